Background: an optimization exercise with open tools, aiming at small area and a short achievable clock period. Do not read the settings as production practice. In this exercise RTL edits were held to simulation tests only and were not proved equivalent to the original. Order is by start time. A run may have started before the one above it ended, and the first run may already hold edits. Not every run is shown, and edits may drop behaviour that the tests do not exercise. Power figures rest on the tool's default switching activity, not on a simulated workload.

===== design/flow/design.v =====
`timescale 1ns / 1ps
module ARMcpu64(ibus, clk, reset, daddrbus, databus_in, databus_out, dwrite, iaddrbus);
    input [31:0] ibus;
    input clk, reset;
    output [63:0] daddrbus, iaddrbus;
    input [63:0] databus_in;
    output [63:0] databus_out;
    output dwrite;
    reg [63:2] pc;
    assign iaddrbus = {pc, 2'b00};
    wire if_cb_or_st = (ibus[31:24] == 8'b10110100) | (ibus[31:24] == 8'b10110101) |
                       (ibus[31:24] == 8'b01010101) | (ibus[31:24] == 8'b01010110) |
                       (ibus[31:24] == 8'b01010111) | (ibus[31:24] == 8'b01011000) |
                       (ibus[31:21] == 11'b11111000000);
    wire [4:0] if_rb = if_cb_or_st ? ibus[4:0] : ibus[20:16];
    reg [31:0] ir;
    reg [4:0]  id_rb;
    reg [63:2] id_pc;
    always @(posedge clk) begin
        ir    <= ibus;
        id_rb <= if_rb;
        id_pc <= pc;
    end
    wire [10:0] op11 = ir[31:21];
    wire [9:0]  op10 = ir[31:22];
    wire [7:0]  op8  = ir[31:24];
    wire [5:0]  op6  = ir[31:26];
    wire [8:0]  op9  = ir[31:23];
    wire i_add   = op11 == 11'b10001011000;
    wire i_adds  = op11 == 11'b10101011000;
    wire i_sub   = op11 == 11'b11001011000;
    wire i_subs  = op11 == 11'b11101011000;
    wire i_and   = op11 == 11'b10001010000;
    wire i_ands  = op11 == 11'b11101010000;
    wire i_orr   = op11 == 11'b10101010000;
    wire i_eor   = op11 == 11'b11001010000;
    wire i_lsl   = op11 == 11'b11010011011;
    wire i_lsr   = op11 == 11'b11010011010;
    wire i_ldur  = op11 == 11'b11111000010;
    wire i_stur  = op11 == 11'b11111000000;
    wire i_addi  = op10 == 10'b1001000100;
    wire i_addis = op10 == 10'b1011000100;
    wire i_subi  = op10 == 10'b1101000100;
    wire i_subis = op10 == 10'b1111000100;
    wire i_andi  = op10 == 10'b1001001000;
    wire i_andis = op10 == 10'b1111001000;
    wire i_orri  = op10 == 10'b1011001000;
    wire i_eori  = op10 == 10'b1101001000;
    wire i_movz  = op9  == 9'b110100101;
    wire i_b     = op6  == 6'b000101;
    wire i_cbz   = op8  == 8'b10110100;
    wire i_cbnz  = op8  == 8'b10110101;
    wire i_beq   = op8  == 8'b01010101;
    wire i_bne   = op8  == 8'b01010110;
    wire i_blt   = op8  == 8'b01010111;
    wire i_bge   = op8  == 8'b01011000;
    wire d_branch = i_b | i_cbz | i_cbnz | i_beq | i_bne | i_blt | i_bge;
    wire d_immI   = i_addi | i_addis | i_subi | i_subis | i_andi | i_andis | i_orri | i_eori;
    wire d_mem    = i_ldur | i_stur;
    wire d_sub    = i_sub | i_subs | i_subi | i_subis;
    wire d_flags  = i_adds | i_subs | i_ands | i_addis | i_subis | i_andis;
    wire d_fand   = i_ands | i_andis;
    wire d_sel_and = i_and | i_ands | i_andi | i_andis;
    wire d_sel_or  = i_orr | i_orri | i_movz;
    wire d_sel_xor = i_eor | i_eori;
    wire d_sel_shl = i_lsl;
    wire d_sel_shr = i_lsr;
    wire d_sel_add = ~(d_sel_and | d_sel_or | d_sel_xor | d_sel_shl | d_sel_shr);
    wire [4:0] rn = ir[9:5];
    wire [4:0] rd = ir[4:0];
    reg  [63:0] wb_data;
    reg  [4:0]  wb_rd;
    reg         wb_we;       
    reg         wb_zero;     
    reg [31*64-1:0] rf;      
    reg [30:0] rz;           
    integer k;
    always @(posedge clk) begin
        for (k = 0; k < 31; k = k + 1)
            if (wb_we && wb_rd == k) begin
                rf[64*k +: 64] <= wb_data;
                rz[k] <= wb_zero;
            end
    end
    wire [30:0] sa, sb;
    genvar gi;
    generate
        for (gi = 0; gi < 31; gi = gi + 1) begin : g_sel
            assign sa[gi] = (rn == gi);
            assign sb[gi] = (id_rb == gi);
        end
    endgenerate
    reg [63:0] rfa, rfb;
    reg        rfbz;
    always @(*) begin
        rfa  = 64'b0;
        rfb  = 64'b0;
        rfbz = 1'b0;
        for (k = 0; k < 31; k = k + 1) begin
            rfa  = rfa  | ({64{sa[k]}} & rf[64*k +: 64]);
            rfb  = rfb  | ({64{sb[k]}} & rf[64*k +: 64]);
            rfbz = rfbz | (sb[k] & rz[k]);
        end
    end
    wire byp_a = wb_we & (wb_rd == rn);
    wire byp_b = wb_we & (wb_rd == id_rb);
    wire [63:0] ra = byp_a ? wb_data : rfa;
    wire [63:0] rb = byp_b ? wb_data : rfb;
    wire        rbz = byp_b ? wb_zero : (rfbz | (id_rb == 5'd31));
    wire [63:0] movval = {ir[22:21] == 2'd3 ? ir[20:5] : 16'b0,
                          ir[22:21] == 2'd2 ? ir[20:5] : 16'b0,
                          ir[22:21] == 2'd1 ? ir[20:5] : 16'b0,
                          ir[22:21] == 2'd0 ? ir[20:5] : 16'b0};
    wire [63:0] immval = d_mem ? {{55{ir[20]}}, ir[20:12]} : {52'b0, ir[21:10]};
    reg [63:0] ra_rev;
    always @(*) for (k = 0; k < 64; k = k + 1) ra_rev[k] = ra[63-k];
    wire [63:0] opa = i_movz ? movval : (i_lsr ? ra_rev : ra);
    wire [63:0] opb0 = i_movz ? 64'b0 : ((d_immI | d_mem) ? immval : rb);
    wire [63:0] opb = d_sub ? ~opb0 : opb0;
    reg [63:0] ex_a, ex_b;
    reg [63:0] ex_sd;
    reg        ex_cin, ex_f, ex_fand;
    reg        ex_sadd, ex_sand, ex_sor, ex_sxor, ex_sshl, ex_sshr;
    reg [5:0]  ex_sh;
    reg        ex_ld, ex_st, ex_we;
    reg [4:0]  ex_rd;
    always @(posedge clk) begin
        ex_a    <= opa;
        ex_b    <= opb;
        ex_sd   <= rb;
        ex_cin  <= d_sub;
        ex_f    <= d_flags;
        ex_fand <= d_fand;
        ex_sadd <= d_sel_add;
        ex_sand <= d_sel_and;
        ex_sor  <= d_sel_or;
        ex_sxor <= d_sel_xor;
        ex_sshl <= d_sel_shl;
        ex_sshr <= d_sel_shr;
        ex_sh   <= ir[15:10];
        ex_ld   <= i_ldur;
        ex_st   <= i_stur;
        ex_we   <= ~(i_stur | d_branch) & (rd != 5'd31);
        ex_rd   <= rd;
    end
    wire [63:0] p = ex_a ^ ex_b;
    wire [63:0] g = ex_a & ex_b;
    wire [64:0] c;
    ks64 carry(.g(g), .p(p), .cin(ex_cin), .c(c));
    wire [63:0] sum = p ^ c[63:0];
    wire [63:0] shl = ex_a << ex_sh;
    reg  [63:0] shl_rev;
    always @(*) for (k = 0; k < 64; k = k + 1) shl_rev[k] = shl[63-k];
    wire [63:0] res = ({64{ex_sadd}} & sum) |
                      ({64{ex_sand}} & g) |
                      ({64{ex_sor}}  & (p | g)) |
                      ({64{ex_sxor}} & p) |
                      ({64{ex_sshl}} & shl) |
                      ({64{ex_sshr}} & shl_rev);
    wire [63:0] kk = {ex_a[62:0] | ex_b[62:0], ex_cin};
    wire zadd = &(~(p ^ kk));
    wire zand = ~|g;
    wire fz  = ex_f & (ex_fand ? zand : zadd);
    wire flt = ex_f & (ex_fand ? (g[63] ^ c[64] ^ c[63]) : (p[63] ^ c[64]));
    wire taken = i_b | (i_cbz & rbz) | (i_cbnz & ~rbz) |
                 (i_beq & fz) | (i_bne & ~fz) | (i_blt & flt) | (i_bge & ~flt);
    wire [61:0] boff = i_b ? {{36{ir[25]}}, ir[25:0]} : {{43{ir[23]}}, ir[23:5]};
    wire [63:2] target = id_pc + boff;
    wire [63:2] pc4 = pc + 62'd1;
    always @(posedge clk) begin
        if (reset)
            pc <= 62'b0;
        else if (taken)
            pc <= target;
        else
            pc <= pc4;
    end
    reg [63:0] mem_res;
    reg [63:0] mem_sd;
    reg        mem_ld, mem_st, mem_we;
    reg [4:0]  mem_rd;
    always @(posedge clk) begin
        mem_res <= res;
        mem_sd  <= ex_sd;
        mem_ld  <= ex_ld;
        mem_st  <= ex_st;
        mem_we  <= ex_we;
        mem_rd  <= ex_rd;
    end
    assign daddrbus    = mem_res;
    assign databus_out = mem_sd;
    assign dwrite      = mem_st;
    wire [63:0] wbd = mem_ld ? databus_in : mem_res;
    always @(posedge clk) begin
        wb_data <= wbd;
        wb_zero <= ~|wbd;
        wb_we   <= mem_we;
        wb_rd   <= mem_rd;
    end
endmodule
module ks64(g, p, cin, c);
    input  [63:0] g, p;
    input         cin;
    output [64:0] c;
    wire [63:0] gg [0:6];
    wire [63:0] pp [0:6];
    assign gg[0] = {g[63:1], g[0] | (p[0] & cin)};
    assign pp[0] = p;
    genvar l, i;
    generate
        for (l = 0; l < 6; l = l + 1) begin : lvl
            for (i = 0; i < 64; i = i + 1) begin : bt
                if (i >= (1 << l)) begin : comb
                    assign gg[l+1][i] = gg[l][i] | (pp[l][i] & gg[l][i - (1 << l)]);
                    assign pp[l+1][i] = pp[l][i] & pp[l][i - (1 << l)];
                end else begin : pass
                    assign gg[l+1][i] = gg[l][i];
                    assign pp[l+1][i] = pp[l][i];
                end
            end
        end
    endgenerate
    assign c = {gg[6], cin};
endmodule

===== design/flow/run.sh =====
#!/bin/bash
# synth_recipe.tcl (not shown) runs the flow's synth.tcl, then flattens the netlist and writes it again
# the make line also repeats each setting of config.mk as NAME=value (left out here)
make -C /OpenROAD-flow-scripts/flow DESIGN_CONFIG=/design/flow/config.mk WORK_HOME=/design/flow/orfs CLKGATE_MAP_FILE= SYNTH_SCRIPT=/design/flow/synth_recipe.tcl finish

===== design/flow/constraint.sdc =====
create_clock -name core_clock -period 11.0 [get_ports {clk}]
set_input_delay 2.2000 -clock core_clock [delete_from_list [all_inputs] [get_ports {clk}]]
set_output_delay 2.2000 -clock core_clock [all_outputs]
set_load 0.01 [all_outputs]

===== design/flow/config.mk =====
export PLATFORM = sky130hd
export DESIGN_NAME = ARMcpu64
export DESIGN_NICKNAME = ARMcpu64
export VERILOG_FILES = /design/flow/design.v
export SDC_FILE = /design/flow/constraint.sdc
export NUM_CORES = 4
export LEC_CHECK = 0
export ABC_CLOCK_PERIOD_IN_PS = 3500
export CAP_MARGIN = 20
export CORE_MARGIN = 2
export CORE_UTILIZATION = 50
export PLACE_DENSITY = 0.6
export SETUP_SLACK_MARGIN = 5
export SLEW_MARGIN = 20

==> run summary, run 1 <==
* Crit start category: flip-flop
* Main synth FF type: edfxtp_1
* Port Buffers at 288
* CTS Buf Count at just under 300
* Initial DRT Pass Iterations at 13
* Maximum clock insertion buffer count at 4
* Grt ovf at 0
* Num rows at 176
* Vias per cell at 8.18
* Syn avg cell area at 12.7 um^2
* Root Buffer: clkbuf_16
* Worst Path Arrival at 6.70 ns
* Worst vdd rail ir drop at 0.195 mV
* Area Growth Syn to Fin at 15.0%
* Max_cap viols at 0
* Chip width at 485 um
* Fin crit period at approximately 6.0 ns
* Via count at roughly 100k
* Static Leakage at about 0.045 uW
* Antenna viol nets, final at 0
* Cells after Synth at around 9.1k
* Tcrit/Tclk final at 0.544
* Largest net degree at the start of global routing at 66
* Share of the synthesized area in the top cell type at 0.522
* Number of global-route vias before repair at ~94k
* Synth async-reset ratio at 0
* CP Data Required Time at 11.72 ns
* Nets@finish at 9,599
* Routability cong. at between 1 and 1.5
* Max-slew violation count at 0
* Crit. Startpoint: ir[9]$_DFF_P_
* Post-synthesis sequential area ratio at 0.623
* Top Ports at about 290
* Post-Route WL at 627,000 um
* Clock tree sinks at between 2k and 3k
* Post-DP HPWL at 372,000 um
* Yosys cell types at 92
* CP endpoint kind: flip-flop
* Die Ht at 485 um
* Hold Crit Start: ex_rd[3]$_DFF_P_
* CTS tree: done
* Status: complete, no violations
* DR WL/cell at slightly below 50 um
* H-tree levels at 5
* DRC at 0
* Reg-to-reg startpoint: ir[9]$_DFF_P_
* Slew HR at 0.0729
* Synth area leaders: edfxtp_1, dfxtp_1, a22oi_1, a221oi_1, a22o_1
* Starting density of the core at 0.503
* Total negative slack at 0 ns
* Cts hold-fix bufs at 0
* Final setup viols at 0
* Initial drt markers at 25.3k
* RSZ-0062 raised after global routing: false
* Flops & latches, synth at 2,598
* Final hold vios at 0
* Pwr dens at approximately 220 nW/um^2
* Synth warn at 2
* Netlist Area Pre-Place at 116,000 um^2
* Leading area contributor after synthesis: edfxtp_1
* Worst min path class: flip-flop to flip-flop
* Clock slew at reported path FFs at 0.06 ns
* Post-synth EDFFs at between 2k and 2.5k
* Total core area at 230,000 um^2
* Die Area at approximately 240,000 um^2
* Hold_ws at 0.291 ns
* All-Layer GR Usage at 0.512
* Fraction of layout cells with a size suffix above 1 at 0.112
* Initial antenna violation count at 68
* Global-route wire length before repair at 822,000 um
* Fmax at 167 MHz
* Worst Tran Pin Value at 1.39 ns
* Clock latency (worst-skew pair) at 0.97 ns
* Critical Path Fanout Max at 20
* Worst Skew at 0.0929 ns
* Crit Path Category: flip-flop to flip-flop
registers in the layout (all words and copies together), names as in the netlist, 6 cells and up:
name,count
ex_sd,64
rz,31
id_pc,62
pc,62
mem_res,64
ir,32
ex_b,64
ex_sh,6
mem_sd,64
rf,1984
wb_data,64
ex_a,64
placed cells by master, fill, tap and decap left out, types with 29 or more instances in the layout:
cell / n
a22oi_1: 933
clkbuf_16: 297
clkinv_1: 38
ha_1: 190
clkdlybuf4s50_1: 287
a31oi_1: 29
bufinv_16: 32
a22o_1: 469
a222oi_1: 130
nor2_4: 97
nand4_1: 332
a21o_1: 85
inv_1: 175
o21ai_0: 284
dfxtp_1: 561
a211oi_1: 73
mux4_2: 49
clkbuf_1: 58
edfxtp_1: 2015
xor2_1: 82
a221oi_1: 479
nor2_1: 325
nor4_1: 53
xnor2_1: 213
clkinv_2: 30
mux2_2: 83
o221ai_1: 50
buf_4: 307
mux2i_1: 104
nor3_1: 146
a21oi_1: 369
nand3_1: 197
diode_2: 94
nand2_1: 409
buf_12: 33
power breakdown:
part / total, uW / switching, uW / leakage, uW / internal, uW
Clock: 9920 / 4110 / 0.00456 / 5810
Combinational: 6330 / 4640 / 0.0170 / 1690
Sequential: 13600 / 1140 / 0.0231 / 12400
Total: 29800 / 9890 / 0.0447 / 19900
stage by stage:
stage               setup slack [ns]  total power (uW)  instances   util  area [um^2]
floorplan                       6.18             15800       9098      -       116000
global placement                5.12             19500      12000  0.537       123000
detailed placement              5.08             19500      12000  0.537       124000
CTS                             4.99             29200      12500  0.578       133000
global route                    5.03             30100      12500  0.578       133000
finish                          5.01             29800      12600  0.579       133000
cell usage after synthesis (83+ instances only):
master    count
edfxtp_1   2015
a22oi_1     933
dfxtp_1     583
clkbuf_1    556
a221oi_1    479
a22o_1      469
nor2_1      421
nand2_1     409
a21oi_1     376
nand4_1     332
o21ai_0     289
xnor2_1     213
nand3_1     199
ha_1        190
inv_1       177
nor3_1      153
a222oi_1    130
buf_1       106
mux2i_1     104
a21o_1       85
mux2_2       83
what timing repair did:
| item | in CTS | in global routing |
|---|---|---|
| setup buffers | 0 | 0 |
| gates cloned | 0 | 1 |
| endpoints found under the setup margin | 3 | 50 |
| pin swaps | 0 | 1 |
| hold endpoints to repair | 0 | 0 |
| gates resized for setup | 0 | 3 |
metal layers:
layer,part of all wire,global-route usage
met1,0.33,0.647
met2,0.38,0.676
met3,0.19,0.249
met4,0.094,0.370
met5,0.0011,0.00816
final timing paths:
check / slack [ns] / to / cells after the start
hold reg to reg: 0.29 / mem_rd[3]$_DFF_P_ / 0
setup / recovery: 5.01 / ex_a[29]$_DFF_P_ / 11
setup reg to reg: 5.01 / ex_a[29]$_DFF_P_ / 11
hold / removal: 0.29 / mem_rd[3]$_DFF_P_ / 0
area by class of cell:
type,count,area [um^2]
Inverter,183,688
Multi-Input combinational cell,5604,41100
Timing Repair Buffer,630,5870
Fill cell,18400,96900
Clock buffer,371,7870
Antenna cell,94,235
Tap cell,3026,3790
Sequential cell,2598,72200
Clock inverter,131,1540
worst max-delay path: stages (launching register included):
cell and delay, ns:
dfxtp_1 0.31, buf_4 0.36, nand2b_1 0.55, nor2_4 0.91
buf_4 0.68, buf_4 0.68, a221oi_1 0.20, nand4_1 0.14
nor3_1 0.10, a21oi_1 1.02, mux2i_1 0.20, o21ai_0 0.56
logic make-up after synthesis:
family                   Yosys count  synth area share
AO/OA/AOI/OAI                   3145             0.204
flip-flops                      2598             0.623
AND/OR/NAND/NOR                 1732            0.0729
buffers and inverters            897            0.0302
XOR/XNOR                         295            0.0223
multiplexers                     236            0.0266
adder cells (fa/ha/maj)          193            0.0210
other                              1         0.0000324
==> run 2: changes to the inputs <==
--- a/design/flow/design.v
+++ b/design/flow/design.v
@@ -13,13 +13,33 @@
                        (ibus[31:24] == 8'b01010111) | (ibus[31:24] == 8'b01011000) |
                        (ibus[31:21] == 11'b11111000000);
     wire [4:0] if_rb = if_cb_or_st ? ibus[4:0] : ibus[20:16];
+    wire [25:0] if_off = (ibus[31:26] == 6'b000101) ? ibus[25:0] : {{7{ibus[23]}}, ibus[23:5]};
+    wire [4:0] if_rn = ibus[9:5];
+    wire [30:0] if_sa, if_sb;
+    genvar gi;
+    generate
+        for (gi = 0; gi < 31; gi = gi + 1) begin : g_sel
+            assign if_sa[gi] = (if_rn == gi);
+            assign if_sb[gi] = (if_rb == gi);
+        end
+    endgenerate
+    reg        mem_we;
+    reg [4:0]  mem_rd;
+    wire if_byp_a = mem_we & (mem_rd == if_rn) & ~&if_rn;
+    wire if_byp_b = mem_we & (mem_rd == if_rb) & ~&if_rb;
     reg [31:0] ir;
-    reg [4:0]  id_rb;
+    reg [30:0] sa, sb;
+    reg        byp_a, byp_b;
     reg [63:2] id_pc;
-    always @(posedge clk) begin
-        ir    <= ibus;
-        id_rb <= if_rb;
-        id_pc <= pc;
+    reg [25:0] id_off;
+    always @(posedge clk) begin
+        ir     <= ibus;
+        sa     <= if_sa;
+        sb     <= if_sb;
+        byp_a  <= if_byp_a;
+        byp_b  <= if_byp_b;
+        id_pc  <= pc;
+        id_off <= if_off;
     end
     wire [10:0] op11 = ir[31:21];
     wire [9:0]  op10 = ir[31:22];
@@ -73,40 +93,30 @@
     reg         wb_we;       
     reg         wb_zero;     
     reg [31*64-1:0] rf;      
-    reg [30:0] rz;           
+    reg [30:0] rnz;          
     integer k;
     always @(posedge clk) begin
         for (k = 0; k < 31; k = k + 1)
             if (wb_we && wb_rd == k) begin
                 rf[64*k +: 64] <= wb_data;
-                rz[k] <= wb_zero;
+                rnz[k] <= ~wb_zero;
             end
     end
-    wire [30:0] sa, sb;
-    genvar gi;
-    generate
-        for (gi = 0; gi < 31; gi = gi + 1) begin : g_sel
-            assign sa[gi] = (rn == gi);
-            assign sb[gi] = (id_rb == gi);
+    reg [63:0] rfa, rfb;
+    reg        rfbnz;
+    always @(*) begin
+        rfa   = 64'b0;
+        rfb   = 64'b0;
+        rfbnz = 1'b0;
+        for (k = 0; k < 31; k = k + 1) begin
+            rfa   = rfa   | ({64{sa[k]}} & rf[64*k +: 64]);
+            rfb   = rfb   | ({64{sb[k]}} & rf[64*k +: 64]);
+            rfbnz = rfbnz | (sb[k] & rnz[k]);
         end
-    endgenerate
-    reg [63:0] rfa, rfb;
-    reg        rfbz;
-    always @(*) begin
-        rfa  = 64'b0;
-        rfb  = 64'b0;
-        rfbz = 1'b0;
-        for (k = 0; k < 31; k = k + 1) begin
-            rfa  = rfa  | ({64{sa[k]}} & rf[64*k +: 64]);
-            rfb  = rfb  | ({64{sb[k]}} & rf[64*k +: 64]);
-            rfbz = rfbz | (sb[k] & rz[k]);
-        end
-    end
-    wire byp_a = wb_we & (wb_rd == rn);
-    wire byp_b = wb_we & (wb_rd == id_rb);
+    end
     wire [63:0] ra = byp_a ? wb_data : rfa;
     wire [63:0] rb = byp_b ? wb_data : rfb;
-    wire        rbz = byp_b ? wb_zero : (rfbz | (id_rb == 5'd31));
+    wire        rbz = byp_b ? wb_zero : ~rfbnz;
     wire [63:0] movval = {ir[22:21] == 2'd3 ? ir[20:5] : 16'b0,
                           ir[22:21] == 2'd2 ? ir[20:5] : 16'b0,
                           ir[22:21] == 2'd1 ? ir[20:5] : 16'b0,
@@ -161,10 +171,10 @@
     wire zadd = &(~(p ^ kk));
     wire zand = ~|g;
     wire fz  = ex_f & (ex_fand ? zand : zadd);
-    wire flt = ex_f & (ex_fand ? (g[63] ^ c[64] ^ c[63]) : (p[63] ^ c[64]));
+    wire flt = ex_f & (c[64] ^ (ex_fand ? (g[63] ^ c[63]) : p[63]));
     wire taken = i_b | (i_cbz & rbz) | (i_cbnz & ~rbz) |
                  (i_beq & fz) | (i_bne & ~fz) | (i_blt & flt) | (i_bge & ~flt);
-    wire [61:0] boff = i_b ? {{36{ir[25]}}, ir[25:0]} : {{43{ir[23]}}, ir[23:5]};
+    wire [61:0] boff = {{36{id_off[25]}}, id_off};
     wire [63:2] target = id_pc + boff;
     wire [63:2] pc4 = pc + 62'd1;
     always @(posedge clk) begin
@@ -177,8 +187,7 @@
     end
     reg [63:0] mem_res;
     reg [63:0] mem_sd;
-    reg        mem_ld, mem_st, mem_we;
-    reg [4:0]  mem_rd;
+    reg        mem_ld, mem_st;
     always @(posedge clk) begin
         mem_res <= res;
         mem_sd  <= ex_sd;
@@ -204,7 +213,7 @@
     output [64:0] c;
     wire [63:0] gg [0:6];
     wire [63:0] pp [0:6];
-    assign gg[0] = {g[63:1], g[0] | (p[0] & cin)};
+    assign gg[0] = g;
     assign pp[0] = p;
     genvar l, i;
     generate
@@ -220,5 +229,5 @@
             end
         end
     endgenerate
-    assign c = {gg[6], cin};
+    assign c = {gg[6] | (pp[6] & {64{cin}}), cin};
 endmodule
==> design/flow/flow/run.sh (new file) <==
#!/bin/bash
set -euo pipefail
export SETUP_SLACK_MARGIN=7.2
bash standard.sh > standard_flow.log 2>&1
==> design/flow/standard.sh (new file) <==
#!/bin/bash
# synth_recipe.tcl (not shown) runs the flow's synth.tcl, then flattens the netlist and writes it again
# the make line also repeats each setting of config.mk as NAME=value (left out here)
make -C /OpenROAD-flow-scripts/flow DESIGN_CONFIG=/design/flow/config.mk WORK_HOME=/design/flow/orfs CLKGATE_MAP_FILE= SYNTH_SCRIPT=/design/flow/synth_recipe.tcl "${@:-finish}"
==> design/flow/config.mk (replaced) <==
export PLATFORM = sky130hd
export DESIGN_NAME = ARMcpu64
export DESIGN_NICKNAME = ARMcpu64
export VERILOG_FILES = /design/flow/design.v
export SDC_FILE = /design/flow/constraint.sdc
export NUM_CORES = 4
export LEC_CHECK = 0
export CAP_MARGIN = 20
export CORE_MARGIN = 2
export CORE_UTILIZATION = 50
export PLACE_DENSITY = 0.6
export SLEW_MARGIN = 20
export TNS_END_PERCENT = 5
removed: design/flow/run.sh
==> run summary, run 2 <==
* Clock latency (worst-skew pair) at 1.01 ns (+0.04 ns)
* Synth async-reset ratio at 0 (unchanged)
* Final setup viols at 0 (unchanged)
* Synth area leaders: edfxtp_1, dfxtp_1, a221oi_1, a22o_1, a22oi_1
* Top Ports at 291 (unchanged)
* Netlist Area Pre-Place at 118,000 um^2 (+2.2%)
* Initial drt markers at 23.1k (-8.6%)
* Placed cell area at 125,000 um^2 (+1.5%)
* Tcrit/Tclk final at 0.415 (-0.129)
* Synth warn at 2 (unchanged)
* Worst path bufs/invs at 2 (-1)
* Clock slew at reported path FFs at 0.06 ns (about the same)
* RSZ-0062 raised after global routing: true
* Total core area at 235,000 um^2 (+2.3%)
* Slew HR at 0.0713 (-0.00156)
* CTS Buf Count at 300 (+3.1%)
* Worst vdd rail ir drop at 0.174 mV (-11%)
* CP max stage delay at 0.88 ns (-0.14 ns)
* Met3 WL at 116,000 um (-1.3%)
* Num rows at 178 (+1.1%)
* DRC at 0 (unchanged)
* Most frequent cells after synthesis: edfxtp_1, a22oi_1, dfxtp_1, a221oi_1, a22o_1
* Pwr dens at 220 nW/um^2 (-1.9%)
* Reg area at 74,300 um^2 (+2.9%)
* Die Ht at 491 um (+1.1%)
* Commonest non-fill, non-tap cells in the layout: edfxtp_1, a22oi_1, a221oi_1
* Routed wl met2 at 249,000 um (+3.6%)
* Initial DRT Pass Iterations at 9 (-4)
* Final hold vios at 0 (unchanged)
* Nets@finish at 9,762 (+1.7%)
* Final Cell Area at 137,000 um^2 (+2.8%)
* Vias per cell at 8.06 (-1.5%)
* CP Cell Sequence: buf_4 > buf_4 > a22oi_1 > nand3_1 > nor3_1 > a21oi_1 > o21ai_0 > xnor2_1
* Post-DP HPWL at 373,000 um (+0.35%)
* Slowest-stage cell, CP: a21oi_1
* Status: complete, no violations
* Critical Path Fanout Max at 25 (+25%)
* Main synth FF type: edfxtp_1
* Commonest non-fill, non-tap cell in the layout: edfxtp_1
* Chip width at 491 um (+1.1%)
* Max-slew violation count at 0 (unchanged)
* Largest Register: rf
* Worst Skew at 0.0867 ns (-0.00627 ns)
* Die Area at 241,000 um^2 (+2.1%)
* Pre-CTS setup slack at 5.01 ns (-0.0670 ns)
* H-tree levels at 5 (unchanged)
* Crit path top cell by count: buf_4
* Worst min path class: flip-flop to flip-flop
* CP endpoint kind: flip-flop
* Count leader, synth: edfxtp_1
* CP Data Required Time at 11.79 ns (+0.07 ns)
* Fraction of layout cells with a size suffix above 1 at 0.140 (+0.0283)
* Crit Path Category: flip-flop to flip-flop
* Cell count after placement at 12.3k (+1.9%)
* Number of global-route vias before repair at 95.0k (+1.1%)
* Cells after Synth at 9,274 (+1.9%)
* Fill cell total of the finished layout at 18.9k (+2.6%)
* Post-Route WL at 634,000 um (+1.2%)
* Area Growth Syn to Fin at 15.7%
* Worst Tran Pin Value at 1.39 ns (+0.00234 ns)
* Cts hold-fix bufs at 0 (unchanged)
* Global-route wire length before repair at 833,000 um (+1.3%)
* Wl on met1 at 211,000 um (+0.54%)
* Max_cap viols at 0 (unchanged)
* Leading area contributor after synthesis: edfxtp_1
* Root Buffer: clkbuf_16
* Clock tree sinks at 2,682 (+3.2%)
* Fin crit period at 4.56 ns (-1.42 ns)
* Worst Path Arrival at 5.35 ns (-1.35 ns)
* Fmax at 219 MHz (+31%)
* Yosys cell types at 94 (+2.2%)
* Port Buffers at 288 (unchanged)
* Share of the synthesized area in the top cell type at 0.511 (-0.0111)
* All-Layer GR Usage at 0.507 (-0.00567)
* Footprint of the multi-input gates at 42,100 um^2 (+2.5%)
* Fin worst setup slack at 6.44 ns (+1.42 ns)
* Highest routed layer: met5
* Crit start category: flip-flop
* Routability cong. at 1.05 (-3.7%)
* Initial antenna violation count at 80 (+18%)
* Maximum clock insertion buffer count at 4 (unchanged)
* Static Leakage at 0.0470 uW (+5.2%)
* Flops & latches, synth at 2,682 (+3.2%)
* Antenna viol nets, final at 0 (unchanged)
* Grt ovf at 0 (unchanged)
* CTS tree: done
* Largest net degree at the start of global routing at 83 (+26%)
* Non-Filler Instances at 12.9k (+2.2%)
* CP delay by family, top: buffers and inverters
* Post-synth EDFFs at 2,015 (unchanged)
* Syn avg cell area at 12.8 um^2 (+0.22%)
* Max FFs per register at 1,984 (unchanged)
* Starting density of the core at 0.503 (-0.000641)
* Total negative slack at 0 ns (unchanged)
* DR WL/cell at 49.1 um (-1.0%)
* Via count at 104k (+0.71%)
* Final core occ at 0.582 (+0.00285)
* Post-synthesis sequential area ratio at 0.624 (+0.000990)
## run 2: cell types whose count changed after synthesis, sizes merged, moves of 84 or more
cell	delta
a21oi	+95
a221oi	+173
a222oi	-129
a22o	+176
a22oi	-222
dfxtp	+84
nor2	-152
## run 2: power breakdown
group / switching, uW / internal [uW] / total [uW]
sequential: 1440 / 12700 / 14200
clock: 4260 / 5970 / 10200
combinational: 4010 / 1680 / 5690
total: 9710 / 20400 / 30100
## run 2: per-stage QoR
| stage | hold slack, ns | total power, uW |
|---|---|---|
| floorplan | 0.310 | 15900 |
| global placement | 0.310 | 19300 |
| detailed placement | 0.312 | 19300 |
| CTS | 0.313 | 29500 |
| global route | 0.326 | 30500 |
| finish | 0.322 | 30100 |
## run 2: layout make-up
cell class              count  area share
diodes                     65     0.00119
clock buffers             384      0.0601
inverters                 253     0.00703
multi-input cells        5616       0.307
repair buffers            619      0.0423
well taps                3150      0.0288
flip-flops and latches   2682       0.542
clock inverters           145      0.0111
## run 2: timing repair
action                                 CTS  global route
endpoints found under the hold margin    0             0
pin swaps                               30            28
gates resized for setup                373           103
gates cloned                             1             1
setup endpoints to repair              414           526
setup buffers                           36            21
## run 2: cells by family (layout without fill, tap and decap cells)
| kind of cell | Yosys count | in the layout | share of synthesized area |
|---|---|---|---|
| AO/OA/AOI/OAI | 3177 | 3177 | 0.201 |
| flip-flops | 2682 | 2682 | 0.624 |
| AND/OR/NAND/NOR | 1642 | 1642 | 0.0684 |
| buffers and inverters | 977 | 1401 | 0.0315 |
| multiplexers | 326 | 326 | 0.0340 |
| XOR/XNOR | 277 | 277 | 0.0205 |
| adder cells (fa/ha/maj) | 192 | 192 | 0.0204 |
| other | 1 | 67 | 0.0000317 |
## run 2: worst paths after layout
check,endpoint,from,cells after the start,slack [ns]
min,mem_sd[60]$_DFF_P_,ex_sd[60]$_DFF_P_,0,0.32
min reg2reg,mem_sd[60]$_DFF_P_,ex_sd[60]$_DFF_P_,0,0.32
max,ex_b[23]$_DFF_P_,sb[22]$_DFF_P_,8,6.44
max reg2reg,ex_b[23]$_DFF_P_,sb[22]$_DFF_P_,8,6.44
## run 2: layer usage
metal	up-vias	global-route usage
met5	-	0.00417
met4	52	0.350
met3	3496	0.256
met2	12200	0.687
met1	50400	0.624
li1	37900	-
==> run 3: changes to the inputs <==
--- a/design/flow/design.v
+++ b/design/flow/design.v
@@ -23,21 +23,14 @@
             assign if_sb[gi] = (if_rb == gi);
         end
     endgenerate
-    reg        mem_we;
-    reg [4:0]  mem_rd;
-    wire if_byp_a = mem_we & (mem_rd == if_rn) & ~&if_rn;
-    wire if_byp_b = mem_we & (mem_rd == if_rb) & ~&if_rb;
     reg [31:0] ir;
     reg [30:0] sa, sb;
-    reg        byp_a, byp_b;
     reg [63:2] id_pc;
     reg [25:0] id_off;
     always @(posedge clk) begin
         ir     <= ibus;
         sa     <= if_sa;
         sb     <= if_sb;
-        byp_a  <= if_byp_a;
-        byp_b  <= if_byp_b;
         id_pc  <= pc;
         id_off <= if_off;
     end
@@ -88,18 +81,19 @@
     wire d_sel_add = ~(d_sel_and | d_sel_or | d_sel_xor | d_sel_shl | d_sel_shr);
     wire [4:0] rn = ir[9:5];
     wire [4:0] rd = ir[4:0];
-    reg  [63:0] wb_data;
-    reg  [4:0]  wb_rd;
-    reg         wb_we;       
-    reg         wb_zero;     
+    reg         mem_ld, mem_st, mem_we;    
+    reg [4:0]   mem_rd;
+    reg [63:0]  mem_res;
+    wire [63:0] wbd = mem_ld ? databus_in : mem_res;
+    wire        wbnz = |wbd;
     reg [31*64-1:0] rf;      
     reg [30:0] rnz;          
     integer k;
     always @(posedge clk) begin
         for (k = 0; k < 31; k = k + 1)
-            if (wb_we && wb_rd == k) begin
-                rf[64*k +: 64] <= wb_data;
-                rnz[k] <= ~wb_zero;
+            if (mem_we && mem_rd == k) begin
+                rf[64*k +: 64] <= wbd;
+                rnz[k] <= wbnz;
             end
     end
     reg [63:0] rfa, rfb;
@@ -114,9 +108,9 @@
             rfbnz = rfbnz | (sb[k] & rnz[k]);
         end
     end
-    wire [63:0] ra = byp_a ? wb_data : rfa;
-    wire [63:0] rb = byp_b ? wb_data : rfb;
-    wire        rbz = byp_b ? wb_zero : ~rfbnz;
+    wire [63:0] ra = rfa;
+    wire [63:0] rb = rfb;
+    wire        rbz = ~rfbnz;
     wire [63:0] movval = {ir[22:21] == 2'd3 ? ir[20:5] : 16'b0,
                           ir[22:21] == 2'd2 ? ir[20:5] : 16'b0,
                           ir[22:21] == 2'd1 ? ir[20:5] : 16'b0,
@@ -185,9 +179,7 @@
         else
             pc <= pc4;
     end
-    reg [63:0] mem_res;
     reg [63:0] mem_sd;
-    reg        mem_ld, mem_st;
     always @(posedge clk) begin
         mem_res <= res;
         mem_sd  <= ex_sd;
@@ -199,13 +191,6 @@
     assign daddrbus    = mem_res;
     assign databus_out = mem_sd;
     assign dwrite      = mem_st;
-    wire [63:0] wbd = mem_ld ? databus_in : mem_res;
-    always @(posedge clk) begin
-        wb_data <= wbd;
-        wb_zero <= ~|wbd;
-        wb_we   <= mem_we;
-        wb_rd   <= mem_rd;
-    end
 endmodule
 module ks64(g, p, cin, c);
     input  [63:0] g, p;
==> design/flow/flow/run.sh (replaced) <==
#!/bin/bash
set -euo pipefail
export SETUP_SLACK_MARGIN=7.3
export BUFFER_PORTS_ARGS="-buffer_cell sky130_fd_sc_hd__buf_2"
bash standard.sh > standard_flow.log 2>&1
--- a/design/flow/config.mk
+++ b/design/flow/config.mk
@@ -8,6 +8,7 @@
 export CAP_MARGIN = 20
 export CORE_MARGIN = 2
 export CORE_UTILIZATION = 50
+export CTS_BUF_LIST = sky130_fd_sc_hd__clkbuf_8
 export PLACE_DENSITY = 0.6
 export SLEW_MARGIN = 20
 export TNS_END_PERCENT = 5
==> run summary, run 3 <==
* Worst r2r path cells at 7 (-1)
* Mux share of post-synthesis cell area at 0.0319 (-0.00208)
* Initial antenna violation count at 77 (-3.8%)
* XOR/XNOR share of the synthesized area at 0.0209 (+0.000445)
* Largest Register: rf
* Commonest non-fill, non-tap cells in the layout: edfxtp_1, a22oi_1, nand3_1
* Hold Crit Start: ex_sd[23]$_DFF_P_
* Root Buffer: clkbuf_8
* All-Layer GR Usage at 0.497 (-0.00941)
* Die Area at 234,000 um^2 (-2.8%)
* Worst Path Arrival at 5.45 ns (+0.10 ns)
* Syn avg cell area at 12.9 um^2 (+1.3%)
* Share of the synthesized area in the top cell type at 0.526 (+0.0149)
* Max_cap viols at 0 (unchanged)
* Worst Tran Pin Value at 1.32 ns (-0.0727 ns)
* Largest net degree at the start of global routing at 77 (-7.2%)
* Port Buffers at 288 (unchanged)
* Total Power at 27,100 uW (-10%)
* Fill cell total of the finished layout at 18.8k (-0.42%)
* Initial DRT Pass Iterations at 12 (+3)
* Num rows at 176 (-1.1%)
* Synth area leaders: edfxtp_1, dfxtp_1, a22oi_1, ha_1, a221oi_1
* Grt ovf at 0 (unchanged)
* Leading area contributor after synthesis: edfxtp_1
* Yosys cell types at 87 (-7.4%)
* Static Leakage at 0.0452 uW (-3.8%)
* Starting density of the core at 0.501 (-0.00157)
* Final setup viols at 0 (unchanged)
* Post-DP HPWL at 353,000 um (-5.6%)
* Hold depth at 0 (unchanged)
* Cells after Synth at 8,892 (-4.1%)
* Worst min path class: flip-flop to flip-flop
* Fmax at 225 MHz (+2.6%)
* Post-synth EDFFs at 2,015 (unchanged)
* Global-route wire length before repair at 797,000 um (-4.3%)
* CP Data Required Time at 12.00 ns (+0.21 ns)
* Reg area at 73,000 um^2 (-1.8%)
* Max FFs per register at 1,984 (unchanged)
* Most frequent cells after synthesis: edfxtp_1, a22oi_1, dfxtp_1, clkbuf_1, nand3_1
* Via count at 101k (-2.7%)
* Reg-to-reg startpoint: sb[5]$_DFF_P_
* Worst Hold Endpoint: mem_sd[23]$_DFF_P_
* Commonest non-fill, non-tap cell in the layout: edfxtp_1
* Routability cong. at 1.03 (-1.6%)
* Top Ports at 291 (unchanged)
* Total negative slack at 0 ns (unchanged)
* Initial drt markers at 24.3k (+5.0%)
* Clock tree sinks at 2,609 (-2.7%)
* Critical Path Fanout Max at 27 (+8.0%)
* Max-slew violation count at 0 (unchanged)
* Chip width at 484 um (-1.4%)
* Area fraction in compound gates after synthesis at 0.192 (-0.00932)
* Footprint of the multi-input gates at 41,000 um^2 (-2.6%)
* Tcrit/Tclk final at 0.405 (-0.0103)
* CTS tree: done
* Clock latency (worst-skew pair) at 1.19 ns (+0.18 ns)
* Cell count after placement at 11.8k (-4.2%)
* Post-synthesis sequential area ratio at 0.629 (+0.00548)
* H-tree levels at 5 (unchanged)
* Synth warn at 2 (unchanged)
* Fraction of layout cells with a size suffix above 1 at 0.192 (+0.0522)
* Number of global-route vias before repair at 93.8k (-1.3%)
* Main synth FF type: edfxtp_1
* Clock slew at reported path FFs at 0.07 ns (about the same)
* Die Ht at 484 um (-1.4%)
* Adder-cell share of the synthesized area at 0.0210 (+0.000595)
* Pwr dens at 206 nW/um^2 (-6.1%)
* Worst vdd rail ir drop at 0.209 mV (+20%)
* Hold_ws at 0.316 ns (-0.00682 ns)
* Nets@finish at 9,539 (-2.3%)
* RSZ-0062 raised after global routing: true
* Status: complete, no violations
* Post-Route WL at 603,000 um (-4.9%)
* Flops & latches, synth at 2,609 (-2.7%)
* Synth async-reset ratio at 0 (unchanged)
* CP endpoint kind: flip-flop
* Count leader, synth: edfxtp_1
* CTS Buf Count at 432 (+44%)
* Fin crit period at 4.45 ns (-0.114 ns)
* Area Growth Syn to Fin at 14.2%
* Antenna viol nets, final at 0 (unchanged)
* Slew HR at 0.120 (+0.0485)
* Non-Filler Instances at 12.7k (-1.6%)
* Vias per cell at 7.96 (-1.2%)
* DRC at 0 (unchanged)
* Largest family of logic cells by synthesized area: compound AO/OA/AOI/OAI gates
* Netlist Area Pre-Place at 115,000 um^2 (-2.8%)
* Total core area at 229,000 um^2 (-2.5%)
* Worst Skew at 0.0846 ns (-0.00202 ns)
* Register-to-register setup slack at 6.55 ns (+0.11 ns)
* Endpoint of the lowest-slack register-to-register path: ex_b[42]$_DFF_P_
* Simple-Gate Fraction of Synth Area at 0.0752 (+0.00684)
* Maximum clock insertion buffer count at 4 (unchanged)
* DR WL/cell at 47.5 um (-3.4%)
* Final hold vios at 0 (unchanged)
* Crit Path Category: flip-flop to flip-flop
* Crit start category: flip-flop
-- run 3: worst max-delay path, cell delays in order, from the launching register on --
cell and delay (ns):
dfxtp_4 0.66, buf_4 0.78, buf_4 0.74, a22oi_1 0.25
nand4_1 0.15, or4_1 0.77, o21ai_0 0.52, xnor2_1 0.24
-- run 3: worst max path at each step --
| stage | slack (ns) | start | end | cells after the start |
|---|---|---|---|---|
| 2_1_floorplan | 7.00 | mem_rd[2]$_DFF_P_ | rf[192]$_DFFE_PP_ | 3 |
| 6_report | 6.55 | sb[5]$_DFF_P_ | ex_b[42]$_DFF_P_ | 7 |
| 4_1_cts | 7.07 | pc[28]$_SDFF_PP0_ | iaddrbus[28] | 1 |
| 5_1_grt | 6.95 | ex_a[7]$_DFF_P_ | mem_res[62]$_DFF_P_ | 13 |
| 3_3_place_gp | 5.47 | ex_a[37]$_DFF_P_ | pc[30]$_SDFF_PP0_ | 14 |
| 3_5_place_dp | 5.42 | ex_a[39]$_DFF_P_ | pc[21]$_SDFF_PP0_ | 14 |
-- run 3: timing repair --
action                                  in CTS  in global routing
buffers inserted                            69                  7
endpoints found under the setup margin     474                628
pin swaps                                   51                 21
hold buffers                                 0                  0
gates resized for setup                    460                 64
cloned                                      12                  2
-- run 3: report_power, final --
part | internal [uW] | switching (uW)
Combinational | 1450 | 4330
Clock | 4370 | 4140
Sequential | 12300 | 469
-- run 3: per-layer routing --
layer  global-route usage  vias to the layer above  share of wire
met5              0.00653                        -         0.0010
met4                0.328                       52          0.086
met3                0.260                     3320           0.19
met2                0.673                    12200           0.39
met1                0.614                    48700           0.33
li1                     -                    36900              -
-- run 3: metrics by stage --
stage / setup WS [ns] / area [um^2] / utilization
after floorplan: 7.00 / 115000 / -
after global placement: 5.47 / 120000 / 0.523
after detailed placement: 5.42 / 120000 / 0.523
after CTS: 7.07 / 131000 / 0.569
after global routing: 6.95 / 131000 / 0.571
final: 6.55 / 131000 / 0.572
-- run 3: kinds of logic after synthesis --
| family | Yosys count |
|---|---|
| XOR/XNOR | 275 |
| adder cells (fa/ha/maj) | 192 |
| flip-flops | 2609 |
| other | 1 |
| AO/OA/AOI/OAI | 2925 |
| multiplexers | 289 |
| AND/OR/NAND/NOR | 1721 |
| buffers and inverters | 880 |
-- run 3: cell type report --
class | instances | area share
Multi-Input combinational cell | 5408 | 0.312
Tap cell | 3026 | 0.0288
Clock inverter | 317 | 0.0150
Clock buffer | 454 | 0.0476
Inverter | 189 | 0.00545
Timing Repair Buffer | 609 | 0.0334
Antenna cell | 100 | 0.00191
Sequential cell | 2609 | 0.556
==> run 4: changes to the inputs <==
--- a/design/flow/design.v
+++ b/design/flow/design.v
@@ -12,7 +12,6 @@
                        (ibus[31:24] == 8'b01010101) | (ibus[31:24] == 8'b01010110) |
                        (ibus[31:24] == 8'b01010111) | (ibus[31:24] == 8'b01011000) |
                        (ibus[31:21] == 11'b11111000000);
-    wire [4:0] if_rb = if_cb_or_st ? ibus[4:0] : ibus[20:16];
     wire [25:0] if_off = (ibus[31:26] == 6'b000101) ? ibus[25:0] : {{7{ibus[23]}}, ibus[23:5]};
     wire [4:0] if_rn = ibus[9:5];
     wire [30:0] if_sa, if_sb;
@@ -20,7 +19,7 @@
     generate
         for (gi = 0; gi < 31; gi = gi + 1) begin : g_sel
             assign if_sa[gi] = (if_rn == gi);
-            assign if_sb[gi] = (if_rb == gi);
+            assign if_sb[gi] = if_cb_or_st ? (ibus[4:0] == gi) : (ibus[20:16] == gi);
         end
     endgenerate
     reg [31:0] ir;
@@ -165,19 +164,22 @@
     wire zadd = &(~(p ^ kk));
     wire zand = ~|g;
     wire fz  = ex_f & (ex_fand ? zand : zadd);
-    wire flt = ex_f & (c[64] ^ (ex_fand ? (g[63] ^ c[63]) : p[63]));
-    wire taken = i_b | (i_cbz & rbz) | (i_cbnz & ~rbz) |
-                 (i_beq & fz) | (i_bne & ~fz) | (i_blt & flt) | (i_bge & ~flt);
+    wire x_lt = ex_fand ? (g[63] ^ c[63]) : p[63];        
+    wire t_oth = i_b | (i_cbz & rbz) | (i_cbnz & ~rbz) | (i_beq & fz) | (i_bne & ~fz);
+    wire flt1 = ex_f & ~x_lt;
+    wire flt0 = ex_f & x_lt;
+    wire taken1 = t_oth | (i_blt & flt1) | (i_bge & ~flt1);
+    wire taken0 = t_oth | (i_blt & flt0) | (i_bge & ~flt0);
     wire [61:0] boff = {{36{id_off[25]}}, id_off};
     wire [63:2] target = id_pc + boff;
     wire [63:2] pc4 = pc + 62'd1;
+    wire [63:2] npc1 = taken1 ? target : pc4;
+    wire [63:2] npc0 = taken0 ? target : pc4;
     always @(posedge clk) begin
         if (reset)
             pc <= 62'b0;
-        else if (taken)
-            pc <= target;
         else
-            pc <= pc4;
+            pc <= c[64] ? npc1 : npc0;
     end
     reg [63:0] mem_sd;
     always @(posedge clk) begin
--- a/design/flow/config.mk
+++ b/design/flow/config.mk
@@ -11,4 +11,3 @@
 export CTS_BUF_LIST = sky130_fd_sc_hd__clkbuf_8
 export PLACE_DENSITY = 0.6
 export SLEW_MARGIN = 20
-export TNS_END_PERCENT = 5
==> run summary, run 4 <==
* Post-synth EDFFs at 2,015 (unchanged)
* Max FFs per register at 1,984 (unchanged)
* Synth warn at 2 (unchanged)
* Routed wl met2 at 242,000 um (+3.1%)
* Count leader, synth: edfxtp_1
* Wl on met1 at 210,000 um (+4.8%)
* Final core occ at 0.586 (+0.0138)
* Largest Register: rf
* Die Area at 234,000 um^2 (about the same)
* Fmax at 244 MHz (+8.6%)
* Commonest non-fill, non-tap cell in the layout: edfxtp_1
* Worst Skew at 0.0757 ns (-0.00896 ns)
* Fraction of layout cells with a size suffix above 1 at 0.217 (+0.0244)
* Static Leakage at 0.0463 uW (+2.4%)
* Starting density of the core at 0.502 (about the same)
* Crit start category: flip-flop
* Clock latency (worst-skew pair) at 1.17 ns (-0.02 ns)
* Main synth FF type: edfxtp_1
* Post-synthesis sequential area ratio at 0.629 (about the same)
* CP max stage delay at 0.87 ns (+0.09 ns)
* Number of cells on the critical path at 7 (unchanged)
* Cts hold-fix bufs at 0 (unchanged)
* Reg-to-reg startpoint: sa[15]$_DFF_P_
* Die Ht at 484 um (about the same)
* Worst min path class: flip-flop to flip-flop
* Flops & latches, synth at 2,609 (unchanged)
* Post-DP HPWL at 360,000 um (+2.0%)
* Worst Path Arrival at 5.01 ns (-0.44 ns)
* Synth area leaders: edfxtp_1, dfxtp_1, a22oi_1, ha_1, a221oi_1
* Worst Tran Pin Value at 1.28 ns (-0.0427 ns)
* Chip width at 484 um (about the same)
* Worst vdd rail ir drop at 0.293 mV (+40%)
* Netlist Area Pre-Place at 115,000 um^2 (about the same)
* Via count at 102k (+1.1%)
* Global-route wire length before repair at 817,000 um (+2.5%)
* DRC at 0 (unchanged)
* Fin crit period at 4.10 ns (-0.352 ns)
* Clock tree sinks at 2,609 (unchanged)
* Yosys cell types at 95 (+9.2%)
* Routability cong. at 1.05 (+1.5%)
* Met3 WL at 117,000 um (+0.65%)
* Synth async-reset ratio at 0 (unchanged)
* RSZ-0062 raised after global routing: true
* All-Layer GR Usage at 0.512 (+0.0146)
* Register-to-register setup slack at 6.90 ns (+0.35 ns)
* Area Growth Syn to Fin at 16.8%
* Total core area at 229,000 um^2 (about the same)
* Final hold vios at 0 (unchanged)
* Cell count after placement at 11.7k (-0.12%)
* CP Capture Point: ex_a[52]$_DFF_P_
* DR WL/cell at 48.9 um (+3.0%)
* Number of global-route vias before repair at 93.7k (-0.16%)
* CP Cell Sequence: buf_4 > buf_6 > a22oi_1 > nand4_1 > or4_1 > mux2i_1 > o21ai_0
* Syn avg cell area at 12.9 um^2 (about the same)
* Max_cap viols at 0 (unchanged)
* Root Buffer: clkbuf_8
* Final setup viols at 0 (unchanged)
* Endpoint of the lowest-slack register-to-register path: ex_a[52]$_DFF_P_
* Clock slew at reported path FFs at 0.07 ns (about the same)
* Vias per cell at 8.03 (+0.81%)
* Grt ovf at 0 (unchanged)
* Commonest non-fill, non-tap cells in the layout: edfxtp_1, a22oi_1, nand3_1
* Antenna viol nets, final at 0 (unchanged)
* Cells after Synth at 8,884 (-0.090%)
* Most frequent cells after synthesis: edfxtp_1, a22oi_1, dfxtp_1, clkbuf_1, nand3_1
* Crit Path Category: flip-flop to flip-flop
* Post-Route WL at 624,000 um (+3.3%)
* Initial antenna violation count at 80 (+3.9%)
* H-tree levels at 5 (unchanged)
* Num rows at 176 (unchanged)
* CP delay by family, top: buffers and inverters
* Tcrit/Tclk final at 0.373 (-0.0320)
* Highest routed layer: met5
* Slowest-stage cell, CP: dfxtp_4
* Slew HR at 0.148 (+0.0285)
* Largest net degree at the start of global routing at 78 (+1.3%)
* Leading area contributor after synthesis: edfxtp_1
* Pwr dens at 221 nW/um^2 (+7.1%)
* Crit. Startpoint: sa[15]$_DFF_P_
* Max-slew violation count at 0 (unchanged)
* Hold_ws at 0.286 ns (-0.0297 ns)
* Worst r2r path cells at 7 (unchanged)
* Top Ports at 291 (unchanged)
* Nets@finish at 9,619 (+0.84%)
* Worst path bufs/invs at 2 (unchanged)
* Status: complete, no violations
* Initial DRT Pass Iterations at 11 (-1)
* CP Data Required Time at 11.91 ns (-0.09 ns)
* CTS tree: done
* Critical Path Fanout Max at 29 (+7.4%)
* Initial drt markers at 24.7k (+1.7%)
* Maximum clock insertion buffer count at 4 (unchanged)
* Total negative slack at 0 ns (unchanged)
* Port Buffers at 288 (unchanged)
* CP endpoint kind: flip-flop
* Non-Filler Instances at 12.8k (+0.31%)
* Share of the synthesized area in the top cell type at 0.526 (about the same)
* CTS Buf Count at 425 (-1.6%)
-- run 4: how the worst min path moves through the flow --
stage,startpoint,end,slack [ns],cells past startpoint
after floorplan,ex_ld$_DFF_P_,mem_ld$_DFF_P_,0.31,0
after global placement,ex_sd[5]$_DFF_P_,mem_sd[5]$_DFF_P_,0.31,0
after detailed placement,ex_sd[39]$_DFF_P_,mem_sd[39]$_DFF_P_,0.31,0
after CTS,ex_sd[10]$_DFF_P_,mem_sd[10]$_DFF_P_,0.30,0
after global routing,ex_sd[10]$_DFF_P_,mem_sd[10]$_DFF_P_,0.32,0
final,ex_sd[10]$_DFF_P_,mem_sd[10]$_DFF_P_,0.29,0
-- run 4: layout make-up --
cell class                 count  area, um^2
multi-input combinational   5397       41800
inverter                     188         726
clock inverter               295        1950
antenna                       71         178
timing repair buffer         708        6520
tap                         3026        3790
clock buffer                 457        6290
fill                       18500       94900
sequential                  2609       73100
-- run 4: through the flow --
step                area (um^2)  setup slack [ns]  power [uW]
floorplan                115000              7.00       16200
global placement         120000              5.48       19300
detailed placement       120000              5.55       19300
CTS                      133000              7.08       28800
global route             134000              7.10       30100
finish                   134000              6.90       29700
-- run 4: cell families (layout without fill, tap and decap cells) --
group,Yosys count,after routing,synth area share
flops,2609,2609,0.629
compound gates,2939,2939,0.193
simple gates,1722,1722,0.0764
other cells,1,73,0.0000326
buf+inv,879,1648,0.0298
fa+ha+maj,192,192,0.0210
xor+xnor,272,272,0.0207
mux,270,270,0.0299
-- run 4: where the power goes --
| part | total [uW] | leakage (uW) | switching [uW] | internal (uW) |
|---|---|---|---|---|
| registers | 13100 | 0.0232 | 587 | 12500 |
| clock network | 8560 | 0.00466 | 4130 | 4430 |
| logic | 8000 | 0.0185 | 5480 | 2530 |
-- run 4: metal layers --
layer / GRT usage / vias up
met5: 0.00408 / -
met4: 0.329 / 62
met3: 0.258 / 3358
met2: 0.693 / 12300
met1: 0.643 / 49600
li1: - / 37100
-- run 4: repair_timing --
item | CTS | global route
pin swaps | 74 | 80
gates cloned | 8 | 8
gates resized for setup | 790 | 195
setup buffers | 133 | 43
endpoints found under the setup margin | 560 | 390
==> run 5: changes to the inputs <==
--- a/design/flow/design.v
+++ b/design/flow/design.v
@@ -22,14 +22,21 @@
             assign if_sb[gi] = if_cb_or_st ? (ibus[4:0] == gi) : (ibus[20:16] == gi);
         end
     endgenerate
+    reg         mem_ld, mem_st, mem_we;    
+    reg [4:0]   mem_rd;
+    wire if_bypz = mem_we & mem_ld &
+                   (if_cb_or_st ? ((mem_rd == ibus[4:0]) & ~&ibus[4:0])
+                                : ((mem_rd == ibus[20:16]) & ~&ibus[20:16]));
     reg [31:0] ir;
     reg [30:0] sa, sb;
+    reg        bypz;
     reg [63:2] id_pc;
     reg [25:0] id_off;
     always @(posedge clk) begin
         ir     <= ibus;
         sa     <= if_sa;
         sb     <= if_sb;
+        bypz   <= if_bypz;
         id_pc  <= pc;
         id_off <= if_off;
     end
@@ -80,20 +87,29 @@
     wire d_sel_add = ~(d_sel_and | d_sel_or | d_sel_xor | d_sel_shl | d_sel_shr);
     wire [4:0] rn = ir[9:5];
     wire [4:0] rd = ir[4:0];
-    reg         mem_ld, mem_st, mem_we;    
-    reg [4:0]   mem_rd;
     reg [63:0]  mem_res;
     wire [63:0] wbd = mem_ld ? databus_in : mem_res;
-    wire        wbnz = |wbd;
+    wire        resnz = |mem_res;
+    reg         wb_ldwe, wb_ldnz;
+    reg [4:0]   wb_rd;
+    always @(posedge clk) begin
+        wb_ldwe <= mem_we & mem_ld;
+        wb_ldnz <= |databus_in;
+        wb_rd   <= mem_rd;
+    end
     reg [31*64-1:0] rf;      
     reg [30:0] rnz;          
     integer k;
     always @(posedge clk) begin
         for (k = 0; k < 31; k = k + 1)
-            if (mem_we && mem_rd == k) begin
+        begin
+            if (mem_we && mem_rd == k)
                 rf[64*k +: 64] <= wbd;
-                rnz[k] <= wbnz;
-            end
+            if (mem_we && !mem_ld && mem_rd == k)
+                rnz[k] <= resnz;
+            else if (wb_ldwe && wb_rd == k)
+                rnz[k] <= wb_ldnz;
+        end
     end
     reg [63:0] rfa, rfb;
     reg        rfbnz;
@@ -109,7 +125,7 @@
     end
     wire [63:0] ra = rfa;
     wire [63:0] rb = rfb;
-    wire        rbz = ~rfbnz;
+    wire        rbz = bypz ? ~wb_ldnz : ~rfbnz;
     wire [63:0] movval = {ir[22:21] == 2'd3 ? ir[20:5] : 16'b0,
                           ir[22:21] == 2'd2 ? ir[20:5] : 16'b0,
                           ir[22:21] == 2'd1 ? ir[20:5] : 16'b0,
==> run summary, run 5 <==
* Status: complete, no violations
* CTS Buf Count at 439 (+3.3%)
* Port Buffers at 288 (unchanged)
* Clock tree sinks at 2,617 (+0.31%)
* Flops & latches, synth at 2,617 (+0.31%)
* Worst Tran Pin Value at 1.30 ns (+0.0202 ns)
* Max FFs per register at 1,984 (unchanged)
* Starting density of the core at 0.502 (about the same)
* Root Buffer: clkbuf_8
* Worst min path class: flip-flop to flip-flop
* Synth area leaders: edfxtp_1, dfxtp_1, a22oi_1, ha_1, a221oi_1
* Count leader, synth: edfxtp_1
* Reg-to-reg startpoint: sa[0]$_DFF_P_
* Area Growth Syn to Fin at 17.4%
* Endpoint of the lowest-slack register-to-register path: ex_a[18]$_DFF_P_
* Global-route wire length before repair at 817,000 um (about the same)
* Worst r2r path cells at 7 (unchanged)
* Total core area at 232,000 um^2 (+1.3%)
* Leading area contributor after synthesis: edfxtp_1
* Worst vdd rail ir drop at 0.265 mV (-9.6%)
* Crit start category: flip-flop
* Syn avg cell area at 12.8 um^2 (-1.4%)
* Die Ht at 487 um (+0.69%)
* CP Cell Sequence: buf_4 > buf_6 > a22oi_1 > nand4_1 > or4_1 > mux2i_2 > o21ai_0
* RSZ-0062 raised after global routing: true
* Slowest-stage cell, CP: dfxtp_4
* Worst Skew at 0.138 ns (+0.0627 ns)
* Worst Hold Endpoint: mem_sd[57]$_DFF_P_
* CP endpoint kind: flip-flop
* DR WL/cell at 47.7 um (-2.5%)
* Combinational power share at 0.228 (-0.042)
* Most frequent cells after synthesis: edfxtp_1, a22oi_1, dfxtp_1, clkbuf_1, nand3_1
* Synth async-reset ratio at 0 (unchanged)
* Clock network power share at 0.317 (+0.029)
* Share of the synthesized area in the top cell type at 0.519 (-0.00722)
* Post-synth EDFFs at 2,015 (unchanged)
* Total negative slack at 0 ns (unchanged)
* Maximum clock insertion buffer count at 4 (unchanged)
* Sequential Power Share at 0.455 (+0.013)
* Area fraction in compound gates after synthesis at 0.191 (-0.00194)
* CP max stage delay at 0.75 ns (-0.12 ns)
* Fmax at 241 MHz (-1.4%)
* Final hold vios at 0 (unchanged)
* XOR/XNOR share of the synthesized area at 0.0207 (-0.0000589)
* P_sw at 9320 uW (-8.6%)
* Synth warn at 2 (unchanged)
* H-tree levels at 5 (unchanged)
* Yosys cell types at 92 (-3.2%)
* Static Leakage at 0.0476 uW (+2.9%)
* Critical Path Fanout Max at 27 (-6.9%)
* Clock slew at reported path FFs at 0.07 ns (about the same)
* Adder-cell share of the synthesized area at 0.0207 (-0.000288)
* Tcrit/Tclk final at 0.378 (+0.00532)
* Commonest non-fill, non-tap cell in the layout: edfxtp_1
* Post-DP HPWL at 367,000 um (+2.1%)
* Top Ports at 291 (unchanged)
* Pwr dens at 207 nW/um^2 (-6.2%)
* Fraction of layout cells with a size suffix above 1 at 0.227 (+0.0103)
* Largest family of logic cells by synthesized area: compound AO/OA/AOI/OAI gates
* Largest net degree at the start of global routing at 76 (-2.6%)
* Main synth FF type: edfxtp_1
* Commonest non-fill, non-tap cells in the layout: edfxtp_1, a22oi_1, clkbuf_8
* Fin crit period at 4.16 ns (+0.0585 ns)
* Clock latency (worst-skew pair) at 1.19 ns (+0.02 ns)
* Largest Register: rf
* Initial DRT Pass Iterations at 13 (+2)
* Mux share of post-synthesis cell area at 0.0358 (+0.00590)
* Post-synthesis sequential area ratio at 0.622 (-0.00726)
* P_int at 19,000 uW (-2.3%)
* Placed cell area at 122,000 um^2 (+1.4%)
* Number of global-route vias before repair at 95.5k (+2.0%)
* Worst Path Arrival at 5.06 ns (+0.05 ns)
* Via count at 105k (+2.8%)
* Routability cong. at 1.06 (+1.6%)
* Fill cell total of the finished layout at 18.6k (+0.59%)
* Num rows at 177 (+0.57%)
* CTS tree: done
* Reg area at 73,400 um^2 (+0.33%)
* Die Area at 237,000 um^2 (+1.4%)
* Footprint of the multi-input gates at 43,000 um^2 (+3.1%)
* Nets@finish at 9,915 (+3.1%)
* Chip width at 487 um (+0.69%)
* DRC at 0 (unchanged)
* Register-to-register setup slack at 6.84 ns (-0.06 ns)
* Antenna viol nets, final at 0 (unchanged)
* Netlist Area Pre-Place at 117,000 um^2 (+1.4%)
* CP Data Required Time at 11.90 ns (about the same)
* Grt ovf at 0 (unchanged)
* Switching share of power at 0.328 (-0.0150)
* Final Cell Area at 137,000 um^2 (+1.9%)
* Cells after Synth at 9,131 (+2.8%)
* Crit Path Category: flip-flop to flip-flop
* Initial drt markers at 24.5k (-0.95%)
* All-Layer GR Usage at 0.507 (-0.00474)
* Hold depth at 0 (unchanged)
* Post-Route WL at 625,000 um (+0.25%)
* Cts hold-fix bufs at 0 (unchanged)
* Max-slew violation count at 0 (unchanged)
* Final setup viols at 0 (unchanged)
* Initial antenna violation count at 68 (-15%)
* Hold Crit Start: ex_sd[57]$_DFF_P_
* Vias per cell at 8.03 (about the same)
* Slew HR at 0.135 (-0.0135)
* Simple-Gate Fraction of Synth Area at 0.0798 (+0.00339)
* Max_cap viols at 0 (unchanged)
==> run 5: changes by cell type in the layout (fill, tap and decap cells not counted), sizes merged, moves of 19 or more <==
cell	delta
mux2	+48
buf	+46
xnor2	+44
nor3	+43
xor2	-41
nand2	+37
o21ai	+32
clkinv	+29
nor4	+20
diode	+19
==> run 5: per-layer routing <==
| layer | GRT usage | routed length (um) | vias up |
|---|---|---|---|
| met1 | 0.627 | 207000 | 50800 |
| met2 | 0.690 | 245000 | 12600 |
| met3 | 0.247 | 115000 | 3649 |
| met5 | 0.0151 | 755 | - |
| li1 | - | - | 38100 |
| met4 | 0.352 | 58200 | 50 |
==> run 5: stage by stage <==
stage / cells / power [uW] / hold WS (ns) / util / setup slack (ns)
after global placement: 12000 / 18100 / 0.311 / 0.524 / 5.30
after CTS: 12900 / 27600 / 0.292 / 0.581 / 7.06
final: 13100 / 28400 / 0.297 / 0.589 / 6.84
after global routing: 13000 / 28700 / 0.295 / 0.589 / 7.13
after floorplan: 9132 / 15300 / 0.310 / - / 6.01
after detailed placement: 12000 / 18100 / 0.312 / 0.524 / 5.28
==> run 5: power by group through the flow <==
stage | sequential (uW) | clock [uW] | combinational (uW)
finish | 12900 | 9000 | 6460
floorplan | 12800 | 0 | 2440
detailed placement | 13000 | 0 | 5070
CTS | 12900 | 8930 | 5820
global route | 12900 | 9360 | 6440
global placement | 13000 | 0 | 5050
==> run 5: logic make-up (layout without fill, tap and decap cells) <==
group           count (synthesis)  in the layout
simple gates                 1843           1843
mux                           335            335
buf+inv                       907           1750
xor+xnor                      275            275
fa+ha+maj                     192            192
flops                        2617           2617
other cells                     1             92
compound gates               2961           2961
==> run 5: how the worst max path moves through the flow <==
| stage | start | endpoint | cells after the start | slack (ns) |
|---|---|---|---|---|
| 5_1_grt | ex_a[36]$_DFF_P_ | pc[47]$_SDFF_PP0_ | 16 | 7.13 |
| 6_report | sa[0]$_DFF_P_ | ex_a[18]$_DFF_P_ | 7 | 6.84 |
| 4_1_cts | ex_a[4]$_DFF_P_ | pc[41]$_SDFF_PP0_ | 16 | 7.06 |
| 3_5_place_dp | ex_a[32]$_DFF_P_ | pc[25]$_SDFF_PP0_ | 15 | 5.28 |
| 3_3_place_gp | ex_a[32]$_DFF_P_ | pc[33]$_SDFF_PP0_ | 15 | 5.30 |
| 2_1_floorplan | mem_rd[4]$_DFF_P_ | rf[256]$_DFFE_PP_ | 4 | 6.01 |
==> run 5: area by class of cell <==
| class | count | area share |
|---|---|---|
| inverters | 204 | 0.00562 |
| diodes | 90 | 0.00165 |
| repair buffers | 755 | 0.0504 |
| flip-flops and latches | 2617 | 0.536 |
| clock inverters | 321 | 0.0170 |
| multi-input cells | 5608 | 0.314 |
| well taps | 3043 | 0.0278 |
| clock buffers | 470 | 0.0473 |
==> run 5: what timing repair did <==
action	CTS	global route
setup buffers	161	59
setup endpoints to repair	928	394
cloned	7	9
resized for setup	780	280
pin swaps	41	96
==> run 5: worst max-delay path: cells and delay by family (launching register included) <==
kind,cells,cell delay (ns)
DFF,1,0.75
AOI/OAI and AO/OA,2,0.90
buffers and inverters,2,1.19
and+or+nand+nor,2,0.78
muxes,1,0.26
==> run 6: changes to the inputs <==
--- a/design/flow/design.v
+++ b/design/flow/design.v
@@ -22,13 +22,16 @@
             assign if_sb[gi] = if_cb_or_st ? (ibus[4:0] == gi) : (ibus[20:16] == gi);
         end
     endgenerate
+    wire [31:0] if_sa2w = 32'b1 << if_rn;
+    wire [31:0] if_sb2w = if_cb_or_st ? (32'b1 << ibus[4:0]) : (32'b1 << ibus[20:16]);
     reg         mem_ld, mem_st, mem_we;    
     reg [4:0]   mem_rd;
+    reg [30:0]  mem_wsel;                  
     wire if_bypz = mem_we & mem_ld &
                    (if_cb_or_st ? ((mem_rd == ibus[4:0]) & ~&ibus[4:0])
                                 : ((mem_rd == ibus[20:16]) & ~&ibus[20:16]));
     reg [31:0] ir;
-    reg [30:0] sa, sb;
+    reg [30:0] sa, sb, sa2, sb2;
     reg        bypz;
     reg [63:2] id_pc;
     reg [25:0] id_off;
@@ -36,6 +39,8 @@
         ir     <= ibus;
         sa     <= if_sa;
         sb     <= if_sb;
+        sa2    <= if_sa2w[30:0];
+        sb2    <= if_sb2w[30:0];
         bypz   <= if_bypz;
         id_pc  <= pc;
         id_off <= if_off;
@@ -103,9 +108,9 @@
     always @(posedge clk) begin
         for (k = 0; k < 31; k = k + 1)
         begin
-            if (mem_we && mem_rd == k)
+            if (mem_wsel[k])
                 rf[64*k +: 64] <= wbd;
-            if (mem_we && !mem_ld && mem_rd == k)
+            if (mem_wsel[k] && !mem_ld)
                 rnz[k] <= resnz;
             else if (wb_ldwe && wb_rd == k)
                 rnz[k] <= wb_ldnz;
@@ -118,8 +123,8 @@
         rfb   = 64'b0;
         rfbnz = 1'b0;
         for (k = 0; k < 31; k = k + 1) begin
-            rfa   = rfa   | ({64{sa[k]}} & rf[64*k +: 64]);
-            rfb   = rfb   | ({64{sb[k]}} & rf[64*k +: 64]);
+            rfa   = rfa   | ({{32{sa2[k]}}, {32{sa[k]}}} & rf[64*k +: 64]);
+            rfb   = rfb   | ({{32{sb2[k]}}, {32{sb[k]}}} & rf[64*k +: 64]);
             rfbnz = rfbnz | (sb[k] & rnz[k]);
         end
     end
@@ -205,6 +210,8 @@
         mem_st  <= ex_st;
         mem_we  <= ex_we;
         mem_rd  <= ex_rd;
+        for (k = 0; k < 31; k = k + 1)
+            mem_wsel[k] <= ex_we && (ex_rd == k);
     end
     assign daddrbus    = mem_res;
     assign databus_out = mem_sd;
--- a/design/flow/config.mk
+++ b/design/flow/config.mk
@@ -7,7 +7,7 @@
 export LEC_CHECK = 0
 export CAP_MARGIN = 20
 export CORE_MARGIN = 2
-export CORE_UTILIZATION = 50
+export CORE_UTILIZATION = 58
 export CTS_BUF_LIST = sky130_fd_sc_hd__clkbuf_8
-export PLACE_DENSITY = 0.6
+export PLACE_DENSITY = 0.65
 export SLEW_MARGIN = 20
==> run summary, run 6 <==
* All-Layer GR Usage at 0.556 (+0.0484)
* CTS tree: done
* Total core area at 202,000 um^2 (-13%)
* Fill cell total of the finished layout at 14.4k (-22%)
* Post-synthesis sequential area ratio at 0.629 (+0.00712)
* Register-to-register setup slack at 6.85 ns (about the same)
* CP Cell Sequence: ha_4 > nor4_4 > and4_1 > nand4_1 > or4_4 > o31ai_4 > buf_6 > a211oi_4 > nor3_4 > buf_6 > o311ai_4 > or2_4 > buf_6 > buf_16 > a21o_1 > a21oi_2
* Flops & latches, synth at 2,710 (+3.6%)
* Die Ht at 456 um (-6.4%)
* Tcrit/Tclk final at 0.377 (-0.000903)
* Number of global-route vias before repair at 99.0k (+3.7%)
* Worst min path class: flip-flop to flip-flop
* Largest net degree at the start of global routing at 76 (unchanged)
* Port Buffers at 288 (unchanged)
* Worst Path Arrival at 5.18 ns (+0.12 ns)
* Commonest non-fill, non-tap cells in the layout: edfxtp_1, a22oi_1, clkbuf_8
* CP max stage delay at 0.58 ns (-0.17 ns)
* Top Ports at 291 (unchanged)
* Vias per cell at 8.28 (+3.1%)
* Area Growth Syn to Fin at 14.7%
* Worst Skew at 0.134 ns (-0.00475 ns)
* Worst Tran Pin Value at 1.28 ns (-0.0167 ns)
* Root Buffer: clkbuf_8
* Fmax at 241 MHz (+0.24%)
* Most frequent cells after synthesis: edfxtp_1, a22oi_1, dfxtp_1, clkbuf_1, nand3_1
* Share of the synthesized area in the top cell type at 0.512 (-0.00719)
* Antenna viol nets, final at 0 (unchanged)
* Pwr dens at 207 nW/um^2 (-0.31%)
* Slew HR at 0.146 (+0.0112)
* Final setup viols at 0 (unchanged)
* Fin crit period at 4.15 ns (-0.00993 ns)
* H-tree levels at 5 (unchanged)
* Die Area at 208,000 um^2 (-12%)
* Non-Filler Instances at 12.8k (-2.4%)
* Clock slew at reported path FFs at 0.07 ns (about the same)
* Reg-to-reg startpoint: ex_a[57]$_DFF_P_
* Status: complete, no violations
* Clock latency (worst-skew pair) at 1.19 ns (about the same)
* Max FFs per register at 1,984 (unchanged)
* Fraction of layout cells with a size suffix above 1 at 0.200 (-0.0266)
* Count leader, synth: edfxtp_1
* DRC at 0 (unchanged)
* Crit start category: flip-flop
* CP endpoint kind: flip-flop
* Total negative slack at 0 ns (unchanged)
* Initial antenna violation count at 68 (unchanged)
* Clock tree sinks at 2,710 (+3.6%)
* Post-Route WL at 598,000 um (-4.3%)
* Global-route wire length before repair at 797,000 um (-2.5%)
* Worst r2r path cells at 16 (+9)
* CTS Buf Count at 430 (-2.1%)
* Grt ovf at 0 (unchanged)
* CP delay by family, top: simple AND/OR/NAND/NOR gates
* DR WL/cell at 46.8 um (-2.0%)
* Yosys cell types at 100 (+8.7%)
* Synth area leaders: edfxtp_1, dfxtp_1, a22oi_1, nand3_1, ha_1
* Leading area contributor after synthesis: edfxtp_1
* Post-synth EDFFs at 2,015 (unchanged)
* Critical Path Fanout Max at 10 (-63%)
* Worst path bufs/invs at 4 (+2)
* Num rows at 165 (-6.8%)
* Cts hold-fix bufs at 0 (unchanged)
* Final hold vios at 0 (unchanged)
* Maximum clock insertion buffer count at 4 (unchanged)
* Max-slew violation count at 0 (unchanged)
* Initial DRT Pass Iterations at 15 (+2)
* CP Data Required Time at 12.03 ns (+0.13 ns)
* RSZ-0062 raised after global routing: true
* Max_cap viols at 0 (unchanged)
* Cells after Synth at 9,264 (+1.5%)
* Static Leakage at 0.0475 uW (-0.34%)
* Initial drt markers at 27.5k (+12%)
* Syn avg cell area at 12.8 um^2 (about the same)
* Nets@finish at 10.0k (+1.0%)
* Cell count after placement at 11.8k (-1.8%)
* Largest Register: rf
* Crit path top cell by count: buf_6
* Chip width at 456 um (-6.4%)
* Worst vdd rail ir drop at 0.184 mV (-31%)
* Commonest non-fill, non-tap cell in the layout: edfxtp_1
* Netlist Area Pre-Place at 118,000 um^2 (+1.4%)
* Crit Path Category: flip-flop to flip-flop
* Reg area at 75,200 um^2 (+2.5%)
* Crit. Startpoint: ex_a[57]$_DFF_P_
* CP Capture Point: pc[2]$_SDFF_PP0_
* Slowest-stage cell, CP: nor4_4
* Number of cells on the critical path at 16 (+9)
* Starting density of the core at 0.584 (+0.0825)
* Via count at 106k (+0.62%)
* Synth async-reset ratio at 0 (unchanged)
* Post-DP HPWL at 344,000 um (-6.2%)
* Main synth FF type: edfxtp_1
* Endpoint of the lowest-slack register-to-register path: pc[2]$_SDFF_PP0_
* Synth warn at 2 (unchanged)
* Routability cong. at 1.07 (+0.84%)
* Footprint of the multi-input gates at 41,600 um^2 (-3.2%)
==> run 6: changes by cell type after synthesis, moves of 30 or more <==
cell,previous run,this run
dfxtp_1,602,695
buf_1,166,84
o21ai_0,320,381
nand2_1,398,457
clkbuf_1,487,537
mux2_2,133,91
xor2_1,79,120
xnor2_1,196,157
a211oi_2,36,1
nor3_1,76,46
==> run 6: kinds of logic after synthesis <==
group / after synthesis / synth area share
flops: 2710 / 0.629
xor+xnor: 277 / 0.0205
fa+ha+maj: 192 / 0.0204
compound gates: 3023 / 0.190
other cells: 1 / 0.0000317
buf+inv: 866 / 0.0285
simple gates: 1925 / 0.0823
mux: 270 / 0.0291
==> run 6: timing repair <==
action | 4_1_cts | 5_1_grt
buffers inserted | 133 | 45
cloned | 8 | 2
setup endpoints to repair | 364 | 339
pin swaps | 39 | 21
gates resized for setup | 556 | 159
==> run 6: final cells by class <==
cell class                      instances  share of cell area
Clock inverter                        276              0.0136
Inverter                              192             0.00535
Clock buffer                          490              0.0497
Timing Repair Buffer                  702              0.0446
Antenna cell                           58             0.00107
Multi-Input combinational cell       5692               0.307
Sequential cell                      2710               0.554
Tap cell                             2672              0.0246
==> run 6: layer usage <==
layer	GRT usage	share of wire	vias up
li1	-	-	38500
met1	0.638	0.30	49600
met2	0.762	0.39	13100
met3	0.277	0.18	4648
met4	0.487	0.12	63
met5	0.0197	0.0018	-
==> run 6: power breakdown <==
group | switching [uW] | internal (uW)
Sequential | 558 | 12700
Combinational | 4240 | 1650
Clock | 4190 | 4670
Total | 8980 | 19000
==> run 6: stage by stage <==
step	power (uW)	area, um^2	setup WS [ns]	util	hold WS (ns)
2_1_floorplan	15600	118000	7.21	-	0.310
3_3_place_gp	18200	123000	5.88	0.606	0.311
3_5_place_dp	18200	123000	5.86	0.606	0.312
4_1_cts	27300	135000	6.85	0.665	0.268
5_1_grt	28300	136000	6.85	0.670	0.287
6_report	28000	136000	6.85	0.671	0.290
==> run 6: worst min path at each step <==
stage / from / end / slack (ns) / depth (start not counted)
5_1_grt: ex_sd[43]$_DFF_P_ / mem_sd[43]$_DFF_P_ / 0.29 / 0
3_3_place_gp: ex_sd[12]$_DFF_P_ / mem_sd[12]$_DFF_P_ / 0.31 / 0
2_1_floorplan: ex_ld$_DFF_P_ / mem_ld$_DFF_P_ / 0.31 / 0
3_5_place_dp: ex_ld$_DFF_P_ / mem_ld$_DFF_P_ / 0.31 / 0
6_report: ex_sd[43]$_DFF_P_ / mem_sd[43]$_DFF_P_ / 0.29 / 0
4_1_cts: ex_sd[43]$_DFF_P_ / mem_sd[43]$_DFF_P_ / 0.27 / 0
==> run 7: changes to the inputs <==
==> design/flow/design.v: back to that of run 4 <==
--- a/design/flow/config.mk
+++ b/design/flow/config.mk
@@ -7,7 +7,9 @@
 export LEC_CHECK = 0
 export CAP_MARGIN = 20
 export CORE_MARGIN = 2
-export CORE_UTILIZATION = 58
+export CORE_UTILIZATION = 50
 export CTS_BUF_LIST = sky130_fd_sc_hd__clkbuf_8
-export PLACE_DENSITY = 0.65
+export CTS_CLUSTER_SIZE = 25
+export PLACE_DENSITY = 0.6
 export SLEW_MARGIN = 20
+export TNS_END_PERCENT = 40
==> run summary, run 7 <==
* Num rows at 176 (+6.7%)
* Syn avg cell area at 12.9 um^2 (+1.4%)
* Worst Hold Endpoint: mem_sd[14]$_DFF_P_
* Slew HR at 0.147 (+0.000694)
* Cells after Synth at 8,884 (-4.1%)
* Fin crit period at 4.07 ns (-0.0783 ns)
* Register-to-register setup slack at 6.93 ns (+0.08 ns)
* CTS Buf Count at 430 (unchanged)
* Count leader, synth: edfxtp_1
* Yosys cell types at 95 (-5.0%)
* Slowest-stage cell, CP: dfxtp_4
* Hold Crit Start: ex_sd[14]$_DFF_P_
* H-tree levels at 5 (unchanged)
* Largest Register: rf
* Worst Skew at 0.0855 ns (-0.0481 ns)
* Max FFs per register at 1,984 (unchanged)
* Commonest non-fill, non-tap cells in the layout: edfxtp_1, a22oi_1, clkbuf_8
* Total Power at 29,400 uW (+4.8%)
* Synth warn at 2 (unchanged)
* Initial antenna violation count at 81 (+19%)
* Leading area contributor after synthesis: edfxtp_1
* Global-route wire length before repair at 793,000 um (-0.48%)
* Max_cap viols at 0 (unchanged)
* Crit start category: flip-flop
* Grt ovf at 0 (unchanged)
* Pwr dens at 220 nW/um^2 (+6.7%)
* Most frequent cells after synthesis: edfxtp_1, a22oi_1, dfxtp_1, clkbuf_1, nand3_1
* CP Cell Sequence: buf_4 > buf_4 > a221oi_1 > nand3_1 > or4_1 > o21ai_0 > xnor2_1
* Tcrit/Tclk final at 0.370 (-0.00712)
* CP endpoint kind: flip-flop
* Synth async-reset ratio at 0 (unchanged)
* Fmax at 246 MHz (+1.9%)
* Clock tree sinks at 2,609 (-3.7%)
* Commonest non-fill, non-tap cell in the layout: edfxtp_1
* Reg area at 73,100 um^2 (-2.8%)
* CP Data Required Time at 12.02 ns (about the same)
* Endpoint of the lowest-slack register-to-register path: ex_b[46]$_DFF_P_
* Crit. Startpoint: sb[25]$_DFF_P_
* Hold depth at 0 (unchanged)
* Worst min path class: flip-flop to flip-flop
* Worst Tran Pin Value at 1.28 ns (-0.00104 ns)
* Final setup viols at 0 (unchanged)
* Port Buffers at 288 (unchanged)
* Post-Route WL at 602,000 um (+0.58%)
* Critical Path Fanout Max at 25 (+15)
* Maximum clock insertion buffer count at 4 (unchanged)
* Die Ht at 484 um (+6.2%)
* Total core area at 229,000 um^2 (+13%)
* Post-synth EDFFs at 2,015 (unchanged)
* Worst Path Arrival at 5.09 ns (-0.09 ns)
* Antenna viol nets, final at 0 (unchanged)
* Number of global-route vias before repair at 93.2k (-5.9%)
* CP max stage delay at 0.87 ns (+0.29 ns)
* CTS tree: done
* Combinational power share at 0.256 (+0.046)
* Post-synthesis sequential area ratio at 0.629 (about the same)
* P_sw at 9930 uW (+11%)
* Initial DRT Pass Iterations at 14 (-1)
* Switching share of power at 0.338 (+0.0176)
* Footprint of the multi-input gates at 41,300 um^2 (-0.89%)
* Fill cell total of the finished layout at 18.5k (+28%)
* RSZ-0062 raised after global routing: true
* Worst vdd rail ir drop at 0.241 mV (+31%)
* Vias per cell at 7.99 (-3.4%)
* Post-DP HPWL at 346,000 um (+0.38%)
* Die Area at 234,000 um^2 (+13%)
* Crit path top cell by count: buf_4
* Largest net degree at the start of global routing at 78 (+2.6%)
* Clock slew at reported path FFs at 0.07 ns (about the same)
* Nets@finish at 9,596 (-4.2%)
* Status: complete, no violations
* Final hold vios at 0 (unchanged)
* Worst r2r path cells at 7 (-9)
* Via count at 102k (-3.9%)
* Netlist Area Pre-Place at 115,000 um^2 (-2.7%)
* Synth area leaders: edfxtp_1, dfxtp_1, a22oi_1, ha_1, a221oi_1
* Area Growth Syn to Fin at 15.9%
* Flops & latches, synth at 2,609 (-3.7%)
* Starting density of the core at 0.502 (-0.0828)
* Clock latency (worst-skew pair) at 1.20 ns (about the same)
* DRC at 0 (unchanged)
* Reg-to-reg startpoint: sb[25]$_DFF_P_
* Sequential Power Share at 0.446 (-0.028)
* Crit Path Category: flip-flop to flip-flop
* P_int at 19,400 uW (+2.1%)
* Static Leakage at 0.0460 uW (-3.2%)
* Total negative slack at 0 ns (unchanged)
* Share of the synthesized area in the top cell type at 0.526 (+0.0144)
* Routability cong. at 1.07 (about the same)
* DR WL/cell at 47.3 um (+1.0%)
* Top Ports at 291 (unchanged)
* Root Buffer: clkbuf_8
* Clock network power share at 0.298 (-0.018)
* Initial drt markers at 25.0k (-9.0%)
* Main synth FF type: edfxtp_1
* All-Layer GR Usage at 0.493 (-0.0622)
* Fraction of layout cells with a size suffix above 1 at 0.203 (+0.00308)
* Max-slew violation count at 0 (unchanged)
* Chip width at 484 um (+6.2%)
-- run 7: changes by cell type in the layout (fill, tap and decap cells not counted), moves of 35 or more --
cell      previous run  this run
nand2_1            455       354
buf_2              119       168
o21ai_0            353       267
a211oi_2             3        41
nor2_1             315       277
buf_6              183       148
dfxtp_2            244        91
nor2_4               5        41
buf_4              373       320
inv_1              315       277
-- run 7: logic make-up (layout without fill, tap and decap cells) --
group                    Yosys count  in the layout  synth area share
multiplexers                     270            270            0.0299
XOR/XNOR                         272            272            0.0207
AO/OA/AOI/OAI                   2939           2940             0.193
adder cells (fa/ha/maj)          192            192            0.0210
buffers and inverters            879           1636            0.0298
flip-flops                      2609           2609             0.629
AND/OR/NAND/NOR                 1722           1723            0.0764
other                              1             65         0.0000326
-- run 7: critical path, delay by kind of cell, from the launching register on --
family	cells	cell delay (ns)
buffers and inverters	2	1.42
AND/OR/NAND/NOR	2	0.95
flip-flops	1	0.87
AO/OA/AOI/OAI	2	0.41
XOR/XNOR	1	0.17
-- run 7: layout make-up --
| cell class | instances | area share |
|---|---|---|
| Clock buffer | 468 | 0.0483 |
| Sequential cell | 2609 | 0.548 |
| Timing Repair Buffer | 678 | 0.0438 |
| Inverter | 188 | 0.00540 |
| Tap cell | 3026 | 0.0284 |
| Clock inverter | 302 | 0.0156 |
| Antenna cell | 63 | 0.00118 |
| Multi-Input combinational cell | 5399 | 0.310 |
-- run 7: how the worst max path moves through the flow --
stage,end,slack [ns],cells past startpoint
after floorplan,rf[192]$_DFFE_PP_,7.00,3
after global placement,rnz[15]$_DFFE_PP_,5.62,6
after detailed placement,pc[48]$_SDFF_PP0_,5.50,14
after CTS,iaddrbus[11],7.06,1
after global routing,pc[50]$_SDFF_PP0_,7.04,15
final,ex_b[46]$_DFF_P_,6.93,7
-- run 7: stage by stage --
stage / worst slack (ns) / hold slack (ns) / utilization / instance area, um^2 / std cells
6_report: 6.93 / 0.315 / 0.582 / 133000 / 12700
5_1_grt: 7.04 / 0.323 / 0.581 / 133000 / 12700
4_1_cts: 7.06 / 0.311 / 0.572 / 131000 / 12600
3_5_place_dp: 5.50 / 0.312 / 0.524 / 120000 / 11700
3_3_place_gp: 5.62 / 0.310 / 0.523 / 120000 / 11700
2_1_floorplan: 7.00 / 0.310 / - / 115000 / 8885
-- run 7: per-layer routing --
layer	wire, um	track usage
met1	200000	0.619
met2	235000	0.667
met3	114000	0.243
met4	51500	0.326
met5	743	0.0112
-- run 7: power groups by stage --
stage | Combinational (uW) | Sequential [uW] | Clock (uW)
after floorplan | 3140 | 13000 | 0
after global placement | 5960 | 13200 | 0
after detailed placement | 5980 | 13200 | 0
after CTS | 6540 | 13000 | 8680
after global routing | 7590 | 13100 | 9110
final | 7530 | 13100 | 8760
-- run 7: timing repair --
action	4_1_cts	5_1_grt
endpoints found under the setup margin	445	493
gates resized for setup	431	319
gates cloned	6	10
pin swaps	32	57
setup buffers	58	99
hold buffers	0	0
==> run 8: changes to the inputs <==
--- a/design/flow/design.v
+++ b/design/flow/design.v
@@ -22,14 +22,21 @@
             assign if_sb[gi] = if_cb_or_st ? (ibus[4:0] == gi) : (ibus[20:16] == gi);
         end
     endgenerate
+    reg         mem_ld, mem_st, mem_we;    
+    reg [4:0]   mem_rd;
+    wire if_bypz = mem_we & mem_ld &
+                   (if_cb_or_st ? ((mem_rd == ibus[4:0]) & ~&ibus[4:0])
+                                : ((mem_rd == ibus[20:16]) & ~&ibus[20:16]));
     reg [31:0] ir;
     reg [30:0] sa, sb;
+    reg        bypz;
     reg [63:2] id_pc;
     reg [25:0] id_off;
     always @(posedge clk) begin
         ir     <= ibus;
         sa     <= if_sa;
         sb     <= if_sb;
+        bypz   <= if_bypz;
         id_pc  <= pc;
         id_off <= if_off;
     end
@@ -80,20 +87,29 @@
     wire d_sel_add = ~(d_sel_and | d_sel_or | d_sel_xor | d_sel_shl | d_sel_shr);
     wire [4:0] rn = ir[9:5];
     wire [4:0] rd = ir[4:0];
-    reg         mem_ld, mem_st, mem_we;    
-    reg [4:0]   mem_rd;
     reg [63:0]  mem_res;
     wire [63:0] wbd = mem_ld ? databus_in : mem_res;
-    wire        wbnz = |wbd;
+    wire        resnz = |mem_res;
+    reg         wb_ldwe, wb_ldnz;
+    reg [4:0]   wb_rd;
+    always @(posedge clk) begin
+        wb_ldwe <= mem_we & mem_ld;
+        wb_ldnz <= |databus_in;
+        wb_rd   <= mem_rd;
+    end
     reg [31*64-1:0] rf;      
     reg [30:0] rnz;          
     integer k;
     always @(posedge clk) begin
         for (k = 0; k < 31; k = k + 1)
-            if (mem_we && mem_rd == k) begin
+        begin
+            if (mem_we && mem_rd == k)
                 rf[64*k +: 64] <= wbd;
-                rnz[k] <= wbnz;
-            end
+            if (mem_we && !mem_ld && mem_rd == k)
+                rnz[k] <= resnz;
+            else if (wb_ldwe && wb_rd == k)
+                rnz[k] <= wb_ldnz;
+        end
     end
     reg [63:0] rfa, rfb;
     reg        rfbnz;
@@ -109,7 +125,7 @@
     end
     wire [63:0] ra = rfa;
     wire [63:0] rb = rfb;
-    wire        rbz = ~rfbnz;
+    wire        rbz = bypz ? ~wb_ldnz : ~rfbnz;
     wire [63:0] movval = {ir[22:21] == 2'd3 ? ir[20:5] : 16'b0,
                           ir[22:21] == 2'd2 ? ir[20:5] : 16'b0,
                           ir[22:21] == 2'd1 ? ir[20:5] : 16'b0,
==> run summary, run 8 <==
* Antenna viol nets, final at 0 (unchanged)
* Vias per cell at 8.02 (+0.30%)
* Synth async-reset ratio at 0 (unchanged)
* P_int at 18,600 uW (-4.3%)
* Clock slew at reported path FFs at 0.06 ns (about the same)
* Commonest non-fill, non-tap cells in the layout: edfxtp_1, a22oi_1, nand3_1
* Flops & latches, synth at 2,617 (+0.31%)
* Max_cap viols at 0 (unchanged)
* Routability cong. at 1.02 (-4.5%)
* Starting density of the core at 0.502 (about the same)
* Grt ovf at 0 (unchanged)
* CP endpoint kind: flip-flop
* Commonest non-fill, non-tap cell in the layout: edfxtp_1
* Cell count after placement at 12.0k (+2.3%)
* Crit Path Category: flip-flop to flip-flop
* Final setup viols at 0 (unchanged)
* Leading area contributor after synthesis: edfxtp_1
* Non-Filler Instances at 13.0k (+2.3%)
* Switching share of power at 0.334 (-0.00391)
* Pwr dens at 207 nW/um^2 (-6.1%)
* Clock latency (worst-skew pair) at 1.20 ns (about the same)
* All-Layer GR Usage at 0.515 (+0.0215)
* Yosys cell types at 92 (-3.2%)
* Worst min path class: flip-flop to flip-flop
* Maximum clock insertion buffer count at 4 (unchanged)
* Area Growth Syn to Fin at 15.8%
* CTS tree: done
* Count leader, synth: edfxtp_1
* Fmax at 239 MHz (-2.6%)
* Slowest-stage cell, CP: dfxtp_4
* DR WL/cell at 48.6 um (+2.8%)
* Fraction of layout cells with a size suffix above 1 at 0.204 (+0.000739)
* Share of the synthesized area in the top cell type at 0.519 (-0.00722)
* Via count at 104k (+2.6%)
* Worst vdd rail ir drop at 0.283 mV (+18%)
* Port Buffers at 288 (unchanged)
* Fill cell total of the finished layout at 18.7k (+1.2%)
* Nets@finish at 9,856 (+2.7%)
* Die Ht at 487 um (+0.69%)
* Worst Skew at 0.154 ns (+0.0680 ns)
* Global-route wire length before repair at 829,000 um (+4.6%)
* Die Area at 237,000 um^2 (+1.4%)
* Hold_ws at 0.311 ns (-0.00456 ns)
* Slew HR at 0.138 (-0.00897)
* Worst r2r path cells at 7 (unchanged)
* Num rows at 177 (+0.57%)
* Crit start category: flip-flop
* CP max stage delay at 0.86 ns (about the same)
* CP Cell Sequence: buf_6 > buf_4 > a222oi_1 > nand3_1 > or4_1 > o221ai_1 > xnor2_1
* Clock network power share at 0.313 (+0.015)
* Post-Route WL at 633,000 um (+5.2%)
* Total core area at 232,000 um^2 (+1.3%)
* Status: complete, no violations
* Sequential Power Share at 0.463 (+0.017)
* H-tree levels at 5 (unchanged)
* Post-DP HPWL at 373,000 um (+8.0%)
* CTS Buf Count at 433 (+0.70%)
* Syn avg cell area at 12.8 um^2 (-1.4%)
* DRC at 0 (unchanged)
* Post-synth EDFFs at 2,015 (unchanged)
* Worst Path Arrival at 5.10 ns (about the same)
* RSZ-0062 raised after global routing: true
* Initial drt markers at 24.9k (-0.68%)
* Cells after Synth at 9,131 (+2.8%)
* Worst Tran Pin Value at 1.29 ns (+0.0135 ns)
* Final core occ at 0.581 (about the same)
* Top Ports at 291 (unchanged)
* Combinational power share at 0.225 (-0.031)
* Clock tree sinks at 2,617 (+0.31%)
* Most frequent cells after synthesis: edfxtp_1, a22oi_1, dfxtp_1, clkbuf_1, nand3_1
* Tcrit/Tclk final at 0.380 (+0.00974)
* Static Leakage at 0.0470 uW (+2.4%)
* Largest Register: rf
* Initial DRT Pass Iterations at 14 (unchanged)
* Largest net degree at the start of global routing at 76 (-2.6%)
* Initial antenna violation count at 66 (-19%)
* Chip width at 487 um (+0.69%)
* Final hold vios at 0 (unchanged)
* P_sw at 9340 uW (-6.0%)
* Max FFs per register at 1,984 (unchanged)
* Main synth FF type: edfxtp_1
* Netlist Area Pre-Place at 117,000 um^2 (+1.4%)
* Total negative slack at 0 ns (unchanged)
* Root Buffer: clkbuf_8
* Post-synthesis sequential area ratio at 0.622 (-0.00726)
* Number of global-route vias before repair at 96.1k (+3.1%)
* CP Data Required Time at 11.92 ns (-0.10 ns)
* Fin crit period at 4.18 ns (+0.107 ns)
* Critical Path Fanout Max at 30 (+20%)
* Synth warn at 2 (unchanged)
* Max-slew violation count at 0 (unchanged)
* Synth area leaders: edfxtp_1, dfxtp_1, a22oi_1, ha_1, a221oi_1
* Hold depth at 0 (unchanged)
* Total Power at 27,900 uW (-4.9%)
run 8: cell count changes after synthesis, sizes merged, moves of 32 or more:
cell / before / now
mux2: 85 / 133
xnor2: 152 / 196
nor3: 34 / 77
xor2: 120 / 79
nand2: 361 / 398
o21ai: 290 / 322
run 8: through the flow:
stage / worst slack [ns] / instance area [um^2]
floorplan: 6.01 / 117000
global placement: 5.49 / 122000
detailed placement: 5.50 / 122000
CTS: 7.06 / 133000
global route: 6.96 / 135000
finish: 6.82 / 135000
run 8: what timing repair did:
action / 4_1_cts / 5_1_grt
pin swaps: 57 / 30
endpoints found under the setup margin: 579 / 663
setup buffers: 76 / 92
hold buffers: 0 / 0
cloned: 10 / 1
resized for setup: 474 / 317
run 8: power by group through the flow:
| stage | Clock [uW] | Combinational, uW | Sequential [uW] |
|---|---|---|---|
| floorplan | 0 | 2430 | 12800 |
| global placement | 0 | 5170 | 13000 |
| global route | 9100 | 6220 | 12900 |
| detailed placement | 0 | 5170 | 13100 |
| finish | 8740 | 6270 | 12900 |
| CTS | 8670 | 5660 | 12900 |
run 8: logic make-up (layout without fill, tap and decap cells):
| family | Yosys count | after routing | share of synthesized area |
|---|---|---|---|
| fa+ha+maj | 192 | 192 | 0.0207 |
| xor+xnor | 275 | 275 | 0.0207 |
| compound gates | 2961 | 2961 | 0.191 |
| mux | 335 | 335 | 0.0358 |
| simple gates | 1843 | 1843 | 0.0798 |
| other cells | 1 | 78 | 0.0000322 |
| buf+inv | 907 | 1683 | 0.0300 |
| flops | 2617 | 2617 | 0.622 |
run 8: area by class of cell:
class / instances / area (um^2) / share of cell area
antenna: 76 / 190 / 0.00141
clock buffer: 456 / 6280 / 0.0465
inverter: 204 / 767 / 0.00568
sequential: 2617 / 73300 / 0.543
multi-input combinational: 5608 / 42500 / 0.315
timing repair buffer: 702 / 6000 / 0.0444
tap: 3043 / 3810 / 0.0282
clock inverter: 321 / 2220 / 0.0164
run 8: final timing paths:
kind | startpoint | endpoint | slack [ns]
setup / recovery | sb[9]$_DFF_P_ | ex_b[11]$_DFF_P_ | 6.82
hold / removal | ex_sd[43]$_DFF_P_ | mem_sd[43]$_DFF_P_ | 0.31
setup reg to reg | sb[9]$_DFF_P_ | ex_b[11]$_DFF_P_ | 6.82
hold reg to reg | ex_sd[43]$_DFF_P_ | mem_sd[43]$_DFF_P_ | 0.31
run 8: metal layers:
metal	vias to the layer above	wire [um]	GRT usage	share of wire
li1	38000	-	-	-
met5	-	626	0.0208	0.00099
met4	36	55000	0.345	0.087
met3	3490	117000	0.255	0.18
met1	50500	211000	0.638	0.33
met2	12400	249000	0.701	0.39
run 8: critical path: cells and delay by family (launching register included):
family          cells  cell delay [ns]
simple gates        2             0.80
compound gates      2             0.48
flops               1             0.86
buf+inv             2             1.30
xor+xnor            1             0.42
==> run 9: changes to the inputs <==
--- a/design/flow/design.v
+++ b/design/flow/design.v
@@ -22,21 +22,14 @@
             assign if_sb[gi] = if_cb_or_st ? (ibus[4:0] == gi) : (ibus[20:16] == gi);
         end
     endgenerate
-    reg         mem_ld, mem_st, mem_we;    
-    reg [4:0]   mem_rd;
-    wire if_bypz = mem_we & mem_ld &
-                   (if_cb_or_st ? ((mem_rd == ibus[4:0]) & ~&ibus[4:0])
-                                : ((mem_rd == ibus[20:16]) & ~&ibus[20:16]));
     reg [31:0] ir;
     reg [30:0] sa, sb;
-    reg        bypz;
     reg [63:2] id_pc;
     reg [25:0] id_off;
     always @(posedge clk) begin
         ir     <= ibus;
         sa     <= if_sa;
         sb     <= if_sb;
-        bypz   <= if_bypz;
         id_pc  <= pc;
         id_off <= if_off;
     end
@@ -87,29 +80,20 @@
     wire d_sel_add = ~(d_sel_and | d_sel_or | d_sel_xor | d_sel_shl | d_sel_shr);
     wire [4:0] rn = ir[9:5];
     wire [4:0] rd = ir[4:0];
+    reg         mem_ld, mem_st, mem_we;    
+    reg [4:0]   mem_rd;
     reg [63:0]  mem_res;
     wire [63:0] wbd = mem_ld ? databus_in : mem_res;
-    wire        resnz = |mem_res;
-    reg         wb_ldwe, wb_ldnz;
-    reg [4:0]   wb_rd;
-    always @(posedge clk) begin
-        wb_ldwe <= mem_we & mem_ld;
-        wb_ldnz <= |databus_in;
-        wb_rd   <= mem_rd;
-    end
+    wire        wbnz = |wbd;
     reg [31*64-1:0] rf;      
     reg [30:0] rnz;          
     integer k;
     always @(posedge clk) begin
         for (k = 0; k < 31; k = k + 1)
-        begin
-            if (mem_we && mem_rd == k)
+            if (mem_we && mem_rd == k) begin
                 rf[64*k +: 64] <= wbd;
-            if (mem_we && !mem_ld && mem_rd == k)
-                rnz[k] <= resnz;
-            else if (wb_ldwe && wb_rd == k)
-                rnz[k] <= wb_ldnz;
-        end
+                rnz[k] <= wbnz;
+            end
     end
     reg [63:0] rfa, rfb;
     reg        rfbnz;
@@ -125,7 +109,7 @@
     end
     wire [63:0] ra = rfa;
     wire [63:0] rb = rfb;
-    wire        rbz = bypz ? ~wb_ldnz : ~rfbnz;
+    wire        rbz = ~rfbnz;
     wire [63:0] movval = {ir[22:21] == 2'd3 ? ir[20:5] : 16'b0,
                           ir[22:21] == 2'd2 ? ir[20:5] : 16'b0,
                           ir[22:21] == 2'd1 ? ir[20:5] : 16'b0,
==> design/flow/flow/run.sh (replaced) <==
#!/bin/bash
set -euo pipefail
export SETUP_SLACK_MARGIN=7.5
export BUFFER_PORTS_ARGS="-buffer_cell sky130_fd_sc_hd__buf_2"
bash standard.sh > standard_flow.log 2>&1
==> run summary, run 9 <==
* Netlist Area Pre-Place at 115,000 um^2 (-1.4%)
* Crit Path Category: flip-flop to flip-flop
* Root Buffer: clkbuf_8
* Port Buffers at 288 (unchanged)
* Fin crit period at 4.00 ns (-0.172 ns)
* Chip width at 484 um (-0.68%)
* Vias per cell at 7.99 (-0.38%)
* Max FFs per register at 1,984 (unchanged)
* Yosys cell types at 95 (+3.3%)
* Fraction of layout cells with a size suffix above 1 at 0.216 (+0.0119)
* Antenna viol nets, final at 0 (unchanged)
* Hold Crit Start: ex_sd[62]$_DFF_P_
* Top Ports at 291 (unchanged)
* DRC at 0 (unchanged)
* Num rows at 176 (-0.56%)
* Share of the synthesized area in the top cell type at 0.526 (+0.00722)
* Fin worst setup slack at 7.00 ns (+0.172 ns)
* Mux share of post-synthesis cell area at 0.0299 (-0.00590)
* Worst Tran Pin Value at 1.24 ns (-0.0547 ns)
* Number of global-route vias before repair at 94.1k (-2.1%)
* Initial antenna violation count at 78 (+18%)
* Largest family of logic cells by synthesized area: compound AO/OA/AOI/OAI gates
* Pwr dens at 221 nW/um^2 (+6.8%)
* Clock slew at reported path FFs at 0.07 ns (about the same)
* CP Cell Sequence: buf_4 > a22oi_1 > nand4_1 > or4_1 > nor2_1 > a211oi_1 > xnor2_1
* Leading area contributor after synthesis: edfxtp_1
* Clock tree sinks at 2,609 (-0.31%)
* Area fraction in compound gates after synthesis at 0.193 (+0.00194)
* Initial DRT Pass Iterations at 13 (-1)
* Total core area at 229,000 um^2 (-1.3%)
* Area Growth Syn to Fin at 17.2%
* Worst Skew at 0.0832 ns (-0.0703 ns)
* Cells after Synth at 8,884 (-2.7%)
* Slew HR at 0.174 (+0.0365)
* Clock latency (worst-skew pair) at 1.20 ns (about the same)
* Reg-to-reg startpoint: sb[0]$_DFF_P_
* Non-Filler Instances at 12.8k (-2.0%)
* Slowest-stage cell, CP: buf_4
* Fmax at 250 MHz (+4.3%)
* Largest Register: rf
* H-tree levels at 5 (unchanged)
* Worst Hold Endpoint: mem_sd[62]$_DFF_P_
* DR WL/cell at 47.5 um (-2.2%)
* Maximum clock insertion buffer count at 4 (unchanged)
* Synth warn at 2 (unchanged)
* Max_cap viols at 0 (unchanged)
* Synth area leaders: edfxtp_1, dfxtp_1, a22oi_1, ha_1, a221oi_1
* Adder-cell share of the synthesized area at 0.0210 (+0.000288)
* Worst min path class: flip-flop to flip-flop
* Post-synth EDFFs at 2,015 (unchanged)
* Critical Path Fanout Max at 36 (+20%)
* CTS tree: done
* Global-route wire length before repair at 800,000 um (-3.5%)
* Final setup viols at 0 (unchanged)
* Static Leakage at 0.0465 uW (-1.2%)
* CP endpoint kind: flip-flop
* Post-DP HPWL at 346,000 um (-7.4%)
* Post-Route WL at 607,000 um (-4.2%)
* Most frequent cells after synthesis: edfxtp_1, a22oi_1, dfxtp_1, clkbuf_1, nand3_1
* Cts hold-fix bufs at 0 (unchanged)
* Count leader, synth: edfxtp_1
* Cell count after placement at 11.7k (-2.2%)
* Syn avg cell area at 12.9 um^2 (+1.4%)
* Routability cong. at 1.07 (+4.7%)
* Tcrit/Tclk final at 0.364 (-0.0157)
* Commonest non-fill, non-tap cell in the layout: edfxtp_1
* Register-to-register setup slack at 7.00 ns (+0.17 ns)
* Worst Path Arrival at 4.99 ns (-0.11 ns)
* Crit start category: flip-flop
* Initial drt markers at 25.2k (+1.4%)
* Post-synthesis sequential area ratio at 0.629 (+0.00726)
* Synth async-reset ratio at 0 (unchanged)
* Worst r2r path cells at 7 (unchanged)
* Via count at 102k (-2.3%)
* CP max stage delay at 1.02 ns (+0.16 ns)
* CTS Buf Count at 430 (-0.69%)
* Endpoint of the lowest-slack register-to-register path: ex_b[10]$_DFF_P_
* Simple-Gate Fraction of Synth Area at 0.0764 (-0.00339)
* Flops & latches, synth at 2,609 (-0.31%)
* Die Area at 234,000 um^2 (-1.4%)
* Final core occ at 0.588 (+0.00660)
* Pre-CTS setup slack at 5.50 ns (+0.00557 ns)
* Grt ovf at 0 (unchanged)
* Largest net degree at the start of global routing at 78 (+2.6%)
* Final hold vios at 0 (unchanged)
* Hold depth at 0 (unchanged)
* CP Data Required Time at 11.99 ns (+0.07 ns)
* RSZ-0062 raised after global routing: true
* Total negative slack at 0 ns (unchanged)
* All-Layer GR Usage at 0.498 (-0.0172)
* Starting density of the core at 0.502 (about the same)
* Fill cell total of the finished layout at 18.3k (-2.1%)
* Commonest non-fill, non-tap cells in the layout: edfxtp_1, a22oi_1, clkbuf_8
* Max-slew violation count at 0 (unchanged)
* XOR/XNOR share of the synthesized area at 0.0207 (+0.0000589)
* Die Ht at 484 um (-0.68%)
* Worst vdd rail ir drop at 0.246 mV (-13%)
* Status: complete, no violations
* Nets@finish at 9,637 (-2.2%)
* Main synth FF type: edfxtp_1
[run 9: cell count changes in the layout (fill, tap and decap cells not counted), sizes merged, moves of 26 or more]
cell   change
nand2     -37
nor3      -43
xnor2     -44
o21ai     -32
inv       -26
mux2      -48
xor2      +41
[run 9: cell families (layout without fill, tap and decap cells)]
group / after synthesis / after routing
simple gates: 1722 / 1723
buf+inv: 879 / 1676
xor+xnor: 272 / 272
other cells: 1 / 63
flops: 2609 / 2609
compound gates: 2939 / 2941
mux: 270 / 270
fa+ha+maj: 192 / 192
[run 9: metal layers]
| layer | vias to the layer above | GRT usage | routed length, um |
|---|---|---|---|
| li1 | 37100 | - | - |
| met1 | 49200 | 0.621 | 200000 |
| met2 | 12200 | 0.674 | 236000 |
| met3 | 3383 | 0.249 | 115000 |
| met4 | 58 | 0.329 | 53800 |
| met5 | - | 0.00633 | 856 |
[run 9: what timing repair did]
| action | 4_1_cts | 5_1_grt |
|---|---|---|
| buffers inserted | 153 | 42 |
| cloned | 19 | 0 |
| endpoints found under the setup margin | 607 | 613 |
| resized for setup | 681 | 284 |
| pin swaps | 95 | 44 |
[run 9: final cells by class]
| cell class | instances | area [um^2] | share of cell area |
|---|---|---|---|
| well taps | 3026 | 3790 | 0.0281 |
| flip-flops and latches | 2609 | 73100 | 0.542 |
| clock buffers | 468 | 6440 | 0.0478 |
| multi-input cells | 5400 | 41800 | 0.310 |
| repair buffers | 718 | 6720 | 0.0498 |
| clock inverters | 302 | 2090 | 0.0155 |
| inverters | 188 | 718 | 0.00533 |
| diodes | 61 | 153 | 0.00113 |
[run 9: worst max path at each step]
stage,startpoint,endpoint
finish,sb[0]$_DFF_P_,ex_b[10]$_DFF_P_
global route,ex_a[0]$_DFF_P_,pc[49]$_SDFF_PP0_
CTS,mem_res[42]$_DFF_P_,daddrbus[42]
detailed placement,ex_a[40]$_DFF_P_,pc[48]$_SDFF_PP0_
global placement,databus_in[27],rnz[15]$_DFFE_PP_
floorplan,mem_rd[2]$_DFF_P_,rf[192]$_DFFE_PP_
[run 9: metrics by stage]
step | power (uW) | cell area [um^2] | hold WS, ns
6_report | 29800 | 135000 | 0.322
5_1_grt | 30200 | 135000 | 0.323
4_1_cts | 28800 | 133000 | 0.310
3_5_place_dp | 19200 | 120000 | 0.312
3_3_place_gp | 19100 | 120000 | 0.310
2_1_floorplan | 16200 | 115000 | 0.310
[run 9: power breakdown]
part / internal [uW] / switching, uW
Clock: 4610 / 4150
Combinational: 2560 / 5380
Sequential: 12500 / 566
[run 9: worst max-delay path, delay by kind of cell (launching register included)]
family	cells	cell delay, ns
buffers and inverters	1	1.02
flip-flops	1	1.01
AND/OR/NAND/NOR	3	0.84
AO/OA/AOI/OAI	2	0.56
XOR/XNOR	1	0.27
==> run 10: changes to the inputs <==
==> design/flow/flow/run.sh (replaced) <==
#!/bin/bash
set -euo pipefail
export SETUP_SLACK_MARGIN=7.8
export BUFFER_PORTS_ARGS="-buffer_cell sky130_fd_sc_hd__buf_2"
bash standard.sh > standard_flow.log 2>&1
==> run summary, run 10 <==
* RSZ-0062 raised after global routing: true
* Max_cap viols at 0 (unchanged)
* Fill cell total of the finished layout at 18.3k (-0.19%)
* CP Cell Sequence: buf_6
* Grt ovf at 0 (unchanged)
* Critical Path Fanout Max at 1 (-97%)
* Largest net degree at the start of global routing at 78 (unchanged)
* Count leader, synth: edfxtp_1
* Fin worst setup slack at 7.10 ns (+0.109 ns)
* Routability cong. at 1.02 (-4.8%)
* Post-synth EDFFs at 2,015 (unchanged)
* All-Layer GR Usage at 0.518 (+0.0204)
* CP delay by family, top: flip-flops
* Most frequent cells after synthesis: edfxtp_1, a22oi_1, dfxtp_1, clkbuf_1, nand3_1
* Clock latency (worst-skew pair) at 1.23 ns (+0.03 ns)
* Yosys cell types at 95 (unchanged)
* Maximum clock insertion buffer count at 4 (unchanged)
* Register-to-register setup slack at 7.12 ns (+0.12 ns)
* Clock slew at reported path FFs at 0.07 ns (about the same)
* Worst Path Arrival at 1.70 ns (-3.29 ns)
* Static Leakage at 0.0471 uW (+1.4%)
* Footprint of the multi-input gates at 42,900 um^2 (+2.6%)
* Flops & latches, synth at 2,609 (unchanged)
* Slowest-stage cell, CP: dfxtp_4
* Chip width at 484 um (unchanged)
* Num rows at 176 (unchanged)
* Total core area at 229,000 um^2 (unchanged)
* Tcrit/Tclk final at 0.354 (-0.00987)
* CTS tree: done
* DRC at 0 (unchanged)
* Commonest non-fill, non-tap cell in the layout: edfxtp_1
* Area Growth Syn to Fin at 18.7%
* Pwr dens at 220 nW/um^2 (-0.36%)
* Die Ht at 484 um (unchanged)
* Initial drt markers at 25.6k (+1.6%)
* Status: complete, no violations
* Final Cell Area at 136,000 um^2 (+1.3%)
* Worst r2r path cells at 12 (+5)
* DR WL/cell at 49.3 um (+3.7%)
* CP Data Required Time at 8.80 ns (-3.19 ns)
* Cts hold-fix bufs at 0 (unchanged)
* Root Buffer: clkbuf_8
* Worst Skew at 0.128 ns (+0.0448 ns)
* CTS Buf Count at 432 (+0.47%)
* Worst Hold Endpoint: mem_sd[58]$_DFF_P_
* Crit start category: flip-flop
* H-tree levels at 5 (unchanged)
* Antenna viol nets, final at 0 (unchanged)
* CP max stage delay at 0.43 ns (-0.59 ns)
* Worst vdd rail ir drop at 0.215 mV (-13%)
* Reg-to-reg startpoint: sb[5]$_DFF_P_
* Initial DRT Pass Iterations at 12 (-1)
* Hold depth at 0 (unchanged)
* Worst min path class: flip-flop to flip-flop
* Cells after Synth at 8,884 (unchanged)
* Clock tree sinks at 2,609 (unchanged)
* Placed cell area at 120,000 um^2 (about the same)
* Slew HR at 0.159 (-0.0146)
* Max-slew violation count at 0 (unchanged)
* Fin crit period at 3.90 ns (-0.109 ns)
* Number of global-route vias before repair at 95.1k (+1.1%)
* Fmax at 257 MHz (+2.8%)
* Synth async-reset ratio at 0 (unchanged)
* CP endpoint kind: output port
* Max FFs per register at 1,984 (unchanged)
* Synth warn at 2 (unchanged)
* Final hold vios at 0 (unchanged)
* Port Buffers at 288 (unchanged)
* Netlist Area Pre-Place at 115,000 um^2 (unchanged)
* Fraction of layout cells with a size suffix above 1 at 0.236 (+0.0203)
* Worst path bufs/invs at 1 (unchanged)
* Main synth FF type: edfxtp_1
* Vias per cell at 8.06 (+0.93%)
* Crit Path Category: flip-flop to output port
* Die Area at 234,000 um^2 (unchanged)
* Endpoint of the lowest-slack register-to-register path: pc[58]$_SDFF_PP0_
* Top Ports at 291 (unchanged)
* Synth area leaders: edfxtp_1, dfxtp_1, a22oi_1, ha_1, a221oi_1
* Worst Tran Pin Value at 1.26 ns (+0.0220 ns)
* Initial antenna violation count at 68 (-13%)
* Post-synthesis sequential area ratio at 0.629 (unchanged)
* Leading area contributor after synthesis: edfxtp_1
* Post-Route WL at 632,000 um (+4.2%)
* Nets@finish at 9,694 (+0.59%)
* Syn avg cell area at 12.9 um^2 (unchanged)
* Post-DP HPWL at 363,000 um (+4.9%)
* Largest Register: rf
* Final setup viols at 0 (unchanged)
* Via count at 103k (+1.4%)
* Share of the synthesized area in the top cell type at 0.526 (unchanged)
* Reg area at 73,200 um^2 (about the same)
* Starting density of the core at 0.502 (unchanged)
* Hold Crit Start: ex_sd[58]$_DFF_P_
* Pre-CTS setup slack at 5.55 ns (+0.0476 ns)
* Global-route wire length before repair at 827,000 um (+3.4%)
* Total negative slack at 0 ns (unchanged)
* Commonest non-fill, non-tap cells in the layout: edfxtp_1, a22oi_1, clkbuf_8
-- run 10: metrics by stage --
stage	utilization	cells	total power, uW	hold slack [ns]
2_1_floorplan	-	8885	16200	0.310
3_3_place_gp	0.523	11700	19300	0.310
3_5_place_dp	0.523	11700	19300	0.312
4_1_cts	0.585	12700	29000	0.318
5_1_grt	0.595	12800	30500	0.325
6_report	0.595	12800	30100	0.319
-- run 10: power breakdown --
group | internal, uW | total, uW | switching [uW]
clock | 4410 | 8570 | 4160
sequential | 12500 | 13100 | 610
combinational | 2740 | 8350 | 5610
-- run 10: logic make-up after synthesis --
kind of cell | synth area share
XOR/XNOR | 0.0207
flip-flops | 0.629
buffers and inverters | 0.0298
multiplexers | 0.0299
other | 0.0000326
adder cells (fa/ha/maj) | 0.0210
AO/OA/AOI/OAI | 0.193
AND/OR/NAND/NOR | 0.0764
-- run 10: worst max-delay path by stage --
stage / start / end / depth (start not counted)
4_1_cts: pc[33]$_SDFF_PP0_ / iaddrbus[33] / 1
2_1_floorplan: mem_rd[2]$_DFF_P_ / rf[192]$_DFFE_PP_ / 3
3_5_place_dp: ex_a[19]$_DFF_P_ / pc[53]$_SDFF_PP0_ / 14
3_3_place_gp: ex_a[19]$_DFF_P_ / pc[48]$_SDFF_PP0_ / 14
5_1_grt: mem_res[34]$_DFF_P_ / daddrbus[34] / 1
6_report: mem_sd[21]$_DFF_P_ / databus_out[21] / 1
-- run 10: metal layers --
metal,track usage,vias to the layer above,share of wire
li1,-,37200,-
met4,0.346,52,0.090
met2,0.688,12500,0.39
met3,0.284,3570,0.19
met5,0.0102,-,0.0012
met1,0.641,50000,0.33
-- run 10: repair_timing --
item                                     CTS  global route
buffers inserted                         163            72
pin swaps                                 86           133
resized for setup                       1030           300
endpoints found under the setup margin  1077          1146
gates cloned                               9            13
-- run 10: final cells by class --
| class | count | area share |
|---|---|---|
| Sequential cell | 2609 | 0.536 |
| Multi-Input combinational cell | 5398 | 0.314 |
| Timing Repair Buffer | 775 | 0.0547 |
| Clock buffer | 476 | 0.0480 |
| Tap cell | 3026 | 0.0277 |
| Clock inverter | 294 | 0.0131 |
| Inverter | 188 | 0.00535 |
| Antenna cell | 63 | 0.00116 |
==> run 11: changes to the inputs <==
--- a/design/flow/design.v
+++ b/design/flow/design.v
@@ -22,14 +22,21 @@
             assign if_sb[gi] = if_cb_or_st ? (ibus[4:0] == gi) : (ibus[20:16] == gi);
         end
     endgenerate
+    reg         mem_ld, mem_st, mem_we;    
+    reg [4:0]   mem_rd;
+    wire if_bypz = mem_we & mem_ld &
+                   (if_cb_or_st ? ((mem_rd == ibus[4:0]) & ~&ibus[4:0])
+                                : ((mem_rd == ibus[20:16]) & ~&ibus[20:16]));
     reg [31:0] ir;
     reg [30:0] sa, sb;
+    reg        bypz;
     reg [63:2] id_pc;
     reg [25:0] id_off;
     always @(posedge clk) begin
         ir     <= ibus;
         sa     <= if_sa;
         sb     <= if_sb;
+        bypz   <= if_bypz;
         id_pc  <= pc;
         id_off <= if_off;
     end
@@ -80,20 +87,29 @@
     wire d_sel_add = ~(d_sel_and | d_sel_or | d_sel_xor | d_sel_shl | d_sel_shr);
     wire [4:0] rn = ir[9:5];
     wire [4:0] rd = ir[4:0];
-    reg         mem_ld, mem_st, mem_we;    
-    reg [4:0]   mem_rd;
     reg [63:0]  mem_res;
     wire [63:0] wbd = mem_ld ? databus_in : mem_res;
-    wire        wbnz = |wbd;
+    wire        resnz = |mem_res;
+    reg         wb_ldwe, wb_ldnz;
+    reg [4:0]   wb_rd;
+    always @(posedge clk) begin
+        wb_ldwe <= mem_we & mem_ld;
+        wb_ldnz <= |databus_in;
+        wb_rd   <= mem_rd;
+    end
     reg [31*64-1:0] rf;      
     reg [30:0] rnz;          
     integer k;
     always @(posedge clk) begin
         for (k = 0; k < 31; k = k + 1)
-            if (mem_we && mem_rd == k) begin
+        begin
+            if (mem_we && mem_rd == k)
                 rf[64*k +: 64] <= wbd;
-                rnz[k] <= wbnz;
-            end
+            if (mem_we && !mem_ld && mem_rd == k)
+                rnz[k] <= resnz;
+            else if (wb_ldwe && wb_rd == k)
+                rnz[k] <= wb_ldnz;
+        end
     end
     reg [63:0] rfa, rfb;
     reg        rfbnz;
@@ -109,7 +125,7 @@
     end
     wire [63:0] ra = rfa;
     wire [63:0] rb = rfb;
-    wire        rbz = ~rfbnz;
+    wire        rbz = bypz ? ~wb_ldnz : ~rfbnz;
     wire [63:0] movval = {ir[22:21] == 2'd3 ? ir[20:5] : 16'b0,
                           ir[22:21] == 2'd2 ? ir[20:5] : 16'b0,
                           ir[22:21] == 2'd1 ? ir[20:5] : 16'b0,
==> design/flow/flow/run.sh (replaced) <==
#!/bin/bash
set -euo pipefail
export SETUP_SLACK_MARGIN=7.5
export BUFFER_PORTS_ARGS="-buffer_cell sky130_fd_sc_hd__buf_2"
bash standard.sh > standard_flow.log 2>&1
==> run summary, run 11 <==
* Largest net degree at the start of global routing at 76 (-2.6%)
* Initial DRT Pass Iterations at 13 (+1)
* CP Data Required Time at 11.93 ns (+3.13 ns)
* Max_cap viols at 0 (unchanged)
* Global-route wire length before repair at 835,000 um (+0.93%)
* Synth async-reset ratio at 0 (unchanged)
* Commonest non-fill, non-tap cell in the layout: edfxtp_1
* CP endpoint kind: flip-flop
* Hold_ws at 0.269 ns (-0.0500 ns)
* Final core occ at 0.584 (-0.0113)
* Flops & latches, synth at 2,617 (+0.31%)
* Share of the synthesized area in the top cell type at 0.519 (-0.00722)
* Cts hold-fix bufs at 0 (unchanged)
* Final hold vios at 0 (unchanged)
* Post-synth EDFFs at 2,015 (unchanged)
* Starting density of the core at 0.502 (about the same)
* Area fraction in compound gates after synthesis at 0.191 (-0.00194)
* Synth area leaders: edfxtp_1, dfxtp_1, a22oi_1, ha_1, a221oi_1
* DRC at 0 (unchanged)
* Root Buffer: clkbuf_8
* Die Area at 237,000 um^2 (+1.4%)
* Chip width at 487 um (+0.69%)
* Most frequent cells after synthesis: edfxtp_1, a22oi_1, dfxtp_1, clkbuf_1, nand3_1
* Pwr dens at 206 nW/um^2 (-6.5%)
* Die Ht at 487 um (+0.69%)
* Largest family of logic cells by synthesized area: compound AO/OA/AOI/OAI gates
* Fin crit period at 4.11 ns (+0.212 ns)
* All-Layer GR Usage at 0.518 (about the same)
* Antenna viol nets, final at 0 (unchanged)
* Clock tree sinks at 2,617 (+0.31%)
* Tcrit/Tclk final at 0.373 (+0.0193)
* DR WL/cell at 48.7 um (-1.1%)
* Mux share of post-synthesis cell area at 0.0358 (+0.00590)
* Clock latency (worst-skew pair) at 1.19 ns (-0.04 ns)
* Area Growth Syn to Fin at 16.4%
* Count leader, synth: edfxtp_1
* Fill cell total of the finished layout at 18.7k (+2.1%)
* Crit start category: flip-flop
* Worst Tran Pin Value at 1.33 ns (+0.0655 ns)
* Initial antenna violation count at 73 (+7.4%)
* XOR/XNOR share of the synthesized area at 0.0207 (-0.0000589)
* RSZ-0062 raised after global routing: true
* Routing usage on met3 at 0.254 (-0.0309)
* Leading area contributor after synthesis: edfxtp_1
* Post-Route WL at 635,000 um (+0.54%)
* H-tree levels at 5 (unchanged)
* Max FFs per register at 1,984 (unchanged)
* Main synth FF type: edfxtp_1
* Final setup viols at 0 (unchanged)
* Nets@finish at 9,879 (+1.9%)
* Post-synthesis sequential area ratio at 0.622 (-0.00726)
* Worst min path class: flip-flop to flip-flop
* Grt peak-use layer: met2
* Reg area at 73,300 um^2 (+0.25%)
* Worst vdd rail ir drop at 0.209 mV (-2.5%)
* Grt ovf at 0 (unchanged)
* Critical Path Fanout Max at 7 (+6)
* Synth warn at 2 (unchanged)
* Worst Skew at 0.146 ns (+0.0181 ns)
* Top Ports at 291 (unchanged)
* Total core area at 232,000 um^2 (+1.3%)
* Fmax at 243 MHz (-5.2%)
* Cells after Synth at 9,131 (+2.8%)
* Worst Path Arrival at 5.03 ns (+3.33 ns)
* Vias per cell at 8.09 (+0.41%)
* Clock slew at reported path FFs at 0.06 ns (about the same)
* Largest Register: rf
* Syn avg cell area at 12.8 um^2 (-1.4%)
* Crit Path Category: flip-flop to flip-flop
* Met1 Use GR at 0.650 (+0.00894)
* Pre-CTS setup slack at 5.35 ns (-0.206 ns)
* Initial drt markers at 25.5k (-0.47%)
* Number of global-route vias before repair at 95.9k (+0.82%)
* Via count at 106k (+2.1%)
* Netlist Area Pre-Place at 117,000 um^2 (+1.4%)
* CTS Buf Count at 435 (+0.69%)
* Post-DP HPWL at 378,000 um (+4.3%)
* Port Buffers at 288 (unchanged)
* Fraction of layout cells with a size suffix above 1 at 0.209 (-0.0275)
* CTS tree: done
* Simple-Gate Fraction of Synth Area at 0.0798 (+0.00339)
* Adder-cell share of the synthesized area at 0.0207 (-0.000288)
* Fin worst setup slack at 6.89 ns (-0.212 ns)
* Yosys cell types at 92 (-3.2%)
* Slew HR at 0.109 (-0.0505)
* Footprint of the multi-input gates at 42,700 um^2 (-0.25%)
* Maximum clock insertion buffer count at 4 (unchanged)
* Met2 Usage GRT at 0.700 (+0.0119)
* Total negative slack at 0 ns (unchanged)
* Routability cong. at 1.05 (+2.9%)
* Status: complete, no violations
* Static Leakage at 0.0472 uW (about the same)
* Max-slew violation count at 0 (unchanged)
* Num rows at 177 (+0.57%)
* Commonest non-fill, non-tap cells in the layout: edfxtp_1, a22oi_1, clkbuf_8
-- run 11: layer usage --
metal	up-vias	routed length, um
met2	12800	249000
li1	38000	-
met5	-	726
met4	52	55400
met1	51200	214000
met3	3549	117000
-- run 11: cell type report --
| class | instances | share of cell area |
|---|---|---|
| Sequential cell | 2617 | 0.540 |
| Timing Repair Buffer | 723 | 0.0480 |
| Tap cell | 3043 | 0.0281 |
| Clock buffer | 461 | 0.0468 |
| Multi-Input combinational cell | 5608 | 0.315 |
| Clock inverter | 302 | 0.0144 |
| Inverter | 204 | 0.00565 |
| Antenna cell | 88 | 0.00162 |
-- run 11: kinds of logic after synthesis --
family,after synthesis
XOR/XNOR,275
multiplexers,335
flip-flops,2617
buffers and inverters,907
AO/OA/AOI/OAI,2961
adder cells (fa/ha/maj),192
other,1
AND/OR/NAND/NOR,1843
-- run 11: where the power goes --
part           switching, uW  internal [uW]  leakage [uW]
Sequential               533          12400        0.0232
Clock                   4160           4460       0.00469
Combinational           4660           1740        0.0192
-- run 11: final timing paths --
| check | slack, ns | from | end | cells after the start |
|---|---|---|---|---|
| worst max-delay path | 6.89 | ex_a[31]$_DFF_P_ | pc[22]$_SDFF_PP0_ | 15 |
| worst min-delay path | 0.27 | ex_sd[26]$_DFF_P_ | mem_sd[26]$_DFF_P_ | 0 |
| worst max register to register | 6.89 | ex_a[31]$_DFF_P_ | pc[22]$_SDFF_PP0_ | 15 |
| worst min register to register | 0.27 | ex_sd[26]$_DFF_P_ | mem_sd[26]$_DFF_P_ | 0 |
-- run 11: worst max-delay path: stages, from the launching register on --
cell and delay [ns]:
dfxtp_4 0.36, ha_1 0.28, nor4_1 0.66, nand4_1 0.44
nor2_1 0.36, nand4_1 0.20, o41ai_4 0.17, mux2i_1 0.26
nor2_1 0.07, nor3_2 0.19, o211ai_4 0.20, buf_12 0.21
buf_12 0.13, buf_16 0.14, mux2i_1 0.19, nor2_1 0.06
-- run 11: through the flow --
stage	total power (uW)	instances	instance area [um^2]
3_5_place_dp	18200	12000	122000
2_1_floorplan	15300	9132	117000
3_3_place_gp	18200	12000	122000
6_report	27900	13000	136000
4_1_cts	27100	12900	134000
5_1_grt	28300	13000	136000
-- run 11: what timing repair did --
| action | in CTS | in global routing |
|---|---|---|
| buffers inserted | 108 | 73 |
| resized for setup | 700 | 249 |
| setup endpoints to repair | 1083 | 778 |
| pin swaps | 117 | 53 |
| gates cloned | 14 | 0 |

==> afterwards: timing with drivers on the ports <==
The flow's constraints put no driver on any port. The routed layouts listed below were extracted and timed again, unchanged, in two steps.
Step 1 sets driving cells, clkbuf_16 on the clock port and buf_2 on the other inputs (assumed; they add their load-dependent delay and slew).
Step 2, shift: input delay + t, output delay - t, t = (earliest + latest rising clock arrival at the registers) / 2. This alone moves slack from input paths to output paths.
a / b / c = ideal / step 1 / step 2; a / b = the first two.
| run | t, ns | setup WS [ns] | worst data-port slew with drivers (ns) |
|---|---|---|---|
| run 1 | 1.027 | 5.013 / 5.013 / 5.013 | 0.05 |
| run 2 | 1.079 | 6.436 / 6.436 / 6.028 | 0.12 |
| run 3 | 1.243 | 6.549 / 6.549 / 5.856 | 0.12 |
| run 4 | 1.230 | 6.901 / 6.901 / 6.132 | 0.10 |
| run 5 | 1.204 | 6.842 / 6.842 / 6.388 | 0.10 |
| run 6 | 1.223 | 6.852 / 6.852 / 6.616 | 0.10 |
| run 7 | 1.260 | 6.931 / 6.931 / 5.941 | 0.10 |
| run 8 | 1.227 | 6.823 / 6.823 / 6.227 | 0.06 |
| run 9 | 1.252 | 6.996 / 6.996 / 6.183 | 0.11 |
| run 10 | 1.247 | 7.104 / 7.021 / 6.482 | 0.10 |
| run 11 | 1.212 | 6.892 / 6.892 / 6.380 | 0.12 |
After both steps setup and hold are still met in every run listed. The setup slack of run 7, which loses most, moves by 0.000 ns with the drivers and by -0.990 ns with both steps.
